What follows belongs to an exercise in optimizing a design on an open flow for a short achievable clock period and few clock cycles; a production flow would make more cautious choices.
In this exercise RTL edits were held to simulation tests only and were not proved equivalent to the original.
The runs stand in the order in which they began. Some may have run side by side, so a run need not build on the results above it, and the first need not be the original design.
Not every run is shown, and edits may drop behaviour that the tests do not exercise.
In runs 3 and 4 the design's own scripts or RTL, not TritonCTS, make the clock network.
The clock input has no modelled driver; a real chip could not lean on it and would need a root buffer or a full tree.
Power figures rest on the tool's default switching activity, not on a simulated workload.

<file path="config.mk">
export PLATFORM = sky130hd
export DESIGN_NAME = cpu
export DESIGN_NICKNAME = cpu
export VERILOG_FILES = /design/flow/design.v
export SDC_FILE = /design/flow/constraint.sdc
export NUM_CORES = 4
export LEC_CHECK = 0
export CAP_MARGIN = 20
export CORE_MARGIN = 2
export CORE_UTILIZATION = 40
export PLACE_DENSITY = 0.6
export SLEW_MARGIN = 20
</file>
<file path="constraint.sdc">
create_clock -name core_clock -period 22.0 [get_ports {clk}]
set_input_delay 4.4000 -clock core_clock [delete_from_list [all_inputs] [get_ports {clk}]]
set_output_delay 4.4000 -clock core_clock [all_outputs]
set_load 0.01 [all_outputs]
</file>
<file path="design.v">
module regfile (
    input  logic        clk,
    input  logic        we3,
    input  logic [4:0]  ra1, ra2, wa3,
    input  logic [31:0] wd3,
    output logic [31:0] rd1, rd2
);
    logic [31:0] rf [31:1];
    always_ff @(posedge clk)
        if (we3 && wa3 != 5'd0) rf[wa3] <= wd3;
    assign rd1 = (ra1 != 5'd0) ? rf[ra1] : 32'd0;
    assign rd2 = (ra2 != 5'd0) ? rf[ra2] : 32'd0;
endmodule
module mul_csa (
    input  logic [31:0] a, b,
    output logic [63:0] s, c
);
    wire [63:0] pp0 = {32'd0, a & {32{b[0]}}} << 0;
    wire [63:0] pp1 = {32'd0, a & {32{b[1]}}} << 1;
    wire [63:0] pp2 = {32'd0, a & {32{b[2]}}} << 2;
    wire [63:0] pp3 = {32'd0, a & {32{b[3]}}} << 3;
    wire [63:0] pp4 = {32'd0, a & {32{b[4]}}} << 4;
    wire [63:0] pp5 = {32'd0, a & {32{b[5]}}} << 5;
    wire [63:0] pp6 = {32'd0, a & {32{b[6]}}} << 6;
    wire [63:0] pp7 = {32'd0, a & {32{b[7]}}} << 7;
    wire [63:0] pp8 = {32'd0, a & {32{b[8]}}} << 8;
    wire [63:0] pp9 = {32'd0, a & {32{b[9]}}} << 9;
    wire [63:0] pp10 = {32'd0, a & {32{b[10]}}} << 10;
    wire [63:0] pp11 = {32'd0, a & {32{b[11]}}} << 11;
    wire [63:0] pp12 = {32'd0, a & {32{b[12]}}} << 12;
    wire [63:0] pp13 = {32'd0, a & {32{b[13]}}} << 13;
    wire [63:0] pp14 = {32'd0, a & {32{b[14]}}} << 14;
    wire [63:0] pp15 = {32'd0, a & {32{b[15]}}} << 15;
    wire [63:0] pp16 = {32'd0, a & {32{b[16]}}} << 16;
    wire [63:0] pp17 = {32'd0, a & {32{b[17]}}} << 17;
    wire [63:0] pp18 = {32'd0, a & {32{b[18]}}} << 18;
    wire [63:0] pp19 = {32'd0, a & {32{b[19]}}} << 19;
    wire [63:0] pp20 = {32'd0, a & {32{b[20]}}} << 20;
    wire [63:0] pp21 = {32'd0, a & {32{b[21]}}} << 21;
    wire [63:0] pp22 = {32'd0, a & {32{b[22]}}} << 22;
    wire [63:0] pp23 = {32'd0, a & {32{b[23]}}} << 23;
    wire [63:0] pp24 = {32'd0, a & {32{b[24]}}} << 24;
    wire [63:0] pp25 = {32'd0, a & {32{b[25]}}} << 25;
    wire [63:0] pp26 = {32'd0, a & {32{b[26]}}} << 26;
    wire [63:0] pp27 = {32'd0, a & {32{b[27]}}} << 27;
    wire [63:0] pp28 = {32'd0, a & {32{b[28]}}} << 28;
    wire [63:0] pp29 = {32'd0, a & {32{b[29]}}} << 29;
    wire [63:0] pp30 = {32'd0, a & {32{b[30]}}} << 30;
    wire [63:0] pp31 = {32'd0, a & {32{b[31]}}} << 31;
    wire [63:0] s0_0 = pp0 ^ pp1 ^ pp2;
    wire [63:0] c0_0 = ((pp0 & pp1) | (pp0 & pp2) | (pp1 & pp2)) << 1;
    wire [63:0] s0_1 = pp3 ^ pp4 ^ pp5;
    wire [63:0] c0_1 = ((pp3 & pp4) | (pp3 & pp5) | (pp4 & pp5)) << 1;
    wire [63:0] s0_2 = pp6 ^ pp7 ^ pp8;
    wire [63:0] c0_2 = ((pp6 & pp7) | (pp6 & pp8) | (pp7 & pp8)) << 1;
    wire [63:0] s0_3 = pp9 ^ pp10 ^ pp11;
    wire [63:0] c0_3 = ((pp9 & pp10) | (pp9 & pp11) | (pp10 & pp11)) << 1;
    wire [63:0] s0_4 = pp12 ^ pp13 ^ pp14;
    wire [63:0] c0_4 = ((pp12 & pp13) | (pp12 & pp14) | (pp13 & pp14)) << 1;
    wire [63:0] s0_5 = pp15 ^ pp16 ^ pp17;
    wire [63:0] c0_5 = ((pp15 & pp16) | (pp15 & pp17) | (pp16 & pp17)) << 1;
    wire [63:0] s0_6 = pp18 ^ pp19 ^ pp20;
    wire [63:0] c0_6 = ((pp18 & pp19) | (pp18 & pp20) | (pp19 & pp20)) << 1;
    wire [63:0] s0_7 = pp21 ^ pp22 ^ pp23;
    wire [63:0] c0_7 = ((pp21 & pp22) | (pp21 & pp23) | (pp22 & pp23)) << 1;
    wire [63:0] s0_8 = pp24 ^ pp25 ^ pp26;
    wire [63:0] c0_8 = ((pp24 & pp25) | (pp24 & pp26) | (pp25 & pp26)) << 1;
    wire [63:0] s0_9 = pp27 ^ pp28 ^ pp29;
    wire [63:0] c0_9 = ((pp27 & pp28) | (pp27 & pp29) | (pp28 & pp29)) << 1;
    wire [63:0] s1_0 = s0_0 ^ c0_0 ^ s0_1;
    wire [63:0] c1_0 = ((s0_0 & c0_0) | (s0_0 & s0_1) | (c0_0 & s0_1)) << 1;
    wire [63:0] s1_1 = c0_1 ^ s0_2 ^ c0_2;
    wire [63:0] c1_1 = ((c0_1 & s0_2) | (c0_1 & c0_2) | (s0_2 & c0_2)) << 1;
    wire [63:0] s1_2 = s0_3 ^ c0_3 ^ s0_4;
    wire [63:0] c1_2 = ((s0_3 & c0_3) | (s0_3 & s0_4) | (c0_3 & s0_4)) << 1;
    wire [63:0] s1_3 = c0_4 ^ s0_5 ^ c0_5;
    wire [63:0] c1_3 = ((c0_4 & s0_5) | (c0_4 & c0_5) | (s0_5 & c0_5)) << 1;
    wire [63:0] s1_4 = s0_6 ^ c0_6 ^ s0_7;
    wire [63:0] c1_4 = ((s0_6 & c0_6) | (s0_6 & s0_7) | (c0_6 & s0_7)) << 1;
    wire [63:0] s1_5 = c0_7 ^ s0_8 ^ c0_8;
    wire [63:0] c1_5 = ((c0_7 & s0_8) | (c0_7 & c0_8) | (s0_8 & c0_8)) << 1;
    wire [63:0] s1_6 = s0_9 ^ c0_9 ^ pp30;
    wire [63:0] c1_6 = ((s0_9 & c0_9) | (s0_9 & pp30) | (c0_9 & pp30)) << 1;
    wire [63:0] s2_0 = s1_0 ^ c1_0 ^ s1_1;
    wire [63:0] c2_0 = ((s1_0 & c1_0) | (s1_0 & s1_1) | (c1_0 & s1_1)) << 1;
    wire [63:0] s2_1 = c1_1 ^ s1_2 ^ c1_2;
    wire [63:0] c2_1 = ((c1_1 & s1_2) | (c1_1 & c1_2) | (s1_2 & c1_2)) << 1;
    wire [63:0] s2_2 = s1_3 ^ c1_3 ^ s1_4;
    wire [63:0] c2_2 = ((s1_3 & c1_3) | (s1_3 & s1_4) | (c1_3 & s1_4)) << 1;
    wire [63:0] s2_3 = c1_4 ^ s1_5 ^ c1_5;
    wire [63:0] c2_3 = ((c1_4 & s1_5) | (c1_4 & c1_5) | (s1_5 & c1_5)) << 1;
    wire [63:0] s2_4 = s1_6 ^ c1_6 ^ pp31;
    wire [63:0] c2_4 = ((s1_6 & c1_6) | (s1_6 & pp31) | (c1_6 & pp31)) << 1;
    wire [63:0] s3_0 = s2_0 ^ c2_0 ^ s2_1;
    wire [63:0] c3_0 = ((s2_0 & c2_0) | (s2_0 & s2_1) | (c2_0 & s2_1)) << 1;
    wire [63:0] s3_1 = c2_1 ^ s2_2 ^ c2_2;
    wire [63:0] c3_1 = ((c2_1 & s2_2) | (c2_1 & c2_2) | (s2_2 & c2_2)) << 1;
    wire [63:0] s3_2 = s2_3 ^ c2_3 ^ s2_4;
    wire [63:0] c3_2 = ((s2_3 & c2_3) | (s2_3 & s2_4) | (c2_3 & s2_4)) << 1;
    wire [63:0] s4_0 = s3_0 ^ c3_0 ^ s3_1;
    wire [63:0] c4_0 = ((s3_0 & c3_0) | (s3_0 & s3_1) | (c3_0 & s3_1)) << 1;
    wire [63:0] s4_1 = c3_1 ^ s3_2 ^ c3_2;
    wire [63:0] c4_1 = ((c3_1 & s3_2) | (c3_1 & c3_2) | (s3_2 & c3_2)) << 1;
    wire [63:0] s5_0 = s4_0 ^ c4_0 ^ s4_1;
    wire [63:0] c5_0 = ((s4_0 & c4_0) | (s4_0 & s4_1) | (c4_0 & s4_1)) << 1;
    wire [63:0] s6_0 = s5_0 ^ c5_0 ^ c4_1;
    wire [63:0] c6_0 = ((s5_0 & c5_0) | (s5_0 & c4_1) | (c5_0 & c4_1)) << 1;
    wire [63:0] s7_0 = s6_0 ^ c6_0 ^ c2_4;
    wire [63:0] c7_0 = ((s6_0 & c6_0) | (s6_0 & c2_4) | (c6_0 & c2_4)) << 1;
    assign s = s7_0;
    assign c = c7_0;
endmodule
module cpu (
    input  logic        clk, reset,
    output logic [31:0] pc,
    input  logic [31:0] instr,
    output logic        memwrite,
    output logic [31:0] aluout, writedata,
    input  logic [31:0] readdata
);
    logic [31:0] pc_q;
    logic        x_valid;
    logic [31:0] x_ir, x_pc4;
    logic        m_we, m_load, m_memwrite;
    logic [4:0]  m_rd;
    logic [31:0] m_res, m_wdata;
    logic        w_we;
    logic [4:0]  w_rd;
    logic [31:0] w_res;
    logic        mul_v;
    logic [31:0] mul_a, mul_b;
    logic [63:0] hs, hc;
    logic [5:0] op, funct;
    logic [4:0] rs, rt, rd;
    assign op    = x_ir[31:26];
    assign funct = x_ir[5:0];
    assign rs    = x_ir[25:21];
    assign rt    = x_ir[20:16];
    assign rd    = x_ir[15:11];
    logic is_r, is_addi, is_lw, is_sw, is_beq;
    assign is_r    = (op == 6'b000000);
    assign is_addi = (op == 6'b001000);
    assign is_lw   = (op == 6'b100011);
    assign is_sw   = (op == 6'b101011);
    assign is_beq  = (op == 6'b000100);
    logic f_add, f_sub, f_and, f_or, f_nor, f_sll, f_srl, f_mult, f_mfhi, f_mflo;
    assign f_add  = is_r & (funct == 6'b100000);
    assign f_sub  = is_r & (funct == 6'b100010);
    assign f_and  = is_r & (funct == 6'b100100);
    assign f_or   = is_r & (funct == 6'b100101);
    assign f_nor  = is_r & (funct == 6'b100111);
    assign f_sll  = is_r & (funct == 6'b000000);
    assign f_srl  = is_r & (funct == 6'b000010);
    assign f_mult = is_r & (funct == 6'b011000);
    assign f_mfhi = is_r & (funct == 6'b010000);
    assign f_mflo = is_r & (funct == 6'b010010);
    logic [31:0] rf_a, rf_b, a, b;
    regfile rf(.clk(clk), .we3(w_we), .ra1(rs), .ra2(rt), .wa3(w_rd), .wd3(w_res),
               .rd1(rf_a), .rd2(rf_b));
    logic fa_m, fa_w, fb_m, fb_w;
    assign fa_m = m_we & ~m_load & (m_rd == rs);
    assign fa_w = w_we & (w_rd == rs);
    assign fb_m = m_we & ~m_load & (m_rd == rt);
    assign fb_w = w_we & (w_rd == rt);
    assign a = fa_m ? m_res : fa_w ? w_res : rf_a;
    assign b = fb_m ? m_res : fb_w ? w_res : rf_b;
    logic uses_rt, stall;
    assign uses_rt = is_r | is_sw | is_beq;
    assign stall = x_valid & (
                     (m_we & m_load & ((m_rd == rs) | (uses_rt & (m_rd == rt)))) |
                     ((f_mfhi | f_mflo) & mul_v));
    logic [31:0] simm, srcb, sum, diff, shl, shr, hilo_sel, res;
    logic [63:0] hilo;
    logic        big;
    assign simm = {{16{x_ir[15]}}, x_ir[15:0]};
    assign srcb = is_r ? b : simm;
    assign sum  = a + srcb;
    assign diff = a - b;
    assign big  = |b[31:5];
    assign shl  = big ? 32'd0 : (a << b[4:0]);
    assign shr  = big ? 32'd0 : (a >> b[4:0]);
    assign hilo = hs + hc;
    assign hilo_sel = f_mfhi ? hilo[63:32] : hilo[31:0];
    always_comb begin
        res = 32'd0;                        
        if (~is_r | f_add)      res = sum;
        else if (f_sub)         res = diff;
        else if (f_and)         res = a & b;
        else if (f_or)          res = a | b;
        else if (f_nor)         res = ~a;
        else if (f_sll)         res = shl;
        else if (f_srl)         res = shr;
        else if (f_mfhi | f_mflo) res = hilo_sel;
    end
    logic [4:0]  dest;
    logic        writes;
    assign dest   = is_r ? rd : rt;
    assign writes = (is_r & ~f_mult) | is_addi | is_lw;
    logic        taken;
    logic [31:0] btarget;
    assign taken   = x_valid & ~stall & is_beq & (a == b);
    assign btarget = x_pc4 + {simm[29:0], 2'b00};
    logic [31:0] pcplus4, jtarget, pc_seq;
    logic        f_isj, take_j;
    assign pcplus4 = pc_q + 32'd4;
    assign jtarget = {pcplus4[31:28], instr[25:0], 2'b00};
    assign f_isj   = (instr[31:26] == 6'b000010);
    assign take_j  = f_isj & ~stall & ~taken;
    assign pc_seq  = stall ? pc_q : taken ? btarget : pcplus4;
    always_ff @(posedge clk, posedge reset) begin
        if (reset) begin
            pc_q    <= 32'd0;
            x_valid <= 1'b0;
        end else begin
            pc_q <= take_j ? jtarget : pc_seq;
            if (!stall) x_valid <= ~taken & ~f_isj;
        end
    end
    always_ff @(posedge clk) begin
        if (!stall) begin
            x_ir  <= instr;
            x_pc4 <= pcplus4;
        end
    end
    logic xgo;
    assign xgo = x_valid & ~stall;
    always_ff @(posedge clk, posedge reset) begin
        if (reset) begin
            m_we       <= 1'b0;
            m_load     <= 1'b0;
            m_memwrite <= 1'b0;
            w_we       <= 1'b0;
            mul_v      <= 1'b0;
        end else begin
            m_we       <= xgo & writes & (dest != 5'd0);
            m_load     <= xgo & is_lw;
            m_memwrite <= xgo & is_sw;
            w_we       <= m_we;
            mul_v      <= xgo & f_mult;
        end
    end
    always_ff @(posedge clk) begin
        m_rd    <= dest;
        m_res   <= res;
        m_wdata <= b;
        w_rd    <= m_rd;
        w_res   <= m_load ? readdata : m_res;
        mul_a   <= a;
        mul_b   <= b;
    end
    logic [63:0] ps, pcarry;
    mul_csa mc(.a(mul_a), .b(mul_b), .s(ps), .c(pcarry));
    always_ff @(posedge clk)
        if (mul_v) begin
            hs <= ps;
            hc <= pcarry;
        end
    assign pc        = pc_q;
    assign aluout    = m_res;
    assign writedata = m_wdata;
    assign memwrite  = m_memwrite;
endmodule
</file>
<file path="run.sh">
#!/bin/bash
# synth_recipe.tcl (not shown) runs the flow's synth.tcl, then flattens the netlist and writes it again
# the make line also repeats each setting of config.mk as NAME=value (left out here)
make -C /OpenROAD-flow-scripts/flow DESIGN_CONFIG=/design/flow/config.mk WORK_HOME=/design/flow/orfs CLKGATE_MAP_FILE= SYNTH_SCRIPT=/design/flow/synth_recipe.tcl finish
</file>
==> results of run 1 <==
## cell families after synthesis
| group | share of synthesized area [%] |
|---|---|
| AOI/OAI and AO/OA | 8.22 |
| xor gates and xnor gates | 1.45 |
| adders and majority gates | 22.3 |
| buffers and inverters | 5.81 |
| DFF | 38.2 |
| muxes | 13.3 |
| and+or+nand+nor | 10.6 |
## worst paths after layout
path,startpoint,end,slack (ns),cells after the start
max,flip-flop,m_res[31],13.61,22
min,m_rd[0],w_rd[0],0.39,0
max reg2reg,flip-flop,m_res[31],13.61,22
min reg2reg,m_rd[0],w_rd[0],0.39,0
max in group asynchronous,reset,mul_v,17.17,2
min in group asynchronous,reset,pc_q[0],4.10,2
## through the flow
stage / hold WS [ns] / total power, uW / setup WS (ns) / utilization (%) / instances
after floorplan: 0.367 / 12100 / 15.95 / - / 8664
after global placement: 0.384 / 17600 / 13.32 / 42.7 / 11926
after detailed placement: 0.384 / 17200 / 13.73 / 42.7 / 11926
after CTS: 0.392 / 20300 / 13.73 / 44.6 / 12194
after global routing: 0.399 / 22200 / 13.19 / 44.6 / 12195
final: 0.394 / 20000 / 13.61 / 44.6 / 12198
## power by group through the flow
stage | clock network, uW | registers (uW) | logic, uW
6_report | 2560 | 4350 | 13100
5_1_grt | 2670 | 4350 | 15200
4_1_cts | 2580 | 4340 | 13400
3_5_place_dp | 0 | 4390 | 12800
3_3_place_gp | 0 | 4390 | 13200
2_1_floorplan | 0 | 4350 | 7790
## worst reg2reg max path, delay by kind of cell, from the launching register on
family,cells,cell delay (ns)
flip-flops,1,0.79
multiplexers,3,1.90
AO/OA/AOI/OAI,11,2.79
adder cells (fa/ha/maj),1,0.41
AND/OR/NAND/NOR,3,0.42
buffers and inverters,4,2.06
## routing by layer
layer  wire length [um]  vias to the layer above  track usage (%)
met5                 60                        -                0
met4              22100                       10             14.8
met3              32400                      811             5.41
met2             169000                     3915             44.5
met1             146000                    38132             37.4
li1                   -                    30548                -
## cells in the final DEF (no fill, tap or decap), drive strengths merged, types with 101 or more instances in the layout
cell | synthesis | final
a21oi | 304 | 304
a22oi | 131 | 131
and2 | 661 | 661
buf | 158 | 280
clkbuf | 388 | 189
clkdlybuf4s50 | 0 | 162
dfxtp | 148 | 148
edfxtp | 1174 | 1174
fa | 911 | 911
ha | 371 | 371
inv | 957 | 969
mux2 | 102 | 102
mux2i | 491 | 491
mux4 | 335 | 335
nand2 | 695 | 695
nand3 | 107 | 107
nor2 | 359 | 359
o21ai | 196 | 196
xnor2 | 101 | 101
## final cells by class
type / count / area [um^2]
fill: 23059 / 141000
multi-input combinational: 5799 / 57700
sequential: 1360 / 39200
tap: 3366 / 4210
clock buffer: 189 / 4050
timing repair buffer: 442 / 3800
inverter: 959 / 3600
clock inverter: 79 / 881
antenna: 4 / 10.0
==> flow_summary_export.csv, run 1 <==
group,metric,value,unit
pwr,p_per_area,177,nW/um^2
setup_path,setup.worst_path.start_class,"flip-flop",
yosys,most_used_dff_post_synth,"sky130_fd_sc_hd__edfxtp_1",
yosys,ys_seq_elements,1360,
pwr,netSwitchingFraction,44.7,%
pwr,static-leakage-power,0.0448,uW
floorplan,pin_count,163,
sta,hold_viol,0,
sta,max_clock_freq,119,MHz
grt,overall_global_routing_usage,28.3,%
job,max_cap_viols,0,
grt,wire_length_of_the_first_global_routing_pass,534000,um
yosys,synth_top_area_cell,"sky130_fd_sc_hd__edfxtp_1",
grt,number_of_antenna_violations_at_the_first_check_in_global_routing,19,
clocking,tritoncts.num_buffers,148,
detailed_routing,route.detailed.drc,0,
pwr,max-vdd-ir-drop,0.283,mV
floorplan,dieWidth,510,um
yosys,synth_sequential_area_ratio,38.2,%
yosys,syn-num-nets,10012,
floorplan,initial_utilization,40.3,%
yosys,post_synth_inst_count,8664,
sta,tightest_slew,1.21,ns
floorplan,core-area,254000,um^2
clocking,holdBufCountCts,0,
setup_path,worst_path_most_repeated_cell,"sky130_fd_sc_hd__a21oi_1",
sta,final_cycle_share,38.1,%
detailed_routing,detail_route.vias_per_cell,6.02,
yosys,ys_async_sr_fraction,2.79,%
finish,syn_to_layout_area_delta,10.8,%
finish,post_route_cells_drive_above_1_share,12.2,%
finish,biggestRegsByFlops,"rf.rf: 992 flops, hs: 63 flops, hc: 55 flops",
pwr,p_seq_share,21.7,%
finish,registers.top_by_ff_count,"rf.rf",
finish,largest_reg_flops,992,
setup_path,timing.critical_path.buf_inv,4,
yosys,netlist_area,102000,um^2
detailed_routing,vias,73416,
clocking,tritoncts_clock_tree,"yes",
yosys,yosys_warnings,2,
yosys,synth.distinct_cells,96,
sta,final_setup_violations,0,
sta,max-slew-margin-rel,18.3,%
clocking,numClockSinks,1360,
pwr,clkPwrFrac,12.8,%
setup_path,cp-end-kind,"flip-flop",
detailed_routing,route.final.wire_length,370000,um
place,placed_area,109000,um^2
yosys,netlist_top_cells_count,"1174 x sky130_fd_sc_hd__edfxtp_1, 953 x sky130_fd_sc_hd__inv_1, 911 x sky130_fd_sc_hd__fa_1",
yosys,ys_top_cells_by_area,"sky130_fd_sc_hd__edfxtp_1 34%, sky130_fd_sc_hd__fa_1 18%, sky130_fd_sc_hd__mux4_2 7.2%",
setup_path,critPathRequiredTime,22.76,ns
setup_path,worst_ep_arrival_time,9.15,ns
sta,worst_clock_skew,0.0569,ns
floorplan,die_y,510,um
sta,fin_setup_tns,0,ns
pwr,p_switching,8960,uW
clocking,path_clk_slew,0.06,ns
floorplan,area_enclosed_by_the_die_boundary,260000,um^2
finish,nNetsFinal,10058,
clocking,cts_resized,0,
clocking,cts_max_path_bufs,3,
place,gp_routability_congestion,1.03,
pwr,power.internal,11100,uW
setup_path,cp_cell_sequence,"buf_12 > buf_4 > mux4_2 > mux4_2 > mux2i_2 > o21ai_0 > inv_1 > o21ai_0 > ha_1 > nand3_1 > a211oi_1 > a21boi_0 > o41ai_1 > buf_4 > nand4_1 > a41o_1 > a21oi_1 > a2111oi_0 > a21oi_1 > or3_1 > o211ai_1 > a21oi_1",
setup_path,cpMaxStageDelayCell,"sky130_fd_sc_hd__buf_4",
setup_path,timing.critical_path.slowest_cell_delay,0.83,ns
sta,period_minus_slack,8.39,ns
hold_path,hold_path_class,"reg -> reg",
finish,fin_area,113000,um^2
place,dp.final_hpwl,260000,um
detailed_routing,routed_wire_length_per_instance,30.3,um
setup_path,worst-path-max-fanout,97,
outcome,outcome,"finished clean",
sta,timing.final.max_slew_violations,0,
clocking,worstSkewPairLatency,0.85,ns
clocking,postCtsSetupBuffers,0,
grt,grt-ovfl-total,0,
place,place.port_buffers,162,
yosys,post_synth_edffs,1174,
detailed_routing,ant_nets_after_route,0,
setup_path,worst_path_dominant_cell_family,"compound AO/OA/AOI/OAI gates",
yosys,synth_most_common_cell,"sky130_fd_sc_hd__edfxtp_1",
grt,first_global_vias,75119,
floorplan,row_count,185,
clocking,ctsRootBufferMaster,"sky130_fd_sc_hd__clkbuf_16",
setup_path,crit_type,"reg -> reg",
sta,setup_repair_after_global_routing_missed_its_margin,"no",
grt,grt_max_degree,114,
detailed_routing,drt_pre_antenna_iters,8,
clocking,ctsHtreeMaxLevel,4,
detailed_routing,drt_iter0_drc,8389,
yosys,syn-mean-instance-area,11.8,um^2
yosys,netlist.area_leader.share,34.4,%
pwr,combinationalPowerShare,65.5,%
Testbench counts, summed over its fixed seeds: cycles 17,164.
==> inputs of run 2 (changes only) <==
==> flow/run.sh (new file) <==
#!/bin/bash
# Own layout flow: the standard ORFS flow (standard.sh, unchanged synthesis and
# SDC), with the resizer's setup repair asked to keep a larger slack margin so that
# it works the paths down towards the period the design can reach, not just the
# 22 ns the SDC sets. Each ORFS step logs to orfs/logs/...; make's own output goes
# to flow_make.log here.
set -euo pipefail
MARGIN=${MARGIN:-16.5}
bash standard.sh SETUP_SLACK_MARGIN=$MARGIN TNS_END_PERCENT=100 finish > flow_make.log 2>&1
==> standard.sh (new file) <==
#!/bin/bash
# synth_recipe.tcl (not shown) runs the flow's synth.tcl, then flattens the netlist and writes it again
# the make line also repeats each setting of config.mk as NAME=value (left out here)
make -C /OpenROAD-flow-scripts/flow DESIGN_CONFIG=/design/flow/config.mk WORK_HOME=/design/flow/orfs CLKGATE_MAP_FILE= SYNTH_SCRIPT=/design/flow/synth_recipe.tcl "${@:-finish}"
--- a/config.mk
+++ b/config.mk
@@ -7,2 +7,3 @@
 export LEC_CHECK = 0
+export ABC_CLOCK_PERIOD_IN_PS = 5000
 export CAP_MARGIN = 20
removed: run.sh
==> run 2 against run 1 <==
- via count up 6.0%
- sequential power down 1%
- clock skew grew 0.012 ns
- final cell count rose by 3.5%
- clock-buffer cell count up 6
- utilization up 3.0 points
- critical path type is now reg -> out
- critical endpoint is now writedata[5]
- highest routed layer unchanged
==> flow_summary_export.csv, run 2 <==
group,metric,value,unit
outcome,outcome,"finished clean",
detailed_routing,route.detailed.drc,0,
finish,registers.top_by_ff_count,"rf.rf",
yosys,netlist.area_leader.share,34.4,%
clocking,numClockSinks,1360,
finish,final_cell_count_no_fill,12626,
yosys,ys_async_sr_fraction,2.79,%
clocking,ctsHtreeMaxLevel,4,
sta,fin_setup_tns,0,ns
finish,nNetsFinal,10473,
sta,period_minus_slack,5.93,ns
sta,final_setup_violations,0,
hold_path,hold_path_class,"reg -> reg",
detailed_routing,ant_nets_after_route,0,
grt,grt-ovfl-total,0,
yosys,netlist_top_cells_count,"1174 x sky130_fd_sc_hd__edfxtp_1, 953 x sky130_fd_sc_hd__inv_1, 911 x sky130_fd_sc_hd__fa_1",
setup_path,critPathRequiredTime,17.60,ns
finish,layout_common_cells,"1174 x sky130_fd_sc_hd__edfxtp_1, 878 x sky130_fd_sc_hd__inv_1, 835 x sky130_fd_sc_hd__fa_1",
detailed_routing,vias,77855,
setup_path,setup.worst_path.start_class,"flip-flop",
pwr,static-leakage-power,0.0485,uW
setup_path,worst_setup_path_endpoint,"writedata[5]",
finish,syn_to_layout_area_delta,18.4,%
floorplan,row_count,185,
yosys,synth.distinct_cells,96,
grt,overall_global_routing_usage,31.8,%
detailed_routing,drt_iter0_drc,10444,
finish,biggestRegsByFlops,"rf.rf: 992 flops, hs: 63 flops, hc: 55 flops",
job,max_cap_viols,0,
yosys,post_synth_inst_count,8664,
finish,fin_area,121000,um^2
finish,largest_reg_flops,992,
yosys,syn-num-nets,10012,
clocking,ctsRootBufferMaster,"sky130_fd_sc_hd__clkbuf_16",
setup_path,cp-end-kind,"output pin",
yosys,ys_top_cells_by_area,"sky130_fd_sc_hd__edfxtp_1 34%, sky130_fd_sc_hd__fa_1 18%, sky130_fd_sc_hd__mux4_2 7.2%",
clocking,cts_max_path_bufs,3,
finish,post_route_cells_drive_above_1_share,21.6,%
floorplan,core-area,254000,um^2
floorplan,die_y,510,um
sta,postLayoutSetupSlackWorst,16.07,ns
grt,grt_max_degree,80,
grt,number_of_antenna_violations_at_the_first_check_in_global_routing,39,
yosys,most_used_dff_post_synth,"sky130_fd_sc_hd__edfxtp_1",
sta,hold_viol,0,
setup_path,worst_ep_arrival_time,1.53,ns
sta,max-slew-margin-rel,9.69,%
detailed_routing,routed_wire_length_per_instance,33.1,um
sta,tightest_slew,1.34,ns
yosys,syn-mean-instance-area,11.8,um^2
clocking,tritoncts_clock_tree,"yes",
detailed_routing,drt_pre_antenna_iters,7,
clocking,path_clk_slew,0.07,ns
place,gp_routability_congestion,1.03,
grt,wire_length_of_the_first_global_routing_pass,587000,um
floorplan,initial_utilization,40.3,%
grt,first_global_vias,78828,
clocking,tritoncts.num_buffers,147,
yosys,synth_sequential_area_ratio,38.2,%
yosys,synth_most_common_cell,"sky130_fd_sc_hd__edfxtp_1",
place,numPlacedInstances,11927,
pwr,max-vdd-ir-drop,0.312,mV
place,place.port_buffers,162,
yosys,yosys_warnings,2,
yosys,synth_top_area_cell,"sky130_fd_sc_hd__edfxtp_1",
setup_path,worstReg2RegEnd,"m_res[31]",
pwr,p_per_area,178,nW/um^2
finish,final_util,47.6,%
place,dp.final_hpwl,262000,um
floorplan,pin_count,163,
sta,worst_clock_skew,0.0685,ns
setup_path,r2r_slack,16.19,ns
floorplan,area_enclosed_by_the_die_boundary,260000,um^2
yosys,netlist_area,102000,um^2
sta,max_clock_freq,169,MHz
clocking,worstSkewPairLatency,0.85,ns
yosys,ys_seq_elements,1360,
sta,timing.final.max_slew_violations,0,
setup_path,worst-path-max-fanout,2,
place,pre_cts_ws,13.18,ns
floorplan,dieWidth,510,um
detailed_routing,route.final.wire_length,418000,um
yosys,post_synth_edffs,1174,
setup_path,critPathLaunch,"mul_b[5]",
place,placed_area,109000,um^2
sta,setup_repair_after_global_routing_missed_its_margin,"yes",
finish,layout.cells.most_common,"sky130_fd_sc_hd__edfxtp_1",
setup_path,crit_type,"reg -> out",
finish,layout.filler_cells,22522,
setup_path,timing.reg2reg.worst_path_depth,25,
detailed_routing,detail_route.vias_per_cell,6.17,
sta,final_cycle_share,26.9,%
==> run 2: how the worst min path moves through the flow <==
| stage | from | endpoint | cells past startpoint |
|---|---|---|---|
| global route | m_rd[2] | w_rd[2] | 0 |
| detailed placement | m_rd[2] | w_rd[2] | 0 |
| CTS | m_rd[2] | w_rd[2] | 0 |
| floorplan | m_we | w_we | 0 |
| finish | m_rd[4] | w_rd[4] | 0 |
| global placement | m_rd[2] | w_rd[2] | 0 |
==> run 2: final cells by class <==
| type | count | area, um^2 | area share (%) |
|---|---|---|---|
| repair buffers | 854 | 9760 | 8.05 |
| clock inverters | 77 | 977 | 0.806 |
| flip-flops and latches | 1360 | 39500 | 32.6 |
| diodes | 12 | 30.0 | 0.0248 |
| inverters | 959 | 3610 | 2.98 |
| well taps | 3366 | 4210 | 3.47 |
| clock buffers | 195 | 4050 | 3.34 |
| multi-input cells | 5803 | 59100 | 48.8 |
==> run 2: cells by family after synthesis <==
group,count (synthesis),synth area share [%]
simple gates,2171,10.6
buf+inv,1505,5.81
flops,1360,38.2
fa+ha+maj,1282,22.3
compound gates,1248,8.22
mux,928,13.3
xor+xnor,170,1.45
==> run 2: what timing repair did <==
action	4_1_cts	5_1_grt
endpoints found under the setup margin	219	187
hold buffers	0	0
pin swaps	158	189
gates cloned	54	7
setup buffers	245	109
gates resized for setup	1122	240
hold endpoints to repair	0	0
==> run 2: metal layers <==
metal	track usage [%]	vias up	routed length [um]
met4	19.6	24	31500
met5	0	-	147
met1	40.6	40225	155000
met3	7.49	1177	45100
li1	-	31450	-
met2	49.0	4979	186000
==> run 2: critical path: stages (launching register included) <==
cell and delay (ns):
sky130_fd_sc_hd__dfxtp_4 0.44, sky130_fd_sc_hd__buf_12 0.15, sky130_fd_sc_hd__buf_6 0.10
==> run 2: power by group <==
group          switching [uW]  internal (uW)  total (uW)
sequential                175           4120        4290
combinational            8290           6350       14600
clock                    1120           1500        2620
==> run 2: stage by stage <==
stage	hold WS (ns)	power [uW]
2_1_floorplan	0.367	12100
3_5_place_dp	0.390	17200
4_1_cts	0.399	21200
5_1_grt	0.394	23400
3_3_place_gp	0.385	17500
6_report	0.393	21500
==> inputs of run 3 (changes only) <==
--- a/design.v
+++ b/design.v
@@ -2,5 +2,5 @@
     input  logic        clk,
-    input  logic        we3,
-    input  logic [4:0]  ra1, ra2, wa3,
-    input  logic [31:0] wd3,
+    input  logic [31:1] wsel,
+    input  logic [31:0] wd,
+    input  logic [31:1] rsel1, rsel2,
     output logic [31:0] rd1, rd2
@@ -9,5 +9,12 @@
     always_ff @(posedge clk)
-        if (we3 && wa3 != 5'd0) rf[wa3] <= wd3;
-    assign rd1 = (ra1 != 5'd0) ? rf[ra1] : 32'd0;
-    assign rd2 = (ra2 != 5'd0) ? rf[ra2] : 32'd0;
+        for (int i = 1; i < 32; i++)
+            if (wsel[i]) rf[i] <= wd;
+    always_comb begin
+        rd1 = 32'd0;
+        rd2 = 32'd0;
+        for (int i = 1; i < 32; i++) begin
+            rd1 = rd1 | ({32{rsel1[i]}} & rf[i]);
+            rd2 = rd2 | ({32{rsel2[i]}} & rf[i]);
+        end
+    end
 endmodule
@@ -120,10 +127,19 @@
 );
-    logic [31:0] pc_q;
-    logic        x_valid;
-    logic [31:0] x_ir, x_pc4;
-    logic        m_we, m_load, m_memwrite;
+    localparam int NJ = 4;               
+    localparam int NB = 4;               
+    logic [31:0] pc_q, pcn_q;            
+    logic        x_valid, stall_q, replay, xgo;
+    logic [31:0] x_ir, x_pc, x_pc4;
+    logic        x_is_lw, x_is_sw, x_is_beq, x_is_mult, x_is_addi;
+    logic        x_we, x_is_sum;
+    logic [4:0]  x_dest;
+    logic        x_sub, x_and, x_or, x_nor, x_sll, x_srl, x_hi, x_lo;
+    logic [31:1] x_rsel, x_tsel;
+    logic        fa_ms, fa_mo, fa_w, fa_rf;
+    logic        fb_ms, fb_mo, fb_w, fb_rf;
+    logic        fs_ms, fs_mo, fs_w, fs_rf, fs_imm;
+    logic        m_we, m_load, m_memwrite, m_is_sum;
     logic [4:0]  m_rd;
-    logic [31:0] m_res, m_wdata;
-    logic        w_we;
-    logic [4:0]  w_rd;
+    logic [31:0] m_sum, m_oth, m_wdata, m_addr;
+    logic [31:1] w_wsel;
     logic [31:0] w_res;
@@ -132,79 +148,155 @@
     logic [63:0] hs, hc;
-    logic [5:0] op, funct;
-    logic [4:0] rs, rt, rd;
-    assign op    = x_ir[31:26];
-    assign funct = x_ir[5:0];
-    assign rs    = x_ir[25:21];
-    assign rt    = x_ir[20:16];
-    assign rd    = x_ir[15:11];
-    logic is_r, is_addi, is_lw, is_sw, is_beq;
-    assign is_r    = (op == 6'b000000);
-    assign is_addi = (op == 6'b001000);
-    assign is_lw   = (op == 6'b100011);
-    assign is_sw   = (op == 6'b101011);
-    assign is_beq  = (op == 6'b000100);
-    logic f_add, f_sub, f_and, f_or, f_nor, f_sll, f_srl, f_mult, f_mfhi, f_mflo;
-    assign f_add  = is_r & (funct == 6'b100000);
-    assign f_sub  = is_r & (funct == 6'b100010);
-    assign f_and  = is_r & (funct == 6'b100100);
-    assign f_or   = is_r & (funct == 6'b100101);
-    assign f_nor  = is_r & (funct == 6'b100111);
-    assign f_sll  = is_r & (funct == 6'b000000);
-    assign f_srl  = is_r & (funct == 6'b000010);
-    assign f_mult = is_r & (funct == 6'b011000);
-    assign f_mfhi = is_r & (funct == 6'b010000);
-    assign f_mflo = is_r & (funct == 6'b010010);
-    logic [31:0] rf_a, rf_b, a, b;
-    regfile rf(.clk(clk), .we3(w_we), .ra1(rs), .ra2(rt), .wa3(w_rd), .wd3(w_res),
+    logic [NJ-1:0]  jt_v;
+    logic [31:2]    jt_tag [NJ];
+    logic [31:2]    jt_tgt [NJ];
+    logic [1:0]     jt_ptr;              
+    logic           jp_v;
+    logic [31:2]    jp_tag, jp_tgt;
+    logic [NB-1:0]  bq_v, bq_same;
+    logic [31:2]    bq_tag [NB];
+    logic [31:2]    bq_tgt [NB];
+    logic [4:0]     bq_reg [NB];
+    logic [1:0]     bq_ptr;              
+    logic [31:0] rf_a, rf_b, a, b, srcb, simm;
+    regfile rf(.clk(clk), .wsel(w_wsel), .wd(w_res), .rsel1(x_rsel), .rsel2(x_tsel),
                .rd1(rf_a), .rd2(rf_b));
-    logic fa_m, fa_w, fb_m, fb_w;
-    assign fa_m = m_we & ~m_load & (m_rd == rs);
-    assign fa_w = w_we & (w_rd == rs);
-    assign fb_m = m_we & ~m_load & (m_rd == rt);
-    assign fb_w = w_we & (w_rd == rt);
-    assign a = fa_m ? m_res : fa_w ? w_res : rf_a;
-    assign b = fb_m ? m_res : fb_w ? w_res : rf_b;
-    logic uses_rt, stall;
-    assign uses_rt = is_r | is_sw | is_beq;
-    assign stall = x_valid & (
-                     (m_we & m_load & ((m_rd == rs) | (uses_rt & (m_rd == rt)))) |
-                     ((f_mfhi | f_mflo) & mul_v));
-    logic [31:0] simm, srcb, sum, diff, shl, shr, hilo_sel, res;
+    assign simm = {{16{x_ir[15]}}, x_ir[15:0]};
+    assign a    = ({32{fa_ms}} & m_sum) | ({32{fa_mo}} & m_oth) |
+                  ({32{fa_w}}  & w_res) | ({32{fa_rf}} & rf_a);
+    assign b    = ({32{fb_ms}} & m_sum) | ({32{fb_mo}} & m_oth) |
+                  ({32{fb_w}}  & w_res) | ({32{fb_rf}} & rf_b);
+    assign srcb = ({32{fs_ms}} & m_sum) | ({32{fs_mo}} & m_oth) |
+                  ({32{fs_w}}  & w_res) | ({32{fs_rf}} & rf_b) | ({32{fs_imm}} & simm);
+    logic [31:0] sum, shl, shr, oth;
+    logic [32:0] sum33;
     logic [63:0] hilo;
     logic        big;
-    assign simm = {{16{x_ir[15]}}, x_ir[15:0]};
-    assign srcb = is_r ? b : simm;
-    assign sum  = a + srcb;
-    assign diff = a - b;
-    assign big  = |b[31:5];
-    assign shl  = big ? 32'd0 : (a << b[4:0]);
-    assign shr  = big ? 32'd0 : (a >> b[4:0]);
-    assign hilo = hs + hc;
-    assign hilo_sel = f_mfhi ? hilo[63:32] : hilo[31:0];
-    always_comb begin
-        res = 32'd0;                        
-        if (~is_r | f_add)      res = sum;
-        else if (f_sub)         res = diff;
-        else if (f_and)         res = a & b;
-        else if (f_or)          res = a | b;
-        else if (f_nor)         res = ~a;
-        else if (f_sll)         res = shl;
-        else if (f_srl)         res = shr;
-        else if (f_mfhi | f_mflo) res = hilo_sel;
-    end
-    logic [4:0]  dest;
-    logic        writes;
-    assign dest   = is_r ? rd : rt;
-    assign writes = (is_r & ~f_mult) | is_addi | is_lw;
+    assign sum33 = {a, 1'b1} + {srcb ^ {32{x_sub}}, x_sub};
+    assign sum   = sum33[32:1];
+    assign big   = |b[31:5];
+    assign shl   = big ? 32'd0 : (a << b[4:0]);
+    assign shr   = big ? 32'd0 : (a >> b[4:0]);
+    assign hilo  = hs + hc;
+    assign oth   = ({32{x_and}} & (a & b)) | ({32{x_or}} & (a | b)) |
+                   ({32{x_nor}} & ~a) | ({32{x_sll}} & shl) | ({32{x_srl}} & shr) |
+                   ({32{x_hi}} & hilo[63:32]) | ({32{x_lo}} & hilo[31:0]);
     logic        taken;
     logic [31:0] btarget;
-    assign taken   = x_valid & ~stall & is_beq & (a == b);
+    assign taken   = xgo & x_is_beq & (a == b);
     assign btarget = x_pc4 + {simm[29:0], 2'b00};
-    logic [31:0] pcplus4, jtarget, pc_seq;
-    logic        f_isj, take_j;
-    assign pcplus4 = pc_q + 32'd4;
+    logic x_zero;
+    assign x_zero = xgo & x_is_addi & x_we &
+                    ((a ^ simm) == {(a[30:0] | simm[30:0]), 1'b0});
+    logic       bq_ins, bq_dup;
+    logic [4:0] bq_nreg;
+    assign bq_nreg = (x_ir[20:16] == 5'd0) ? x_ir[25:21] : x_ir[20:16];
+    assign bq_ins  = xgo & x_is_beq & ((x_ir[25:21] == x_ir[20:16]) |
+                                       (x_ir[25:21] == 5'd0) | (x_ir[20:16] == 5'd0));
+    always_comb begin
+        bq_dup = 1'b0;
+        for (int i = 0; i < NB; i++)
+            if (bq_v[i] && bq_tag[i] == x_pc[31:2]) bq_dup = 1'b1;
+    end
+    logic [5:0] f_op, f_funct;
+    logic [4:0] f_rs, f_rt, f_rd, f_dest;
+    assign f_op    = instr[31:26];
+    assign f_funct = instr[5:0];
+    assign f_rs    = instr[25:21];
+    assign f_rt    = instr[20:16];
+    assign f_rd    = instr[15:11];
+    logic f_is_r, f_is_addi, f_is_lw, f_is_sw, f_is_beq, f_is_j;
+    assign f_is_r    = (f_op == 6'b000000);
+    assign f_is_addi = (f_op == 6'b001000);
+    assign f_is_lw   = (f_op == 6'b100011);
+    assign f_is_sw   = (f_op == 6'b101011);
+    assign f_is_beq  = (f_op == 6'b000100);
+    assign f_is_j    = (f_op == 6'b000010);
+    logic f_add, f_sub, f_and, f_or, f_nor, f_sll, f_srl, f_mult, f_mfhi, f_mflo;
+    assign f_add  = f_is_r & (f_funct == 6'b100000);
+    assign f_sub  = f_is_r & (f_funct == 6'b100010);
+    assign f_and  = f_is_r & (f_funct == 6'b100100);
+    assign f_or   = f_is_r & (f_funct == 6'b100101);
+    assign f_nor  = f_is_r & (f_funct == 6'b100111);
+    assign f_sll  = f_is_r & (f_funct == 6'b000000);
+    assign f_srl  = f_is_r & (f_funct == 6'b000010);
+    assign f_mult = f_is_r & (f_funct == 6'b011000);
+    assign f_mfhi = f_is_r & (f_funct == 6'b010000);
+    assign f_mflo = f_is_r & (f_funct == 6'b010010);
+    logic f_we, f_uses_rs, f_uses_rt;
+    assign f_dest    = f_is_r ? f_rd : f_rt;
+    assign f_we      = ((f_is_r & ~f_mult) | f_is_addi | f_is_lw) & (f_dest != 5'd0);
+    assign f_uses_rs = f_is_r | f_is_addi | f_is_lw | f_is_sw | f_is_beq;
+    assign f_uses_rt = f_is_r | f_is_sw | f_is_beq;
+    logic stall_n;
+    assign replay  = x_valid & stall_q;
+    assign xgo     = x_valid & ~stall_q;
+    assign stall_n = xgo & (
+                       (x_is_lw & x_we & ((f_uses_rs & (x_dest == f_rs)) |
+                                          (f_uses_rt & (x_dest == f_rt)))) |
+                       (x_is_mult & (f_mfhi | f_mflo)));
+    logic [31:0] pcplus4, jtarget;
+    assign pcplus4 = ~pcn_q + 32'd4;
     assign jtarget = {pcplus4[31:28], instr[25:0], 2'b00};
-    assign f_isj   = (instr[31:26] == 6'b000010);
-    assign take_j  = f_isj & ~stall & ~taken;
-    assign pc_seq  = stall ? pc_q : taken ? btarget : pcplus4;
+    logic          jt_hit, jt_dup;
+    logic [31:2]   jt_t, pcw, jaddr;
+    assign pcw   = ~pcn_q[31:2];
+    assign jaddr = pcw - 30'd1;
+    always_comb begin
+        jt_hit = 1'b0;
+        jt_dup = 1'b0;
+        jt_t   = '0;
+        for (int i = 0; i < NJ; i++) begin
+            if (jt_v[i] && jt_tag[i] == pcw) begin
+                jt_hit = 1'b1;
+                jt_t   = jt_t | jt_tgt[i];
+            end
+            if (jt_v[i] && jt_tag[i] == jaddr) jt_dup = 1'b1;
+        end
+        if (jp_v && jp_tag == jaddr) jt_dup = 1'b1;
+    end
+    logic        bq_take;
+    logic [31:2] bq_t;
+    always_comb begin
+        bq_take = 1'b0;
+        bq_t    = '0;
+        for (int i = 0; i < NB; i++)
+            if (bq_v[i] && bq_tag[i] == pcw) begin
+                bq_t = bq_t | bq_tgt[i];
+                if (bq_same[i] || (x_zero && x_dest == bq_reg[i])) bq_take = 1'b1;
+            end
+    end
+    logic [31:0] pc_x, pc_nxt;
+    logic        take_j;
+    always_comb begin
+        if (taken)        pc_x = btarget;
+        else if (replay)  pc_x = x_pc;
+        else if (bq_take) pc_x = {bq_t, 2'b00};
+        else if (jt_hit)  pc_x = {jt_t, 2'b00};
+        else              pc_x = pcplus4;
+    end
+    assign take_j = f_is_j & ~taken & ~replay & ~bq_take;
+    assign pc_nxt = take_j ? jtarget : pc_x;
+    logic pm, pms, pmo, ma, mb, wa, wb;
+    assign pm  = xgo & x_we & ~x_is_lw;
+    assign pms = pm & x_is_sum;
+    assign pmo = pm & ~x_is_sum;
+    assign ma  = x_dest == f_rs;
+    assign mb  = x_dest == f_rt;
+    assign wa  = m_we & (m_rd == f_rs);
+    assign wb  = m_we & (m_rd == f_rt);
+    always_ff @(posedge clk) begin
+        fa_ms  <= pms & ma;
+        fa_mo  <= pmo & ma;
+        fa_w   <= ~(pm & ma) & wa;
+        fa_rf  <= ~(pm & ma) & ~wa;
+        fb_ms  <= pms & mb;
+        fb_mo  <= pmo & mb;
+        fb_w   <= ~(pm & mb) & wb;
+        fb_rf  <= ~(pm & mb) & ~wb;
+        fs_ms  <= f_is_r & pms & mb;
+        fs_mo  <= f_is_r & pmo & mb;
+        fs_w   <= f_is_r & ~(pm & mb) & wb;
+        fs_rf  <= f_is_r & ~(pm & mb) & ~wb;
+        fs_imm <= ~f_is_r;
+    end
     always_ff @(posedge clk, posedge reset) begin
@@ -212,16 +304,65 @@
             pc_q    <= 32'd0;
+            pcn_q   <= 32'hffffffff;
             x_valid <= 1'b0;
+            stall_q <= 1'b0;
+            jt_v    <= '0;
+            jt_ptr  <= '0;
+            jp_v    <= 1'b0;
+            bq_v    <= '0;
+            bq_ptr  <= '0;
         end else begin
-            pc_q <= take_j ? jtarget : pc_seq;
-            if (!stall) x_valid <= ~taken & ~f_isj;
+            pc_q    <= pc_nxt;
+            pcn_q   <= ~pc_nxt;
+            x_valid <= ~taken & ~replay & ~bq_take & ~f_is_j;
+            stall_q <= stall_n;
+            jp_v    <= take_j & ~jt_dup;
+            if (bq_ins & ~bq_dup) begin
+                bq_v[bq_ptr] <= 1'b1;
+                bq_ptr       <= bq_ptr + 1'b1;
+            end
+            if (jp_v) begin
+                jt_v[jt_ptr] <= 1'b1;
+                jt_ptr       <= jt_ptr + 1'b1;
+            end
         end
     end
+    always_ff @(posedge clk)
+        if (jp_v) begin
+            jt_tag[jt_ptr] <= jp_tag;
+            jt_tgt[jt_ptr] <= jp_tgt;
+        end
+    always_ff @(posedge clk)
+        if (bq_ins & ~bq_dup) begin
+            bq_tag[bq_ptr]  <= x_pc[31:2];
+            bq_tgt[bq_ptr]  <= btarget[31:2];
+            bq_same[bq_ptr] <= (x_ir[25:21] == x_ir[20:16]);
+            bq_reg[bq_ptr]  <= bq_nreg;
+        end
     always_ff @(posedge clk) begin
-        if (!stall) begin
-            x_ir  <= instr;
-            x_pc4 <= pcplus4;
+        jp_tag    <= jaddr;
+        jp_tgt    <= jtarget[31:2];
+        x_ir      <= instr;
+        x_pc      <= ~pcn_q;
+        x_pc4     <= pcplus4;
+        x_is_lw   <= f_is_lw;
+        x_is_sw   <= f_is_sw;
+        x_is_beq  <= f_is_beq;
+        x_is_mult <= f_mult;
+        x_is_addi <= f_is_addi;
+        x_we      <= f_we;
+        x_is_sum  <= ~f_is_r | f_add | f_sub;
+        x_dest    <= f_dest;
+        x_sub     <= f_sub;
+        x_and     <= f_and;
+        x_or      <= f_or;
+        x_nor     <= f_nor;
+        x_sll     <= f_sll;
+        x_srl     <= f_srl;
+        x_hi      <= f_mfhi;
+        x_lo      <= f_mflo;
+        for (int i = 1; i < 32; i++) begin
+            x_rsel[i] <= (f_rs == 5'(i));
+            x_tsel[i] <= (f_rt == 5'(i));
         end
     end
-    logic xgo;
-    assign xgo = x_valid & ~stall;
     always_ff @(posedge clk, posedge reset) begin
@@ -231,20 +372,29 @@
             m_memwrite <= 1'b0;
-            w_we       <= 1'b0;
             mul_v      <= 1'b0;
+            w_wsel     <= '0;
         end else begin
-            m_we       <= xgo & writes & (dest != 5'd0);
-            m_load     <= xgo & is_lw;
-            m_memwrite <= xgo & is_sw;
-            w_we       <= m_we;
-            mul_v      <= xgo & f_mult;
+            m_we       <= xgo & x_we;
+            m_load     <= xgo & x_is_lw;
+            m_memwrite <= xgo & x_is_sw;
+            mul_v      <= xgo & x_is_mult;
+            for (int i = 1; i < 32; i++)
+                w_wsel[i] <= m_we & (m_rd == 5'(i));
         end
     end
+    always_ff @(posedge clk, posedge reset)
+        if (reset) begin
+            m_addr  <= 32'd0;
+            m_wdata <= 32'd0;
+        end else begin
+            m_addr  <= sum;
+            m_wdata <= b;
+        end
     always_ff @(posedge clk) begin
-        m_rd    <= dest;
-        m_res   <= res;
-        m_wdata <= b;
-        w_rd    <= m_rd;
-        w_res   <= m_load ? readdata : m_res;
-        mul_a   <= a;
-        mul_b   <= b;
+        m_rd     <= x_dest;
+        m_is_sum <= x_is_sum;
+        m_sum    <= sum;
+        m_oth    <= oth;
+        w_res    <= m_load ? readdata : m_is_sum ? m_sum : m_oth;
+        mul_a    <= a;
+        mul_b    <= b;
     end
@@ -258,3 +408,3 @@
     assign pc        = pc_q;
-    assign aluout    = m_res;
+    assign aluout    = m_addr;
     assign writedata = m_wdata;
==> flow/run.sh (replaced) <==
#!/bin/bash
# Own layout flow: the standard ORFS flow (standard.sh: unchanged synthesis,
# SDC and steps) with two changes:
#  - the resizer's setup repair keeps a larger slack margin, so that it works
#    the paths down towards the period the design can reach, not just the
#    22 ns the SDC sets;
#  - the clock tree is a balanced tree of clkbuf_16 built by my_cts.tcl (the
#    port drives 4 buffers, each 3, each 8 leaf buffers that drive the clock
#    pins near them), which has less insertion delay than TritonCTS's here.
# Each ORFS step logs to orfs/logs/...; make's own output goes to
# flow_make.log here.
set -euo pipefail
HERE=$(cd "$(dirname "$0")" && pwd)
export MYCTS_BUF=sky130_fd_sc_hd__clkbuf_16 MYCTS_NET=clk MYCTS_FANOUTS="4 3 8"
bash standard.sh SETUP_SLACK_MARGIN=16.6 TNS_END_PERCENT=100 \
  PRE_CTS_TCL="$HERE/pre_cts.tcl" finish > flow_make.log 2>&1
==> flow/my_cts.tcl (new file) <==
# Clock tree for the clock port: the port drives NROOT root buffers, each root
# drives a group of leaf buffers, each leaf drives a cluster of nearby clock
# pins. Clusters come from recursive bisection of the pin locations, so every
# pin sees the same two buffers and the tree is balanced. Replaces TritonCTS
# (clock_tree_synthesis) for the cts step; the rest of ORFS's cts.tcl (timing
# repair, legalisation) runs as usual.
proc mycts_bisect {pts k} {
  # pts: list of {x y iterm}; returns k clusters (lists of pts), cut across
  # the longer side of their bounding box, in proportion to the clusters
  # each side gets
  if {$k <= 1 || [llength $pts] <= 1} { return [list $pts] }
  set xs [lmap p $pts {lindex $p 0}]
  set ys [lmap p $pts {lindex $p 1}]
  set w [expr {[tcl::mathfunc::max {*}$xs] - [tcl::mathfunc::min {*}$xs]}]
  set h [expr {[tcl::mathfunc::max {*}$ys] - [tcl::mathfunc::min {*}$ys]}]
  set i [expr {$w >= $h ? 0 : 1}]
  set s [lsort -integer -index $i $pts]
  set k1 [expr {$k / 2}]
  set n [expr {[llength $s] * $k1 / $k}]
  return [concat [mycts_bisect [lrange $s 0 [expr {$n - 1}]] $k1] \
                 [mycts_bisect [lrange $s $n end] [expr {$k - $k1}]]]
}

proc mycts_centroid {pts} {
  set sx 0; set sy 0
  foreach p $pts { set sx [expr {$sx + [lindex $p 0]}]; set sy [expr {$sy + [lindex $p 1]}] }
  set n [llength $pts]
  return [list [expr {$sx / $n}] [expr {$sy / $n}]]
}

proc mycts_buffer {block master name x y innet outnet} {
  set inst [odb::dbInst_create $block $master $name]
  $inst setLocation $x $y
  $inst setPlacementStatus PLACED
  [$inst findITerm A] connect $innet
  [$inst findITerm X] connect $outnet
  return $inst
}

# Builds the subtree for pts under driver net innet; fanouts lists the number
# of buffers each level has per parent (the first level hangs on the port).
# Returns the centroid of the buffers made at this level.
proc mycts_level {block pts fanouts innet name} {
  set lcs {}
  set k [lindex $fanouts 0]
  set rest [lrange $fanouts 1 end]
  set i 0
  foreach cpts [mycts_bisect $pts $k] {
    set net [odb::dbNet_create $block "clknet_${name}_$i"]
    $net setSigType CLOCK
    if {[llength $rest] == 0} {
      foreach p $cpts { [lindex $p 2] connect $net }
      set c [mycts_centroid $cpts]
    } else {
      set c [mycts_level $block $cpts $rest $net "${name}_$i"]
    }
    lappend lcs $c
    mycts_buffer $block $::mycts_master "clkbuf_${name}_$i" [lindex $c 0] [lindex $c 1] $innet $net
    incr i
  }
  return [mycts_centroid $lcs]
}

proc mycts_build {} {
  set db [ord::get_db]
  set block [ord::get_db_block]
  set ::mycts_master [$db findMaster $::env(MYCTS_BUF)]
  set clknet [$block findNet $::env(MYCTS_NET)]
  set pts {}
  foreach it [$clknet getITerms] {
    set xy [$it getAvgXY]
    if {![lindex $xy 0]} {
      set b [[$it getInst] getBBox]
      set xy [list 1 [expr {([$b xMin] + [$b xMax]) / 2}] [expr {([$b yMin] + [$b yMax]) / 2}]]
    }
    lappend pts [list [lindex $xy 1] [lindex $xy 2] $it]
  }
  puts "mycts: [llength $pts] sinks, fanouts $::env(MYCTS_FANOUTS)"
  foreach it [$clknet getITerms] { $it disconnect }
  mycts_level $block $pts $::env(MYCTS_FANOUTS) $clknet "t"
  set_propagated_clock [all_clocks]
}
==> flow/pre_cts.tcl (new file) <==
# Sourced by ORFS's cts.tcl before its clock_tree_synthesis call (PRE_CTS_TCL):
# that call builds the clock tree of my_cts.tcl instead of TritonCTS's.
source [file join [file dirname [info script]] my_cts.tcl]
rename clock_tree_synthesis tritoncts_clock_tree_synthesis
proc clock_tree_synthesis {args} {
  puts "clock_tree_synthesis $args: replaced by mycts_build"
  mycts_build
}
--- a/config.mk
+++ b/config.mk
@@ -7,6 +7,6 @@
 export LEC_CHECK = 0
-export ABC_CLOCK_PERIOD_IN_PS = 5000
+export ABC_CLOCK_PERIOD_IN_PS = 1500
 export CAP_MARGIN = 20
 export CORE_MARGIN = 2
-export CORE_UTILIZATION = 40
+export CORE_UTILIZATION = 45
 export PLACE_DENSITY = 0.6
==> run 3 against run 2 <==
- synthesized cell count rose by 26%
- critical endpoint is now aluout[15]
- largest cell class unchanged
- sequential cell count grew 810
- sequential power up 49%
- first-iteration DRC count up 56%
- fmax up 2.8%
- hold slack worse by 0.0032 ns
- worst setup slack better by 0.16 ns
- critical path depth down 1
- highest routed layer unchanged
- combinational power down 27%
==> flow_summary_export.csv, run 3 <==
group,metric,value,unit
sta,timing.final.max_slew_violations,0,
detailed_routing,drt_iter0_drc,16248,
setup_path,cp_cell_sequence,"buf_6",
sta,max-slew-margin-rel,13.6,%
sta,final_setup_violations,0,
floorplan,row_count,196,
finish,post_route_cells_drive_above_1_share,9.34,%
hold_path,hold_path_class,"reg -> reg",
job,max_cap_viols,0,
sta,worst_clock_skew,0.0979,ns
floorplan,initial_utilization,45.3,%
grt,grt_util_met3,11.4,%
finish,largest_reg_flops,992,
floorplan,core-area,286000,um^2
setup_path,timing.critical_path.buf_inv,1,
detailed_routing,drt_pre_antenna_iters,13,
grt,wire_length_of_the_first_global_routing_pass,754000,um
finish,final_util,49.0,%
place,gp_routability_congestion,1.02,
finish,layout_common_cells,"1614 x sky130_fd_sc_hd__edfxtp_1, 1106 x sky130_fd_sc_hd__inv_1, 902 x sky130_fd_sc_hd__fa_1",
setup_path,worst_path_dominant_cell_family,"flip-flops",
grt,grt_use_met1,46.3,%
floorplan,pin_count,163,
clocking,holdBufCountCts,0,
pwr,static-leakage-power,0.0528,uW
yosys,post_synth_inst_count,10925,
yosys,netlist.area_leader.share,37.4,%
setup_path,setup.worst_path.start_class,"flip-flop",
clocking,worstSkewPairLatency,0.66,ns
yosys,post_synth_xor_area_fraction,5.19,%
grt,grt-busiest-layer,"met2",
outcome,outcome,"finished clean",
sta,final_cycle_share,26.2,%
pwr,max-vdd-ir-drop,0.334,mV
floorplan,area_enclosed_by_the_die_boundary,292000,um^2
yosys,ys_top_cells_by_area,"sky130_fd_sc_hd__edfxtp_1 37%, sky130_fd_sc_hd__fa_1 14%, sky130_fd_sc_hd__dfxtp_1 5.8%",
finish,layout.cells.most_common,"sky130_fd_sc_hd__edfxtp_1",
yosys,yosys_warnings,3,
floorplan,dieWidth,540,um
clocking,path_clk_slew,0.12,ns
yosys,most_used_dff_post_synth,"sky130_fd_sc_hd__edfxtp_1",
detailed_routing,route.final.wire_length,551000,um
grt,grt_max_degree,74,
sta,setup_repair_after_global_routing_missed_its_margin,"yes",
yosys,synth_top_family_by_area,"adder cells",
grt,overall_global_routing_usage,36.3,%
sta,period_minus_slack,5.77,ns
floorplan,die_y,540,um
yosys,netlist_top_cells_count,"1614 x sky130_fd_sc_hd__edfxtp_1, 1120 x sky130_fd_sc_hd__inv_1, 909 x sky130_fd_sc_hd__fa_1",
yosys,ys_async_sr_fraction,8.20,%
sta,fin_setup_tns,0,ns
finish,nNetsFinal,12184,
grt,grt-ovfl-total,0,
yosys,share_of_the_synthesized_area_in_compound_gates_ao_oa_aoi_oai,12.7,%
setup_path,critPathRequiredTime,17.60,ns
detailed_routing,route.detailed.drc,0,
place,place.port_buffers,162,
detailed_routing,detail_route.vias_per_cell,6.75,
finish,syn_to_layout_area_delta,8.10,%
pwr,p_per_area,138,nW/um^2
yosys,post_synth_mux_area_share,1.21,%
sta,hold_viol,0,
setup_path,cpMaxStageDelayCell,"sky130_fd_sc_hd__dfrtp_2",
place,dp.final_hpwl,359000,um
detailed_routing,ant_nets_after_route,0,
yosys,synth.distinct_cells,107,
finish,multi_input_area,62200,um^2
yosys,netlist_area,129000,um^2
detailed_routing,routed_wire_length_per_instance,37.7,um
sta,tightest_slew,1.29,ns
yosys,synth_sequential_area_ratio,46.8,%
yosys,ys_seq_elements,2170,
grt,first_global_vias,96560,
setup_path,cp-end-kind,"output pin",
yosys,syn-mean-instance-area,11.8,um^2
finish,registers.top_by_ff_count,"rf.rf",
yosys,synth_simple_gate_area_share,10.6,%
yosys,synth_top_area_cell,"sky130_fd_sc_hd__edfxtp_1",
yosys,synth_fa_ha_area_share,17.8,%
detailed_routing,vias,98578,
yosys,synth_most_common_cell,"sky130_fd_sc_hd__edfxtp_1",
setup_path,worst_ep_arrival_time,1.37,ns
finish,layout.area.seq,61000,um^2
yosys,syn-num-nets,12285,
setup_path,timing.critical_path.slowest_cell_delay,0.54,ns
grt,number_of_antenna_violations_at_the_first_check_in_global_routing,29,
yosys,post_synth_edffs,1614,
setup_path,worst-path-max-fanout,1,
setup_path,crit_type,"reg -> out",
finish,layout.filler_cells,25055,
grt,use_met2,54.5,%
sta,max_clock_freq,173,MHz
-- run 3: final cells by class --
| class | count | share of cell area, % |
|---|---|---|
| antenna | 29 | 0.0519 |
| buffer | 112 | 2.00 |
| inverter | 1141 | 3.09 |
| multi-input combinational | 6920 | 44.5 |
| sequential | 2170 | 43.6 |
| tap | 3762 | 3.36 |
| timing repair buffer | 479 | 3.44 |
-- run 3: logic make-up (layout without fill, tap and decap cells) --
logic type | count (synthesis) | after routing
simple gates | 2555 | 2555
other cells | 0 | 29
compound gates | 2169 | 2170
fa+ha+maj | 1294 | 1294
xor+xnor | 766 | 766
mux | 135 | 135
flops | 2170 | 2170
buf+inv | 1836 | 1732
-- run 3: final timing paths --
path                       startpoint          to  slack [ns]  cells after the start
setup / recovery           m_addr[15]  aluout[15]       16.23                      1
hold / removal               pcn_q[0]    x_pc4[0]        0.39                      1
setup reg to reg           x_tsel[14]   m_oth[19]       16.50                     14
hold reg to reg              pcn_q[0]    x_pc4[0]        0.39                      1
max in group asynchronous       reset  m_addr[26]       16.74                      4
min in group asynchronous       reset     jt_v[0]        4.19                      2
-- run 3: per-layer routing --
layer	part of all wire [%]	wire length [um]
met1	37	201000
met2	43	235000
met3	13	71100
met4	7.8	43200
met5	0.078	428
-- run 3: stage by stage --
stage	setup WS [ns]	total power (uW)	cells	hold WS, ns	cell area, um^2
finish	16.23	19200	14613	0.390	140000
global route	16.23	20900	14588	0.413	140000
CTS	16.24	19200	14536	0.380	138000
detailed placement	14.75	17000	14397	0.416	135000
global placement	14.86	16800	14397	0.412	135000
floorplan	15.35	12900	10925	0.329	130000
-- run 3: power by group --
group | switching, uW | internal [uW] | total, uW
registers | 680 | 5700 | 6380
clock network | 1330 | 916 | 2240
logic | 6250 | 4370 | 10600
total | 8250 | 11000 | 19200
-- run 3: what timing repair did --
item                       in CTS  in global routing
cloned                          3                 12
setup endpoints to repair     504                259
resized for setup             679                248
buffers inserted               24                 36
pin swaps                      13                 46
Testbench counts for the RTL of run 3, summed over its fixed seeds: cycles 16,293.
==> inputs of run 4 (changes only) <==
--- a/design.v
+++ b/design.v
@@ -383,9 +383,13 @@
     end
+    always_ff @(posedge clk) begin
+        m_addr  <= sum;
+        m_wdata <= b;
+    end
     always_ff @(posedge clk, posedge reset)
         if (reset) begin
-            m_addr  <= 32'd0;
-            m_wdata <= 32'd0;
+            m_sum <= 32'd0;
+            mul_b <= 32'd0;
         end else begin
-            m_addr  <= sum;
-            m_wdata <= b;
+            m_sum <= sum;
+            mul_b <= b;
         end
@@ -394,3 +398,2 @@
         m_is_sum <= x_is_sum;
-        m_sum    <= sum;
         m_oth    <= oth;
@@ -398,3 +401,2 @@
         mul_a    <= a;
-        mul_b    <= b;
     end
--- a/flow/run.sh
+++ b/flow/run.sh
@@ -2,3 +2,3 @@
 # Own layout flow: the standard ORFS flow (standard.sh: unchanged synthesis,
-# SDC and steps) with two changes:
+# SDC and steps) with three changes:
 #  - the resizer's setup repair keeps a larger slack margin, so that it works
@@ -8,3 +8,5 @@
 #    port drives 4 buffers, each 3, each 8 leaf buffers that drive the clock
-#    pins near them), which has less insertion delay than TritonCTS's here.
+#    pins near them), which has less insertion delay than TritonCTS's here;
+#  - before it, the registers that drive output ports, and the ports' buffers,
+#    are moved next to the ports' pins (then legalised as usual).
 # Each ORFS step logs to orfs/logs/...; make's own output goes to
--- a/flow/my_cts.tcl
+++ b/flow/my_cts.tcl
@@ -82 +82,37 @@
 }
+
+# Moves each register that drives an output port's buffer next to that
+# buffer, so the register-to-port path has no long wire. Run before the clock
+# tree is built; legalisation follows in cts.tcl.
+proc mycts_pull_outputs {} {
+  set block [ord::get_db_block]
+  set n 0
+  foreach bt [$block getBTerms] {
+    if {[$bt getIoType] ne "OUTPUT"} { continue }
+    set net [$bt getNet]
+    if {$net eq "NULL"} { continue }
+    set drv ""
+    foreach it [$net getITerms] { if {[$it isOutputSignal]} { set drv $it } }
+    if {$drv eq ""} { continue }
+    set buf [$drv getInst]
+    set in ""
+    foreach it [$buf getITerms] { if {[$it isInputSignal] && [$it getNet] ne "NULL"} { set in $it } }
+    if {$in eq ""} { continue }
+    set src ""
+    foreach it [[$in getNet] getITerms] { if {[$it isOutputSignal]} { set src $it } }
+    if {$src eq ""} { continue }
+    set ff [$src getInst]
+    if {![string match "*df*" [[$ff getMaster] getName]]} { continue }
+    # the port's pin, pulled into the core area
+    set pb [$bt getBBox]
+    set core [$block getCoreArea]
+    set x [expr {([$pb xMin] + [$pb xMax]) / 2}]
+    set y [expr {([$pb yMin] + [$pb yMax]) / 2}]
+    set x [expr {min(max($x, [$core xMin] + 2000), [$core xMax] - 8000)}]
+    set y [expr {min(max($y, [$core yMin] + 2000), [$core yMax] - 4000)}]
+    $buf setLocation $x $y
+    $ff setLocation $x $y
+    incr n
+  }
+  puts "mycts: moved $n output registers next to their port buffers"
+}
==> flow/pre_cts.tcl (replaced) <==
# Sourced by ORFS's cts.tcl before its clock_tree_synthesis call (PRE_CTS_TCL):
# moves the output ports' registers and buffers to their pins, then that call
# builds the clock tree of my_cts.tcl instead of TritonCTS's.
source [file join [file dirname [info script]] my_cts.tcl]
rename clock_tree_synthesis tritoncts_clock_tree_synthesis
proc clock_tree_synthesis {args} {
  puts "clock_tree_synthesis $args: replaced by mycts_pull_outputs, mycts_build"
  mycts_pull_outputs
  mycts_build
}
--- a/config.mk
+++ b/config.mk
@@ -10,3 +10,3 @@
 export CORE_MARGIN = 2
-export CORE_UTILIZATION = 45
+export CORE_UTILIZATION = 50
 export PLACE_DENSITY = 0.6
==> run 4 against run 3 <==
- still clean
- sequential cell count unchanged
- largest power group unchanged
- sequential power about the same
- synthesized cell count did not move
- highest routed layer unchanged
- hold slack improved by 0.039 ns
- total power is 0.24% lower
- synthesized area stayed put
==> flow_summary_export.csv, run 4 <==
group,metric,value,unit
grt,overall_global_routing_usage,40.3,%
detailed_routing,vias,99535,
floorplan,row_count,186,
yosys,netlist.area_leader.share,37.4,%
finish,final_util,54.7,%
detailed_routing,ant_nets_after_route,0,
yosys,yosys_warnings,3,
sta,max-slew-margin-rel,12.2,%
yosys,netlist_area,129000,um^2
pwr,power.internal,11000,uW
pwr,clkPwrFrac,11.6,%
floorplan,core-area,257000,um^2
detailed_routing,route.final.wire_length,547000,um
sta,timing.final.max_slew_violations,0,
pwr,static-leakage-power,0.0533,uW
sta,period_minus_slack,5.56,ns
yosys,synth_sequential_area_ratio,46.8,%
setup_path,worst-path-max-fanout,28,
grt,grt-ovfl-total,0,
pwr,report.power.total,19200,uW
yosys,ys_top_cells_by_area,"sky130_fd_sc_hd__edfxtp_1 37%, sky130_fd_sc_hd__fa_1 14%, sky130_fd_sc_hd__dfxtp_1 5.8%",
finish,multi_input_area,62600,um^2
clocking,worstSkewPairLatency,0.64,ns
sta,worst_clock_skew,0.0795,ns
hold_path,hold_path_class,"reg -> reg",
pwr,max-vdd-ir-drop,0.232,mV
pwr,combinationalPowerShare,55.2,%
sta,final_cycle_share,25.3,%
yosys,post_synth_edffs,1614,
clocking,holdBufCountCts,0,
job,max_cap_viols,0,
yosys,synth.distinct_cells,107,
finish,post_route_cells_drive_above_1_share,10.5,%
grt,first_global_vias,97110,
floorplan,dieWidth,513,um
detailed_routing,route.detailed.drc,0,
place,place.port_buffers,162,
yosys,syn-mean-instance-area,11.8,um^2
pwr,p_per_area,136,nW/um^2
finish,layout.cells.most_common,"sky130_fd_sc_hd__edfxtp_1",
yosys,netlist_top_cells_count,"1614 x sky130_fd_sc_hd__edfxtp_1, 1120 x sky130_fd_sc_hd__inv_1, 909 x sky130_fd_sc_hd__fa_1",
detailed_routing,routed_wire_length_per_instance,38.2,um
sta,fin_setup_tns,0,ns
finish,layout.filler_cells,21697,
floorplan,pin_count,163,
yosys,ys_seq_elements,2170,
detailed_routing,detail_route.vias_per_cell,6.96,
sta,final_setup_violations,0,
finish,nNetsFinal,12255,
hold_path,timing.hold.worst.start,"x_is_sum",
yosys,most_used_dff_post_synth,"sky130_fd_sc_hd__edfxtp_1",
setup_path,r2r_slack,16.44,ns
finish,largest_reg_flops,992,
setup_path,setup.worst_path.start_class,"flip-flop",
yosys,synth_top_area_cell,"sky130_fd_sc_hd__edfxtp_1",
grt,number_of_antenna_violations_at_the_first_check_in_global_routing,41,
hold_path,min_delay_path_depth,0,
setup_path,crit_type,"reg -> reg",
sta,hold_viol,0,
clocking,path_clk_slew,0.10,ns
place,dp.final_hpwl,355000,um
grt,grt_max_degree,74,
yosys,synth_most_common_cell,"sky130_fd_sc_hd__edfxtp_1",
setup_path,worst_ep_arrival_time,6.07,ns
setup_path,timing.reg2reg.worst_path_depth,17,
setup_path,cp-end-kind,"flip-flop",
place,gp_routability_congestion,1.03,
floorplan,die_y,513,um
floorplan,area_enclosed_by_the_die_boundary,263000,um^2
yosys,syn-num-nets,12285,
finish,registers.top_by_ff_count,"rf.rf",
yosys,ys_async_sr_fraction,8.20,%
setup_path,critPathRequiredTime,22.52,ns
detailed_routing,drt_iter0_drc,18487,
floorplan,initial_utilization,50.3,%
pwr,p_switching,8190,uW
yosys,post_synth_inst_count,10925,
setup_path,launch_point_of_the_worst_reg_to_reg_path,"x_tsel[13]",
grt,wire_length_of_the_first_global_routing_pass,753000,um
outcome,outcome,"finished clean",
sta,setup_repair_after_global_routing_missed_its_margin,"yes",
finish,layout_common_cells,"1614 x sky130_fd_sc_hd__edfxtp_1, 1108 x sky130_fd_sc_hd__inv_1, 904 x sky130_fd_sc_hd__fa_1",
sta,max_clock_freq,180,MHz
detailed_routing,drt_pre_antenna_iters,20,
setup_path,worstReg2RegEnd,"pcn_q[9]",
pwr,p_seq_share,33.2,%
sta,tightest_slew,1.31,ns
finish,syn_to_layout_area_delta,8.78,%
pwr,netSwitchingFraction,42.7,%
hold_path,timing.hold.worst_endpoint,"m_is_sum",
finish,layout.area.seq,60900,um^2
[run 4: how the worst max path moves through the flow]
stage	end	start	slack, ns	depth (start not counted)
after floorplan	bq_ptr[0]	reset	15.35	1
after global placement	x_we	instr[30]	14.87	9
after detailed placement	x_we	instr[30]	14.83	9
after CTS	pc[3]	pc_q[3]	16.46	1
after global routing	pc[3]	pc_q[3]	16.46	1
final	pcn_q[9]	x_tsel[13]	16.44	17
[run 4: routing by layer]
metal | GRT usage, % | vias to the layer above | routed length, um
met2 | 58.3 | 8454 | 226000
met5 | 0.347 | - | 591
met4 | 21.9 | 54 | 42600
met3 | 13.6 | 2360 | 77600
li1 | - | 38830 | -
met1 | 53.4 | 49837 | 200000
[run 4: final cells by class]
class | instances | area share (%)
multi-input combinational | 6919 | 44.5
sequential | 2170 | 43.3
timing repair buffer | 551 | 4.14
inverter | 1141 | 3.06
tap | 3384 | 3.01
buffer | 112 | 1.99
antenna | 22 | 0.0391
[run 4: kinds of logic after synthesis]
logic type	Yosys count	share of synthesized area, %
buf+inv	1836	5.73
flops	2170	46.8
xor+xnor	766	5.19
fa+ha+maj	1294	17.8
compound gates	2169	12.7
mux	135	1.21
simple gates	2555	10.6
[run 4: what timing repair did]
item / 4_1_cts / 5_1_grt
gates resized for setup: 745 / 319
gates cloned: 5 / 5
buffers inserted: 58 / 78
pin swaps: 35 / 82
setup endpoints to repair: 444 / 241
[run 4: power by group through the flow]
stage	Sequential [uW]	Combinational [uW]	Clock [uW]
finish	6370	10600	2230
global route	6370	12200	2360
CTS	6340	10600	2230
detailed placement	6440	10500	0
global placement	6440	10300	0
floorplan	6070	6950	0
[run 4: critical path: stages, from the launching register on]
cell                       delay [ns]
sky130_fd_sc_hd__dfxtp_4         0.39
sky130_fd_sc_hd__buf_4           0.37
sky130_fd_sc_hd__a222oi_1        0.59
sky130_fd_sc_hd__nand3_1         0.14
sky130_fd_sc_hd__or4_1           0.60
sky130_fd_sc_hd__a21boi_1        0.56
sky130_fd_sc_hd__ha_1            0.36
sky130_fd_sc_hd__nor4_1          0.26
sky130_fd_sc_hd__nand2_1         0.23
sky130_fd_sc_hd__nor2_4          0.33
sky130_fd_sc_hd__and4_4          0.39
sky130_fd_sc_hd__nor2_1          0.16
sky130_fd_sc_hd__nand3_4         0.17
sky130_fd_sc_hd__buf_12          0.16
sky130_fd_sc_hd__buf_4           0.18
sky130_fd_sc_hd__o22ai_1         0.11
sky130_fd_sc_hd__a21oi_2         0.31
sky130_fd_sc_hd__inv_1           0.07
[run 4: per-stage QoR]
step / std cells / instance area [um^2] / setup slack, ns / hold WS (ns)
after global placement: 14018 / 135000 / 14.87 / 0.411
after global routing: 14277 / 141000 / 16.46 / 0.433
after floorplan: 10925 / 130000 / 15.35 / 0.329
final: 14299 / 141000 / 16.44 / 0.429
after detailed placement: 14018 / 135000 / 14.83 / 0.410
after CTS: 14193 / 139000 / 16.46 / 0.424
Testbench counts for the RTL of run 4, summed over its fixed seeds: cycles 16,293.

## what the ideal ports hide
No port has a modelled driver above. Below, the same layouts with a new extraction and two added sets of constraints. Step 1: set_driving_cell puts a clkbuf_16 on clk and a buf_2 on each other input, an assumption about the parent block. Step 2 adds t to the input delays and takes it off the output delays; t is the mean of the earliest and latest rising clock arrival at the registers after step 1. Input paths then give back, and output paths get back, about the clock's delay inside the block. Three values: no drivers, after step 1, after step 2; two values: the first two.
run	shift t [ns]	slack for setup (ns)	worst setup path at the end	worst register clock-pin slew, ns
run 1	0.913	13.608 / 13.608 / 13.608	register to register	0.07 / 0.07
run 2	0.912	16.072 / 15.979 / 15.733	input to register	0.07 / 0.07
run 3	0.818	16.231 / 16.021 / 15.986	input to register	0.12 / 0.12
run 4	0.823	16.444 / 16.266 / 15.942	input to register	0.12 / 0.12
After both steps setup and hold are still met in every run listed. For run 4, which loses most, drivers alone change the setup slack by -0.178 ns; drivers and shift together by -0.502 ns.
